Source: an optimization exercise on an open RTL-to-GDS flow (aim: small area, a short achievable clock period and few clock cycles per item). Production flows keep margins and buffers that such runs may drop. Where RTL was checked, it was by simulation tests only, not by an equivalence proof against the original. Order is by start time. A run may have started before the one above it ended, and the first run may already hold edits. Not every run is shown, and edits may drop behaviour that the tests do not exercise. For runs 2 to 5, only the layout was checked, not whether the RTL still works. Power figures rest on the tool's default switching activity, not on a simulated workload.

==> design.v <==
module mux2 
	#(parameter N = 64)
	(input logic [N-1:0] d0, d1,
	input logic s,
	output logic [N-1:0] y);
	assign y = s ? d1 : d0;
endmodule
module mux4
	#(parameter N = 64)
	(input logic [N-1:0] d00, d01, d10, d11,
	input logic [1:0] s,
	output logic [N-1:0] y);
    always_comb
        case (s)
            2'b00: y = d00;
            2'b01: y = d01;
            2'b10: y = d10;
            2'b11: y = d11;
            default: y = 2'b00;
        endcase
endmodule
module adder 
	#(parameter N = 64)
	(input logic [N-1:0] a, b,
	output logic [N-1:0] y);
	assign y = a + b;
endmodule
module sl2 
	#(parameter N = 64)
	(input logic [N-1:0] a,					
	output logic [N-1:0] y);
	assign y[0] = 1'b0;
	assign y[1] = 1'b0;
	assign y[63:2] = a[61:0];
endmodule
module flopr 
	#(parameter N = 64)
	(input logic clk, reset,
	input logic [N-1:0] d,
	output logic [N-1:0] q);
	always_ff @(posedge clk, posedge reset)
		if (reset) q <= 'b0;
		else q <= d;
endmodule
module flopr_e 
	#(parameter N = 64)
	(input logic clk, reset, enable,
	 input logic [N-1: 0] d,
	 output logic [N-1: 0] q);
	always_ff @(posedge clk, posedge reset)
		if (reset)       q <= '0;
		else if (enable) q <= d;
endmodule
module alu
	#(parameter N = 64)
	(input logic [N-1:0] a, b,
	input logic [3:0] ALUControl,
	output logic [N-1:0] result,
	output logic zero);
	always_comb 
		begin
			case(ALUControl)
				4'b0000: result = a & b;
				4'b0001: result = a | b;
				4'b0010: result = a + b;
				4'b0110: result = a - b;
				4'b0111: result = b;
				default: result = '1;
			endcase
			zero = (result == 0)?  1'b1 : 1'b0;
		end
endmodule
module signext
	(input logic [31:0] a,
	output logic [63:0] y);
	always_comb 
		begin			
			casez(a[31:21])
				11'b111_1100_00?0: y = {{55{a[20]}},a[20:12]}; 					 
				11'b101_1010_????: y = {{45{a[23]}},a[23:5]}; 					 
				11'b110_1001_01??: y = {48'b0, a[20:5]} << (a[22:21] * 16);	 
				default: y = '0;                                				 
		 	endcase
	 	end
endmodule
module regfile
	(input logic clk, reset, we3,
	input logic [4:0] ra1, ra2, wa3,
	input logic [63:0] wd3,
	output logic [63:0] rd1,rd2);
	logic [31:0][63:0] REGS;
	always_ff @(posedge clk, posedge reset)
		begin
			if (reset)
				begin
					for(int i = 0; i < 31; ++i) REGS[i] <= i;
					REGS[31] <= 0;
				end
			else if (we3 && wa3!= 5'd31) REGS[wa3] <= wd3;
		end
	always_comb 
		begin
			rd1 = (wa3 == ra1 && we3 && wa3!= 5'd31)? wd3: REGS[ra1];
			rd2 = (wa3 == ra2 && we3 && wa3!= 5'd31)? wd3: REGS[ra2];
		end		
endmodule
module maindec
	(input logic [10:0] Op,
	output logic Reg2Loc, ALUSrc, MemtoReg, RegWrite, MemRead, MemWrite, Branch,
	output logic [1:0] ALUOp);
	logic [8:0] signalValue;
	always_comb 
		begin
			casez(Op)
				11'b100_0101_1000: signalValue = 9'b0_0_0_1_0_0_0_10;  
				11'b110_0101_1000: signalValue = 9'b0_0_0_1_0_0_0_10;  
				11'b100_0101_0000: signalValue = 9'b0_0_0_1_0_0_0_10;  
				11'b101_0101_0000: signalValue = 9'b0_0_0_1_0_0_0_10;  
				11'b111_1100_0010: signalValue = 9'b0_1_1_1_1_0_0_00;  
				11'b111_1100_0000: signalValue = 9'b1_1_0_0_0_1_0_00;  
				11'b101_1010_0???: signalValue = 9'b1_0_0_0_0_0_1_01;  
				11'b110_1001_01??: signalValue = 9'b0_1_0_1_0_0_0_01;  
				default: signalValue = 9'b0_0_0_0_0_0_0_00;
			endcase
			{Reg2Loc, ALUSrc, MemtoReg, RegWrite, MemRead, MemWrite, Branch, ALUOp} = signalValue;
		end
endmodule
module aludec
	(input logic [10:0] funct,  
	input logic [1:0]  aluop,  
	output logic [3:0] alucontrol);  				
	always_comb
		if (aluop == 2'b00) alucontrol = 4'b0010;													 
		else if (aluop == 2'b01) alucontrol = 4'b0111; 											 
		else if((aluop == 2'b10) & (funct == 11'b10001011000)) alucontrol = 4'b0010;	 
		else if((aluop == 2'b10) & (funct == 11'b11001011000)) alucontrol = 4'b0110;	 
		else if((aluop == 2'b10) & (funct == 11'b10001010000)) alucontrol = 4'b0000;	 
		else if((aluop == 2'b10) & (funct == 11'b10101010000)) alucontrol = 4'b0001;	 
		else alucontrol = 4'b0000;
endmodule
module controller 
	(input logic [10:0] instr,
	output logic [3:0] AluControl,						
	output logic reg2loc, regWrite, AluSrc, Branch,
	memtoReg, memRead, memWrite);
	logic [1:0] AluOp_s;
	maindec decPpal	(.Op(instr), 
							.Reg2Loc(reg2loc), 
							.ALUSrc(AluSrc), 
							.MemtoReg(memtoReg), 
							.RegWrite(regWrite), 
							.MemRead(memRead), 
							.MemWrite(memWrite), 
							.Branch(Branch), 
							.ALUOp(AluOp_s));	
	aludec 	decAlu 	(.funct(instr), 
							.aluop(AluOp_s), 
							.alucontrol(AluControl));
endmodule
module fetch
	#(parameter N = 64)
	(input logic PCSrc_F, clk, reset, stall,
	input logic[N-1:0] PCBranch_F,
	output logic[N-1:0] imem_addr_F);
	logic [N-1:0] pc_in, add_out;
	logic [N-1:0] add_in;
	assign add_in = 3'd4;
	adder #(N)	Add(imem_addr_F, add_in, add_out);
	mux2 #(N)	Mux(add_out, PCBranch_F,PCSrc_F,pc_in);
	flopr_e #(N)	PC(clk, reset, ~stall, pc_in, imem_addr_F);
endmodule
module decode 
	#(parameter N = 64)
	(input logic regWrite_D, reg2loc_D, clk, reset,
	input logic [N-1:0] writeData3_D,
	input logic [31:0] instr_D,
	input logic [4:0] wa3_D,
	output logic [4:0] ra1_D, ra2_D,
	output logic [N-1:0] signImm_D, readData1_D, readData2_D);
	logic [4:0] ra2;	
	assign ra1_D = instr_D[9:5];
	assign ra2_D = ra2;		
	mux2 #(5) ra2mux	(.d0(instr_D[20:16]), .d1(instr_D[4:0]), .s(reg2loc_D), .y(ra2));
	regfile registers	(.clk(clk), .reset(reset), .we3(regWrite_D), .ra1(instr_D[9:5]), .ra2(ra2), .wa3(wa3_D), 
							.wd3(writeData3_D), .rd1(readData1_D), .rd2(readData2_D));				
	signext ext	(.a(instr_D), .y(signImm_D));	
endmodule
module execute
	#(parameter N = 64)
	(input logic AluSrc,
	input logic [3:0] AluControl,
	input logic [N-1:0] PC_E, signImm_E, readData1_E, readData2_E,
	output logic [N-1:0] PCBranch_E, aluResult_E, writeData_E,
	output logic zero_E);
	logic [N-1:0] slOut, muxOut;
	sl2 #(N)		Shift(signImm_E, slOut);
	adder #(N)	Add(PC_E, slOut, PCBranch_E);
	mux2 #(N)	Mux(readData2_E, signImm_E, AluSrc, muxOut);
	alu #(N) 	Alu(readData1_E, muxOut, AluControl, aluResult_E, zero_E);
	assign writeData_E = readData2_E;
endmodule
module memory 	
	(input logic Branch_M, zero_M,					
	output logic PCSrc_M);
	assign PCSrc_M = Branch_M & zero_M;
endmodule
module writeback 
	#(parameter N = 64)
	(input logic [N-1:0] aluResult_W, DM_readData_W,
	input logic memtoReg,
	output logic [N-1:0] writeData3_W);					
	mux2 #(64) MtoRmux (.d0(aluResult_W), .d1(DM_readData_W), .s(memtoReg), .y(writeData3_W));
endmodule
module forwarding_unit 
    (input logic exmem_regwrite, memwb_regwrite,
    input logic  [4:0] idex_rn1, idex_rm2, exmem_rd, memwb_rd,
    output logic [1:0] forwardA, forwardB);
    logic [1:0] forA, forB;
    always_comb 
        begin
            if (exmem_regwrite && exmem_rd !== 31 && exmem_rd === idex_rn1)
                forA = 2'b10;
            else if (memwb_regwrite && memwb_rd !== 31 && memwb_rd === idex_rn1)  
                forA = 2'b01;
            else
                forA = 2'b00;
            if (exmem_regwrite && exmem_rd !== 31 && exmem_rd === idex_rm2)
                forB = 2'b10;
            else if (memwb_regwrite && memwb_rd !== 31 && memwb_rd === idex_rm2)
                forB = 2'b01;
            else
                forB = 2'b00;
            forwardA = forA;
            forwardB = forB;
        end
endmodule
module hazard_detection_unit
	(input logic idex_memread,
	input logic [4:0] idex_rd, ifid_rn1, ifid_rm2,
	output logic stall);
	assign stall = idex_memread && ((idex_rd === ifid_rn1) || (idex_rd === ifid_rm2));
endmodule
module datapath 
	#(parameter N = 64)
	(input logic reset, clk,
	input logic reg2loc,									
	input logic AluSrc,
	input logic [3:0] AluControl,
	input logic	Branch,
	input logic memRead,
	input logic memWrite,
	input logic regWrite,	
	input logic memtoReg,									
	input logic [31:0] IM_readData,
	input logic [N-1:0] DM_readData,
	output logic [N-1:0] IM_addr, DM_addr, DM_writeData,
	output logic DM_writeEnable, DM_readEnable, stall, PCSrc);					
	logic PCSrc_signal, stall_signal, stall_hdu;
	logic [N-1:0] PCBranch_E, aluResult_E, writeData_E, writeData3; 
	logic [N-1:0] signImm_D, readData1_D, readData2_D;
	logic zero_E;
	logic [95:0] qIF_ID;
	logic [280:0] qID_EX;
	logic [202:0] qEX_MEM;
	logic [134:0] qMEM_WB;
	assign stall = stall_signal;
	assign PCSrc = PCSrc_signal;
	fetch #(64) FETCH (.PCSrc_F(PCSrc_signal),
							.clk(clk),
							.reset(reset),
							.PCBranch_F(qEX_MEM[197:134]),
							.imem_addr_F(IM_addr),
							.stall(stall_signal));							
	flopr_e #(96) IF_ID 	(.clk(clk),
						.reset(reset), 
						.enable(~stall_signal),
						.d({IM_addr, IM_readData}),
						.q(qIF_ID));
	logic [4:0] ra1_D, ra2_D;  
	decode #(64)  DECODE 	(.regWrite_D(qMEM_WB[134]),
							.reg2loc_D(reg2loc), 
							.clk(clk),
							.reset(reset),
							.writeData3_D(writeData3),
							.instr_D(qIF_ID[31:0]), 
							.signImm_D(signImm_D), 
							.readData1_D(readData1_D),
							.readData2_D(readData2_D),
							.wa3_D(qMEM_WB[4:0]),
							.ra1_D(ra1_D),
							.ra2_D(ra2_D));				
	logic [9:0] IDEX_mux_out, ID_EX_control;
	hazard_detection_unit HAZARD (.idex_memread(qID_EX[264]), .idex_rd(qID_EX[4:0]), 
									.ifid_rn1(ra1_D), .ifid_rm2(ra2_D), .stall(stall_hdu));
	assign stall_signal = stall_hdu & ~PCSrc_signal;
	mux2 #(10)	controlMUX (.d0({AluSrc, AluControl, Branch, memRead, memWrite, regWrite, memtoReg}), 
						.d1('0), 
						.s(stall_signal), 
						.y(IDEX_mux_out));
	mux2 #(10)  flushMUX1	(.d0(IDEX_mux_out),
									.d1('0),
									.s(PCSrc_signal),
									.y(ID_EX_control));
	flopr  #(281) ID_EX    (.clk(clk),
							.reset(reset), 
							.d({ra1_D, ra2_D, 
							ID_EX_control,
							qIF_ID[95:32], signImm_D, readData1_D, readData2_D, qIF_ID[4:0]}),
							.q(qID_EX));
	logic [N-1:0] f_Rd1, f_Rd2;
	logic [1:0] fwd1, fwd2;
	forwarding_unit FWD (.exmem_regwrite(qEX_MEM[199]), .memwb_regwrite(qMEM_WB[134]),
						.idex_rn1(qID_EX[280:276]), .idex_rm2(qID_EX[275:271]),
						.exmem_rd(qEX_MEM[4:0]), .memwb_rd(qMEM_WB[4:0]),
						.forwardA(fwd1), .forwardB(fwd2));
	mux4 #(N) MuxRd1 	(.d00(qID_EX[132:69]), 	 
						.d01(writeData3), 		 
						.d10(qEX_MEM[132:69]), 	 
						.d11(qID_EX[132:69]), 	 
						.s(fwd1), 
						.y(f_Rd1));
	mux4 #(N) MuxRd2	(.d00(qID_EX[68:5]), 	 
						.d01(writeData3),  		 
						.d10(qEX_MEM[132:69]), 	 
						.d11(qID_EX[68:5]), 	 
						.s(fwd2), 
						.y(f_Rd2));
	execute  #(64) EXECUTE	(.AluSrc(qID_EX[270]),
									.AluControl(qID_EX[269:266]),
									.PC_E(qID_EX[260:197]), 
									.signImm_E(qID_EX[196:133]), 
									.readData1_E(f_Rd1),  
									.readData2_E(f_Rd2),  
									.PCBranch_E(PCBranch_E), 
									.aluResult_E(aluResult_E), 
									.writeData_E(writeData_E), 
									.zero_E(zero_E));											
	logic [4:0] EX_MEM_control;
	logic zero_E_control;
	mux2 #(5) flushMUX2	(.d0(qID_EX[265:261]),
								.d1('0),
								.s(PCSrc_signal),
								.y(EX_MEM_control));
	mux2 #(1) flushMUX3	(.d0(zero_E),
								.d1('0),
								.s(PCSrc_signal),
								.y(zero_E_control));
	flopr #(203) EX_MEM	(.clk(clk),
						.reset(reset), 
						.d({EX_MEM_control, PCBranch_E, zero_E_control, aluResult_E, writeData_E, qID_EX[4:0]}),
						.q(qEX_MEM));
	memory MEMORY	(.Branch_M(qEX_MEM[202]), 
						.zero_M(qEX_MEM[133]), 
						.PCSrc_M(PCSrc_signal));
	assign DM_writeData = qEX_MEM[68:5];
	assign DM_addr = qEX_MEM[132:69];
	assign DM_writeEnable = qEX_MEM[200];
	assign DM_readEnable = qEX_MEM[201];
	flopr #(135) MEM_WB	(.clk(clk),
								.reset(reset), 
								.d({qEX_MEM[199:198], qEX_MEM[132:69],	DM_readData, qEX_MEM[4:0]}),
								.q(qMEM_WB));
	writeback #(64) WRITEBACK	(.aluResult_W(qMEM_WB[132:69]), 
										.DM_readData_W(qMEM_WB[68:5]), 
										.memtoReg(qMEM_WB[133]), 
										.writeData3_W(writeData3));		
endmodule
module processor_arm 
	#(parameter N = 64)
	(input logic CLOCK_50, reset,
	output logic [N-1:0] IM_addr,
	input logic [31:0] IM_readData,
	output logic [N-1:0] DM_writeData, DM_addr,
	output logic DM_writeEnable, DM_readEnable,
	input logic [N-1:0] DM_readData);
	logic [31:0] q;		
	logic [3:0] AluControl;
	logic reg2loc, regWrite, AluSrc, Branch, memtoReg, memRead, memWrite, stall_signal, PCSrc_signal;
	logic [10:0] instr;
	assign q = PCSrc_signal ? 32'b0 : IM_readData;
	controller c	(.instr(instr), 
						.AluControl(AluControl), 
						.reg2loc(reg2loc), 
						.regWrite(regWrite), 
						.AluSrc(AluSrc), 
						.Branch(Branch),
						.memtoReg(memtoReg), 
						.memRead(memRead), 
						.memWrite(memWrite));
	datapath #(64) dp	(.reset(reset), 
							.clk(CLOCK_50), 
							.reg2loc(reg2loc), 
							.AluSrc(AluSrc), 
							.AluControl(AluControl), 
							.Branch(Branch), 
							.memRead(memRead),
							.memWrite(memWrite), 
							.regWrite(regWrite), 
							.memtoReg(memtoReg), 
							.stall(stall_signal),
							.PCSrc(PCSrc_signal),
							.IM_readData(q), 
							.DM_readData(DM_readData), 
							.IM_addr(IM_addr), 
							.DM_addr(DM_addr), 
							.DM_writeData(DM_writeData), 
							.DM_writeEnable(DM_writeEnable), 
							.DM_readEnable(DM_readEnable));				
	flopr_e #(11)	IF_ID_TOP 	(.clk(CLOCK_50),
									.reset(reset), 
									.enable(~stall_signal),
									.d(q[31:21]), 
									.q(instr));
endmodule
==> run.sh <==
#!/bin/bash
# synth_recipe.tcl (not shown) runs the flow's synth.tcl, then flattens the netlist and writes it again
# the make line also repeats each setting of config.mk as NAME=value (left out here)
make -C /OpenROAD-flow-scripts/flow DESIGN_CONFIG=/design/flow/config.mk WORK_HOME=/design/flow/orfs CLKGATE_MAP_FILE= SYNTH_SCRIPT=/design/flow/synth_recipe.tcl finish
==> config.mk <==
export PLATFORM = sky130hd
export DESIGN_NAME = processor_arm
export DESIGN_NICKNAME = processor_arm
export VERILOG_FILES = /design/flow/design.v
export SDC_FILE = /design/flow/constraint.sdc
export NUM_CORES = 8
export LEC_CHECK = 0
export CAP_MARGIN = 20
export CORE_MARGIN = 2
export CORE_UTILIZATION = 40
export SETUP_SLACK_MARGIN = 0.5
export SLEW_MARGIN = 20
==> constraint.sdc <==
create_clock -name core_clock -period 8.5 [get_ports {CLOCK_50}]
set_input_delay 1.7000 -clock core_clock [delete_from_list [all_inputs] [get_ports {CLOCK_50}]]
set_output_delay 1.7000 -clock core_clock [all_outputs]
set_load 0.01 [all_outputs]
==> out/qor.txt, run 1 <==
status: finished clean
Worst-path clk slew: 0.06 ns
H-tree levels: 5
Crit. End Element: register
final hold vios: 0
Setup TNS: 0 ns
HP Class: register to register
final WL: 600000 um
initial antenna violation count: 32
Setup crit start kind: register
pin count of the biggest net entering global routing: 173
pwr/cell area: 191 nW/um^2
count leader, synth: nand2_1
top cell type's share of synthesized area: 45.7%
root buffer cell: clkbuf_16
Initial DRT Pass Iterations: 7
CP max stage cell: o311ai_1
CTS Hold Bufs: 0
Post-synth EDFFs: 0
Worst path most repeated cell: buf_4
top cells by area, synth: dfrtp_1, nand2_1, mux4_2
Post-Syn Area: 150000 sq um
total CTS buffers: 312
IO Port Bufs: 291
Commonest cells post-synth: nand2_1, dfrtp_1, o21ai_0, clkbuf_1, nand3_1
share of flip-flops with an asynchronous set or reset: 100%
Lkg Pwr: 71.6 nW
global route overflow: 0
mean area per synthesized cell: 9.07 sq um
max-slew violations: 0
Final ANT Viol Nets: 0
Clock Latency Late Sink: 0.95 ns
vias in the first global route: 121000
clock skew: 0.0527 ns
Ports: 292
Fmax achieved: 128 MHz
clk sinks: 2824
hpwl dp: 372000 um
final design utilization: 44.9%
peak per-stage delay on the critical path: 0.65 ns
flops & latches, synth: 2824
max-cap violation count: 0
Tot Pwr: 32.2 mW
sequential-to-total area share from yosys stat: 47.0%
filler cell count: 36100
die area: 381000 sq um
dpl ws: 0.208 ns
Starting DRT DRC Count: 15200
biggest area consumer among synthesized cells: dfrtp_1
Netlist cell types: 101
die height: 617 um
Mapped Cells: 16600
core area: 375000 sq um
Final min period: 7.82 ns
Least-Margin Pin Slew: 1.21 ns
Site Rows: 225
RSZ-0062 raised after global routing: false
worst vdd ir: 0.140 mV
DR vias/cell: 6.06
Max-slew headroom: 19.5%
DIE WIDTH: 617 um
residual DRC count: 0
Final Net Count: 16100
CTS tree: done
Synthesis Warnings: 13
Critical Path AT: 8.67 ns
area grow syn2layout: 11.9%
CP Max Fanout: 11
via count: 128000
Initial Util: 40.1%
Final period util: 91.9%
clock buffer depth: 4
final setup violation count: 0
kind of critical path: register to register
critical path required time: 9.36 ns
placer congestion estimate: 1.04
Setup WS post-layout: 0.685 ns
dominant synthesized flop cell: dfrtp_1
gr usage total: 31.0%
share of layout cells above drive strength 1: 12.0%
global-route wire length before repair: 874000 um
Avg WL per Cell: 28.4 um
==> worst paths after layout <==
check                                                 end  slack (ns)             from  depth (start not counted)
max                                      dp.EX_MEM.q[133]        0.68   dp.MEM_WB.q[1]                         29
min                                      dp.EX_MEM.q[135]        0.35  dp.ID_EX.q[198]                          0
max reg2reg                              dp.EX_MEM.q[133]        0.68   dp.MEM_WB.q[1]                         29
min reg2reg                              dp.EX_MEM.q[135]        0.35  dp.ID_EX.q[198]                          0
max in group asynchronous  dp.DECODE.registers.REGS[1649]        5.25            reset                          5
min in group asynchronous   dp.DECODE.registers.REGS[165]        1.61            reset                          3
==> where the power goes <==
part / switching, mW / total (mW) / internal (mW)
logic: 2.57 / 3.59 / 1.02
registers: 0.460 / 14.2 / 13.7
clock network: 5.96 / 14.4 / 8.49
==> critical path, delay by kind of cell, from the launching register on <==
family                   cells  cell delay (ns)
adder cells (fa/ha/maj)      1             0.38
buffers and inverters        5             0.96
AND/OR/NAND/NOR             11             2.88
XOR/XNOR                     3             0.80
flip-flops                   1             0.44
AO/OA/AOI/OAI                9             2.25
==> kinds of logic (layout without fill, tap and decap cells) <==
kind of cell / Yosys count / in the layout / share of synthesized area (%)
xor gates and xnor gates: 187 / 187 / 1.11
adders and majority gates: 176 / 176 / 1.42
DFF: 2824 / 2824 / 47.0
muxes: 904 / 904 / 11.4
buffers and inverters: 1787 / 1326 / 5.04
AOI/OAI and AO/OA: 3843 / 3843 / 14.8
other: 0 / 7 / 0
and+or+nand+nor: 6864 / 6864 / 19.2
==> layout make-up <==
class | instances | area [sq um] | share of cell area, %
tap | 4994 | 6250 | 3.71
multi-input combinational | 12000 | 73400 | 43.6
clock buffer | 437 | 9010 | 5.35
timing repair buffer | 693 | 6930 | 4.12
antenna | 7 | 17.5 | 0.0104
clock inverter | 122 | 1700 | 1.01
inverter | 74 | 304 | 0.181
sequential | 2824 | 70800 | 42.0
==> routing by layer <==
layer  track usage (%)  share of wire [%]  vias up
met5                 0              0.015        -
met3              6.24                9.5     1269
met4              13.7                5.0       16
met2              46.1                 43     6372
met1              43.7                 42    63700
li1                  -                  -    56500
==> state kept, by name, indices dropped and copies added (netlist names) <==
signal / count
dp.ID_EX.q: 279
dp.IF_ID.q: 96
dp.MEM_WB.q: 135
dp.FETCH.PC.q: 64
dp.DECODE.registers.REGS: 2048
dp.EX_MEM.q: 202
==> layout by cell type (no fill, tap or decap), types with 52 or more instances in the layout <==
| master | netlist | routed |
|---|---|---|
| mux2i_4 | 1 | 62 |
| buf_4 | 200 | 320 |
| nor2_1 | 382 | 378 |
| a311oi_1 | 326 | 326 |
| mux2_2 | 93 | 93 |
| dfrtp_1 | 2749 | 2739 |
| mux4_2 | 640 | 640 |
| inv_1 | 72 | 68 |
| a21o_1 | 134 | 134 |
| clkbuf_8 | 0 | 57 |
| mux2i_1 | 168 | 97 |
| xnor2_1 | 115 | 113 |
| clkbuf_16 | 0 | 320 |
| o21ai_0 | 2260 | 2259 |
| clkinv_2 | 0 | 52 |
| a31oi_1 | 114 | 113 |
| ha_1 | 142 | 139 |
| nand3_1 | 1191 | 1191 |
| o31ai_1 | 94 | 91 |
| nor3_1 | 87 | 81 |
| dfstp_2 | 75 | 75 |
| xor2_1 | 68 | 68 |
| nand4_1 | 63 | 63 |
| and3_1 | 211 | 208 |
| clkdlybuf4s50_1 | 0 | 291 |
| buf_12 | 0 | 74 |
| nand2_1 | 4676 | 4642 |
| a21oi_1 | 583 | 579 |
| clkbuf_1 | 1350 | 61 |
==> per-stage QoR <==
stage / hold WS, ns / cells / area [sq um]
after floorplan: 0.331 / 16600 / 150000
after global placement: 0.333 / 20500 / 157000
after detailed placement: 0.335 / 20600 / 157000
after CTS: 0.348 / 21100 / 168000
after global routing: 0.346 / 21100 / 168000
final: 0.346 / 21100 / 168000
==> what timing repair did <==
item                                    in CTS  in global routing
cloned                                       1                  0
gates resized for setup                     14                 35
endpoints found under the setup margin       1                  1
pin swaps                                    2                  6
setup buffers                                1                  7
Testbench counts, summed over its fixed seeds: cycles 288,328, instrs 217,597.
==> run 2, diff against run 1 <==
==> design.v (replaced) <==
module regfile
	(input logic clk, reset, we3,
	input logic [4:0] ra1, ra2, wa3,
	input logic [63:0] wd3,
	output logic [63:0] rd1, rd2);
	logic [30:0][63:0] REGS;
	logic [30:0] written;
	always_ff @(posedge clk, posedge reset)
		if (reset) written <= '0;
		else if (we3 && wa3 != 5'd31) written[wa3] <= 1'b1;
	always_ff @(posedge clk)
		for (int i = 0; i < 31; i++)
			if (we3 && wa3 == i) REGS[i] <= wd3;
	logic [31:0][63:0] rv;
	logic [31:0] wv;
	logic [63:0] r1, r2;
	logic w1, w2;
	assign rv = {64'b0, REGS};
	assign wv = {1'b0, written};
	assign r1 = rv[ra1];
	assign r2 = rv[ra2];
	assign w1 = wv[ra1];
	assign w2 = wv[ra2];
	assign rd1 = w1 ? r1 : {59'b0, ra1 & {5{ra1 != 5'd31}}};
	assign rd2 = w2 ? r2 : {59'b0, ra2 & {5{ra2 != 5'd31}}};
endmodule
module processor_arm
	#(parameter N = 64)
	(input logic CLOCK_50, reset,
	output logic [N-1:0] IM_addr,
	input logic [31:0] IM_readData,
	output logic [N-1:0] DM_writeData, DM_addr,
	output logic DM_writeEnable, DM_readEnable,
	input logic [N-1:0] DM_readData);
	logic clk;
	assign clk = CLOCK_50;
	logic [63:0] pc;                     
	logic [31:0] instr_D;                
	logic [63:0] tgt_D;                  
	logic [63:0] A_E, B_E, S_E;          
	logic cin_E;
	logic [1:0] op_E;                    
	logic we_E, ld_E, st_E;
	logic [4:0] rd_E;
	logic [63:0] res_M, S_M;             
	logic we_M, ld_M, st_M;
	logic [4:0] rd_M;
	logic stall, redirect_D;
	logic f_uncond;
	logic [63:0] f_target;
	assign IM_addr = pc;
	assign f_uncond = (IM_readData[31:24] == 8'hB4) && (IM_readData[4:0] == 5'd31);
	assign f_target = pc + {{43{IM_readData[23]}}, IM_readData[23:5], 2'b00};
	always_ff @(posedge clk, posedge reset)
		if (reset) begin
			pc <= '0;
			instr_D <= '0;
		end else if (redirect_D) begin
			pc <= tgt_D;
			instr_D <= '0;
		end else if (!stall) begin
			if (f_uncond) begin
				pc <= f_target;
				instr_D <= '0;
			end else begin
				pc <= pc + 64'd4;
				instr_D <= IM_readData;
			end
		end
	always_ff @(posedge clk)
		if (!stall) tgt_D <= f_target;
	logic [10:0] op;
	logic isR, isSUB, isAND, isORR, isLD, isST, isCBZ, isMOVZ;
	logic [4:0] rn, rm, rt, p2;
	logic [63:0] wd_M;
	logic [63:0] rf1, rf2, res_E;
	logic zero_E;
	assign op = instr_D[31:21];
	assign isAND = (op == 11'b10001010000);
	assign isORR = (op == 11'b10101010000);
	assign isSUB = (op == 11'b11001011000);
	assign isR = (op == 11'b10001011000) | isSUB | isAND | isORR;
	assign isLD = (op == 11'b11111000010);
	assign isST = (op == 11'b11111000000);
	assign isCBZ = (instr_D[31:24] == 8'b10110100);
	assign isMOVZ = (instr_D[31:23] == 9'b110100101);
	assign rt = instr_D[4:0];
	assign rn = instr_D[9:5];
	assign rm = instr_D[20:16];
	assign p2 = instr_D[28] ? rt : rm;
	regfile registers (.clk(clk), .reset(reset), .we3(we_M), .ra1(rn), .ra2(p2), .wa3(rd_M),
		.wd3(wd_M), .rd1(rf1), .rd2(rf2));
	logic e1, e2, m1, m2;
	assign e1 = we_E && (rd_E == rn);
	assign e2 = we_E && (rd_E == p2);
	assign m1 = we_M && (rd_M == rn);
	assign m2 = we_M && (rd_M == p2);
	logic use1, use2;
	assign use1 = isR | isLD | isST;
	assign use2 = isR | isST | isCBZ;
	assign stall = (ld_E && ((use1 && e1) || (use2 && e2))) || (isCBZ && ld_M && m2);
	logic [63:0] v1, v2;
	assign v1 = e1 ? res_E : m1 ? wd_M : rf1;
	assign v2 = e2 ? res_E : m2 ? wd_M : rf2;
	logic rt_zero;
	assign rt_zero = e2 ? zero_E : m2 ? (res_M == 64'b0) : (rf2 == 64'b0);
	assign redirect_D = isCBZ && !stall && rt_zero;
	logic [63:0] imm;
	always_comb
		if (isMOVZ) imm = {48'b0, instr_D[20:5]} << {instr_D[22:21], 4'b0};
		else imm = {{55{instr_D[20]}}, instr_D[20:12]};
	always_ff @(posedge clk) begin
		A_E <= isMOVZ ? 64'b0 : v1;
		B_E <= isR ? (isSUB ? ~v2 : v2) : imm;
		S_E <= v2;
		cin_E <= isSUB;
		op_E <= {isORR, isAND};
		rd_E <= instr_D[4:0];
	end
	always_ff @(posedge clk, posedge reset)
		if (reset) begin
			we_E <= 1'b0;
			ld_E <= 1'b0;
			st_E <= 1'b0;
		end else begin
			we_E <= !stall && (isR || isLD || isMOVZ) && (instr_D[4:0] != 5'd31);
			ld_E <= !stall && isLD;
			st_E <= !stall && isST;
		end
	always_comb
		case (op_E)
			2'b01: res_E = A_E & B_E;
			2'b10: res_E = A_E | B_E;
			default: res_E = A_E + B_E + {63'b0, cin_E};
		endcase
	always_comb
		case (op_E)
			2'b01: zero_E = ((A_E & B_E) == 64'b0);
			2'b10: zero_E = ((A_E | B_E) == 64'b0);
			default: zero_E = ((A_E ^ B_E) == {A_E[62:0] | B_E[62:0], cin_E});
		endcase
	always_ff @(posedge clk) begin
		res_M <= res_E;
		S_M <= S_E;
		rd_M <= rd_E;
	end
	always_ff @(posedge clk, posedge reset)
		if (reset) begin
			we_M <= 1'b0;
			ld_M <= 1'b0;
			st_M <= 1'b0;
		end else begin
			we_M <= we_E;
			ld_M <= ld_E;
			st_M <= st_E;
		end
	assign DM_addr = res_M;
	assign DM_writeData = S_M;
	assign DM_writeEnable = st_M;
	assign DM_readEnable = ld_M;
	assign wd_M = ld_M ? DM_readData : res_M;
endmodule
==> run 2 against run 1 <==
Compared with the run above:
- still clean on timing, DRC and antenna
- clock-buffer cell count decreased by 88
- utilization increased by 0.78 points
- die area decreased by 13%
- sequential share of layout area increased by 6.3 points
- sequential power decreased by 3%
- non-clock buffer count decreased by 52
- fmax increased by 7.0%
- largest cell class is now sequential cells
==> out/qor.txt, run 2 <==
Logic pwr share: 14.4%
DR WL met2: 250000 um
flops & latches, synth: 2514
final WL: 603000 um
initial antenna violation count: 56
Final min period: 7.31 ns
register share of total power: 44.6%
via count: 107000
Site Rows: 209
final setup violation count: 0
clock share of power: 41.0%
Mapped Cells: 10700
max-slew violations: 0
share of layout cells above drive strength 1: 15.0%
Clock Latency Late Sink: 0.97 ns
Setup crit start kind: register
Max-slew headroom: 6.25%
CP Cell Sequence: buf_4, mux2i_4, buf_12, nand2_1, a211oi_1, nor4_4, nor2_4, a41oi_1, nor4_1, nand4_1, o31ai_4, buf_12, buf_4, a2111oi_0, a221o_1
Crit. End Element: register
Final ANT Viol Nets: 0
area grow syn2layout: 13.7%
post-CTS setup buffers: 0
Avg WL per Cell: 39.3 um
max-cap violation count: 0
CP max stage cell: dfrtp_4
clk sinks: 2514
clock buffer depth: 4
die area: 330000 sq um
Starting DRT DRC Count: 20700
met1 WL: 218000 um
reg2reg end: pc[49]
CTS resizes: 0
critical path required time: 9.29 ns
hold slack: 0.320 ns
max reg flops: 1984
Lkg Pwr: 49.9 nW
biggest area consumer among synthesized cells: edfxtp_1
Commonest cells post-synth: edfxtp_1, nand2_1, a21oi_1, mux4_2, o21ai_0
Least-Margin Pin Slew: 1.40 ns
pwr/cell area: 210 nW/um^2
core area: 324000 sq um
largest register by flop count: registers.REGS
Ports: 292
internal power: 22.2 mW
DIE WIDTH: 574 um
Final period util: 86.0%
final hold vios: 0
worst vdd ir: 0.155 mV
Setup TNS: 0 ns
sequential-to-total area share from yosys stat: 55.0%
H-tree levels: 5
placer congestion estimate: 1.03
Initial Util: 40.2%
flop-to-flop setup slack: 1.19 ns
kind of critical path: register to register
CTS Hold Bufs: 0
Post-synth EDFFs: 2048
residual DRC count: 0
total CTS buffers: 288
CP Max Fanout: 56
Final Net Count: 11000
met3 WL: 87000 um
gr usage total: 35.3%
global route overflow: 0
CTS tree: done
vias in the first global route: 101000
count leader, synth: edfxtp_1
commonest non-fill, non-tap cell in the layout: edfxtp_1
hpwl dp: 381000 um
P_sw: 8.75 mW
top cell type's share of synthesized area: 47.3%
Critical Path AT: 8.10 ns
Worst-path clk slew: 0.07 ns
die height: 574 um
global-route wire length before repair: 822000 um
highest routed layer: met5
filler cell count: 29100
FF-to-FF path depth: 15
peak per-stage delay on the critical path: 0.99 ns
RSZ-0062 raised after global routing: false
Post-Syn Area: 130000 sq um
clock skew: 0.0754 ns
dominant synthesized flop cell: edfxtp_1
worst r2r src: instr_D[28]
HP Class: register to register
pin count of the biggest net entering global routing: 112
root buffer cell: clkbuf_16
Initial DRT Pass Iterations: 9
hold worst-path end: S_M[49]
mean area per synthesized cell: 12.1 sq um
top cells by area, synth: edfxtp_1, mux4_2, dfxtp_1
most frequent cells in the layout: edfxtp_1, nand2_1, a21oi_1
status: finished clean
Netlist cell types: 94
IO Port Bufs: 291
share of flip-flops with an asynchronous set or reset: 5.29%
hold path start: S_E[49]
Fmax achieved: 137 MHz
DR vias/cell: 7.01
Cells on Worst Hold Path: 0
switching part of the total: 28.2%
Synthesis Warnings: 2
run 2: cell types whose count changed in the layout (fill, tap and decap cells not counted), sizes merged, moves of 198 or more:
cell	delta
nand2	-3514
a211oi	+500
nand3	-845
o21ai	-1668
dfrtp	-2616
dfxtp	+333
a311oi	-298
a21oi	+198
edfxtp	+2048
run 2: per-layer routing:
layer	track usage (%)	up-vias
li1	-	41900
met1	45.9	53900
met2	50.0	9480
met3	11.6	2137
met4	23.5	33
met5	0.990	-
run 2: cell families after synthesis:
logic type / after synthesis / share of synthesized area (%)
compound gates: 3029 / 15.2
fa+ha+maj: 201 / 1.95
xor+xnor: 247 / 1.66
simple gates: 2621 / 9.13
flops: 2514 / 55.0
mux: 967 / 13.5
buf+inv: 1155 / 3.63
run 2: cell type report:
type                    instances  area (sq um)  area share [%]
well taps                    4325          5410            3.66
multi-input cells            7065         54500            36.9
inverters                     238           918           0.621
clock inverters               167          1650            1.12
clock buffers                 349          7750            5.24
flip-flops and latches       2514         71500            48.4
diodes                         43           108          0.0728
repair buffers                641          5990            4.05
run 2: how the worst max path moves through the flow:
stage,start,to,slack [ns],depth (start not counted)
after floorplan,reset,instr_D[0],3.25,1
after detailed placement,instr_D[28],pc[49],1.70,15
final,instr_D[28],pc[49],1.19,15
after CTS,instr_D[28],pc[49],1.63,15
after global routing,instr_D[28],pc[49],1.35,15
after global placement,instr_D[28],instr_D[17],1.66,15
run 2: stage by stage:
stage | cells | setup WS [ns] | util, % | total power, mW | instance area [sq um]
3_5_place_dp | 14800 | 1.70 | 42.7 | 18.3 | 138000
5_1_grt | 15300 | 1.35 | 45.7 | 31.5 | 148000
2_1_floorplan | 10700 | 3.25 | - | 16.2 | 130000
6_report | 15300 | 1.19 | 45.7 | 31.0 | 148000
3_3_place_gp | 14800 | 1.66 | 42.7 | 18.2 | 138000
4_1_cts | 15300 | 1.63 | 45.6 | 30.8 | 148000
run 2: power by group through the flow:
stage / registers, mW / clock network, mW / logic, mW
after detailed placement: 14.1 / 0 / 4.21
after global placement: 14.1 / 0 / 4.18
after global routing: 13.8 / 13.2 / 4.48
after CTS: 13.8 / 12.7 / 4.23
after floorplan: 14.0 / 0 / 2.20
final: 13.8 / 12.7 / 4.46
run 2: worst max-delay path, delay by kind of cell, from the launching register on:
kind / cells / cell delay, ns
flops: 1 / 0.99
buf+inv: 4 / 1.67
simple gates: 5 / 2.27
mux: 1 / 0.47
compound gates: 5 / 1.49
==> run 3, diff against run 2 <==
--- a/design.v
+++ b/design.v
@@ -1,28 +1,36 @@
 module regfile
 	(input logic clk, reset, we3,
-	input logic [4:0] ra1, ra2, wa3,
+	input logic [30:0] sel1,
+	input logic [31:0] sel2,             
+	input logic [4:0] wa3,
 	input logic [63:0] wd3,
-	output logic [63:0] rd1, rd2);
+	output logic [63:0] rd1, rd2,
+	output logic zero2);
 	logic [30:0][63:0] REGS;
-	logic [30:0] written;
+	logic [30:0] written, zf;
+	logic wzero;
+	assign wzero = (wd3 == 64'b0);
 	always_ff @(posedge clk, posedge reset)
 		if (reset) written <= '0;
 		else if (we3 && wa3 != 5'd31) written[wa3] <= 1'b1;
 	always_ff @(posedge clk)
 		for (int i = 0; i < 31; i++)
-			if (we3 && wa3 == i) REGS[i] <= wd3;
-	logic [31:0][63:0] rv;
-	logic [31:0] wv;
-	logic [63:0] r1, r2;
-	logic w1, w2;
-	assign rv = {64'b0, REGS};
-	assign wv = {1'b0, written};
-	assign r1 = rv[ra1];
-	assign r2 = rv[ra2];
-	assign w1 = wv[ra1];
-	assign w2 = wv[ra2];
-	assign rd1 = w1 ? r1 : {59'b0, ra1 & {5{ra1 != 5'd31}}};
-	assign rd2 = w2 ? r2 : {59'b0, ra2 & {5{ra2 != 5'd31}}};
+			if (we3 && wa3 == i) begin
+				REGS[i] <= wd3;
+				zf[i] <= wzero;
+			end
+	always_comb begin
+		rd1 = '0;
+		rd2 = '0;
+		zero2 = sel2[31];
+		for (int i = 0; i < 31; i++) begin
+			rd1 = rd1 | ({64{sel1[i] & written[i]}} & REGS[i])
+			          | ({64{sel1[i] & ~written[i]}} & 64'(i));
+			rd2 = rd2 | ({64{sel2[i] & written[i]}} & REGS[i])
+			          | ({64{sel2[i] & ~written[i]}} & 64'(i));
+			zero2 = zero2 | (sel2[i] & (written[i] ? zf[i] : (i == 0)));
+		end
+	end
 endmodule
 module processor_arm
 	#(parameter N = 64)
@@ -34,9 +42,13 @@
 	input logic [N-1:0] DM_readData);
 	logic clk;
 	assign clk = CLOCK_50;
-	logic [63:0] pc;                     
+	logic [7:0] lo;                      
+	logic [53:0] hb;                     
+	logic [11:0] hv;                     
+	logic hc;
 	logic [31:0] instr_D;                
-	logic [63:0] tgt_D;                  
+	logic [7:0] tlo_D;                   
+	logic tc_D;                          
 	logic [63:0] A_E, B_E, S_E;          
 	logic cin_E;
 	logic [1:0] op_E;                    
@@ -46,29 +58,61 @@
 	logic we_M, ld_M, st_M;
 	logic [4:0] rd_M;
 	logic stall, redirect_D;
+	logic [53:0] hi;
+	assign hi = hb + {{42{hv[11]}}, hv} + {53'b0, hc};
+	assign IM_addr = {hb, lo, 2'b00};
 	logic f_uncond;
-	logic [63:0] f_target;
-	assign IM_addr = pc;
+	logic [8:0] f_tlo;                   
 	assign f_uncond = (IM_readData[31:24] == 8'hB4) && (IM_readData[4:0] == 5'd31);
-	assign f_target = pc + {{43{IM_readData[23]}}, IM_readData[23:5], 2'b00};
+	assign f_tlo = {1'b0, lo} + {1'b0, IM_readData[12:5]};
+	logic [4:0] f_p2;
+	logic [30:0] sel1_F, sel1_D;
+	logic [31:0] sel2_F, sel2_D;
+	assign f_p2 = IM_readData[28] ? IM_readData[4:0] : IM_readData[20:16];
+	always_comb
+		for (int i = 0; i < 32; i++) begin
+			if (i < 31) sel1_F[i] = (IM_readData[9:5] == i);
+			sel2_F[i] = (f_p2 == i);
+		end
+	logic [11:0] d_hv;
+	assign d_hv = {instr_D[23], instr_D[23:13]} + {11'b0, tc_D} - {11'b0, lo == 8'd0};
 	always_ff @(posedge clk, posedge reset)
 		if (reset) begin
-			pc <= '0;
+			lo <= '0;
+			hb <= '0;
+			hv <= '0;
+			hc <= 1'b0;
 			instr_D <= '0;
-		end else if (redirect_D) begin
-			pc <= tgt_D;
-			instr_D <= '0;
-		end else if (!stall) begin
-			if (f_uncond) begin
-				pc <= f_target;
+		end else begin
+			hb <= hi;
+			if (redirect_D) begin
+				lo <= tlo_D;
+				hv <= d_hv;
+				hc <= 1'b0;
 				instr_D <= '0;
+			end else if (stall) begin
+				hv <= '0;
+				hc <= 1'b0;
 			end else begin
-				pc <= pc + 64'd4;
 				instr_D <= IM_readData;
+				if (f_uncond) begin
+					lo <= f_tlo[7:0];
+					hv <= {IM_readData[23], IM_readData[23:13]};
+					hc <= f_tlo[8];
+				end else begin
+					lo <= lo + 8'd1;
+					hv <= '0;
+					hc <= (lo == 8'hFF);
+				end
 			end
 		end
 	always_ff @(posedge clk)
-		if (!stall) tgt_D <= f_target;
+		if (!stall) begin
+			tlo_D <= f_tlo[7:0];
+			tc_D <= f_tlo[8];
+			sel1_D <= sel1_F;
+			sel2_D <= sel2_F;
+		end
 	logic [10:0] op;
 	logic isR, isSUB, isAND, isORR, isLD, isST, isCBZ, isMOVZ;
 	logic [4:0] rn, rm, rt, p2;
@@ -82,14 +126,15 @@
 	assign isR = (op == 11'b10001011000) | isSUB | isAND | isORR;
 	assign isLD = (op == 11'b11111000010);
 	assign isST = (op == 11'b11111000000);
-	assign isCBZ = (instr_D[31:24] == 8'b10110100);
+	assign isCBZ = (instr_D[31:24] == 8'b10110100) && (instr_D[4:0] != 5'd31);
 	assign isMOVZ = (instr_D[31:23] == 9'b110100101);
 	assign rt = instr_D[4:0];
 	assign rn = instr_D[9:5];
 	assign rm = instr_D[20:16];
 	assign p2 = instr_D[28] ? rt : rm;
-	regfile registers (.clk(clk), .reset(reset), .we3(we_M), .ra1(rn), .ra2(p2), .wa3(rd_M),
-		.wd3(wd_M), .rd1(rf1), .rd2(rf2));
+	logic rf_zero2;
+	regfile registers (.clk(clk), .reset(reset), .we3(we_M), .sel1(sel1_D), .sel2(sel2_D), .wa3(rd_M),
+		.wd3(wd_M), .rd1(rf1), .rd2(rf2), .zero2(rf_zero2));
 	logic e1, e2, m1, m2;
 	assign e1 = we_E && (rd_E == rn);
 	assign e2 = we_E && (rd_E == p2);
@@ -103,7 +148,7 @@
 	assign v1 = e1 ? res_E : m1 ? wd_M : rf1;
 	assign v2 = e2 ? res_E : m2 ? wd_M : rf2;
 	logic rt_zero;
-	assign rt_zero = e2 ? zero_E : m2 ? (res_M == 64'b0) : (rf2 == 64'b0);
+	assign rt_zero = e2 ? zero_E : m2 ? (res_M == 64'b0) : rf_zero2;
 	assign redirect_D = isCBZ && !stall && rt_zero;
 	logic [63:0] imm;
 	always_comb
--- a/config.mk
+++ b/config.mk
@@ -7,6 +7,6 @@
 export LEC_CHECK = 0
 export CAP_MARGIN = 20
 export CORE_MARGIN = 2
-export CORE_UTILIZATION = 40
-export SETUP_SLACK_MARGIN = 0.5
+export CORE_UTILIZATION = 50
+export SETUP_SLACK_MARGIN = 4.0
 export SLEW_MARGIN = 20
==> run 3 against run 2 <==
Compared with the run above:
- sequential cell count grew 50
- largest power group unchanged
- hold slack worse by 0.0095 ns
- critical path type unchanged
- die area fell by 29%
- cell count decreased by 20%
- still clean
- via count shrank 5.8%
- register-to-register slack gained 2.5 ns
- fmax increased by 53%
==> out/qor.txt, run 3 <==
status: finished clean
Ports: 292
Initial DRT Pass Iterations: 14
clock buffer depth: 4
HP Class: register to register
critical path required time: 9.34 ns
Netlist cell types: 94
max-cap violation count: 0
vias in the first global route: 91600
Clock Latency Late Sink: 1.01 ns
Fmax achieved: 209 MHz
Worst-path clk slew: 0.06 ns
H-tree levels: 5
hold slack: 0.311 ns
gr usage total: 51.6%
placer congestion estimate: 1.03
Worst path most repeated cell: xnor2_1
Max-slew headroom: 8.26%
Post-Syn Area: 114000 sq um
Post-Layout Cell Count: 12300
hpwl dp: 358000 um
kind of critical path: register to register
global-route wire length before repair: 811000 um
sequential-to-total area share from yosys stat: 63.8%
Synthesis Warnings: 2
Commonest cells post-synth: edfxtp_1, a22oi_1, a221oi_1, a22o_1, clkbuf_1
biggest area consumer among synthesized cells: edfxtp_1
commonest non-fill, non-tap cell in the layout: edfxtp_1
worst vdd ir: 0.246 mV
Least-Margin Pin Slew: 1.36 ns
Final period util: 56.2%
Mapped Cells: 8814
pwr/cell area: 219 nW/um^2
final hold vios: 0
mux share of post-synthesis cell area: 1.07%
top cells by area, synth: edfxtp_1, dfxtp_1, a221oi_1
critical path's top delay family: simple AND/OR/NAND/NOR gates
Simple-Gate Fraction of Synth Area: 7.88%
Crit. End Element: register
die area: 232000 sq um
Final ANT Viol Nets: 0
IO Port Bufs: 289
CP Cell Sequence: mux2i_1, xnor2_1, nor2_2, and4b_4, buf_4, or4_1, o211ai_1, o21ai_1, xnor2_1, a21oi_1
Lkg Pwr: 45.4 nW
area grow syn2layout: 14.6%
synthesized-area fraction occupied by adder cells: 2.44%
share of layout cells above drive strength 1: 10.2%
max-slew violations: 0
Avg WL per Cell: 50.4 um
Setup TNS: 0 ns
Setup crit start kind: register
Compound-Gate Fraction of Synth Area: 19.9%
Final Net Count: 9314
via count: 101000
share of flip-flops with an asynchronous set or reset: 5.62%
Placed Cells: 11700
core area: 227000 sq um
mean area per synthesized cell: 13.0 sq um
Post-synth EDFFs: 2087
DIE WIDTH: 482 um
dominant synthesized flop cell: edfxtp_1
clk sinks: 2564
Critical Path AT: 5.61 ns
RSZ-0062 raised after global routing: true
Site Rows: 175
pin count of the biggest net entering global routing: 74
clock skew: 0.0659 ns
residual DRC count: 0
final WL: 619000 um
Synth Area in XOR/XNOR: 1.68%
WP buf/inv: 1
Final min period: 4.78 ns
most frequent cells in the layout: edfxtp_1, a22oi_1, a221oi_1
max reg flops: 1984
Initial Util: 50.3%
Starting DRT DRC Count: 25100
die height: 482 um
global route overflow: 0
CP max stage cell: dfrtp_1
flops & latches, synth: 2564
root buffer cell: clkbuf_16
top cell type's share of synthesized area: 54.8%
CTS tree: done
DR vias/cell: 8.25
initial antenna violation count: 67
CP Max Fanout: 19
peak per-stage delay on the critical path: 0.73 ns
count leader, synth: edfxtp_1
largest register by flop count: registers.REGS
dpl ws: 3.29 ns
final setup violation count: 0
total CTS buffers: 289
Setup WS post-layout: 3.72 ns
largest family of logic cells by synthesized area: compound AO/OA/AOI/OAI gates
==> run 3: cell types whose count changed in the layout (fill, tap and decap cells not counted), sizes merged, moves of 120 or more <==
cell	before	now
nand2	1162	337
a22oi	16	664
mux4	612	0
a22o	3	574
a221oi	55	585
a211oi	532	63
a21oi	784	327
o21ai	595	262
nand4	83	341
mux2i	253	53
nand3	347	215
o22ai	134	14
==> run 3: final cells by class <==
| cell class | count | area (sq um) |
|---|---|---|
| diodes | 64 | 160 |
| clock buffers | 348 | 7700 |
| clock inverters | 150 | 1470 |
| fillers | 18100 | 96200 |
| inverters | 284 | 1080 |
| multi-input cells | 5301 | 38600 |
| flip-flops and latches | 2564 | 72900 |
| well taps | 3009 | 3760 |
| repair buffers | 556 | 5360 |
| repair inverters | 1 | 5.00 |
==> run 3: kinds of logic after synthesis <==
group                    Yosys count
AO/OA/AOI/OAI                   2971
flip-flops                      2564
AND/OR/NAND/NOR                 1774
buffers and inverters            951
adder cells (fa/ha/maj)          219
XOR/XNOR                         219
multiplexers                     115
other                              1
==> run 3: repair_timing <==
item | 4_1_cts | 5_1_grt
resized for setup | 12 | 17
setup endpoints to repair | 62 | 50
hold buffers | 0 | 0
pin swaps | 1 | 2
setup buffers | 1 | 2
cloned | 1 | 1
==> run 3: path summary, 6_finish.rpt <==
path / from / endpoint / slack (ns) / cells past startpoint
max reg2reg: instr_D[19] / B_E[24] / 3.72 / 10
min in group asynchronous: reset / hb[40] / 1.05 / 2
max: instr_D[19] / B_E[24] / 3.72 / 10
min: S_E[5] / S_M[5] / 0.31 / 0
max in group asynchronous: reset / ld_M / 5.97 / 4
min reg2reg: S_E[5] / S_M[5] / 0.31 / 0
==> run 3: metal layers <==
layer	vias up	wire length [um]	share of wire [%]	track usage, %
met4	40	56700	9.2	35.4
met3	3685	115000	19	26.7
met5	-	1090	0.18	2.31
met1	48800	203000	33	63.3
met2	12500	243000	39	69.9
li1	36300	-	-	-
==> run 3: power breakdown <==
group          leakage [nW]  switching [mW]  total (mW)  internal [mW]
logic                  17.3            1.36        2.07          0.703
registers              23.6           0.212        14.1           13.9
clock network          4.49            5.36        12.6           7.24
total                  45.4            6.94        28.8           21.8
==> run 3: stage by stage <==
step / total power [mW] / utilization, % / area [sq um]
2_1_floorplan: 15.3 / - / 114000
3_3_place_gp: 16.3 / 53.3 / 121000
3_5_place_dp: 16.3 / 53.4 / 121000
4_1_cts: 28.5 / 57.5 / 131000
5_1_grt: 29.2 / 57.6 / 131000
6_report: 28.8 / 57.7 / 131000
==> run 4, diff against run 3 <==
--- a/design.v
+++ b/design.v
@@ -50,7 +50,7 @@
 	logic [7:0] tlo_D;                   
 	logic tc_D;                          
 	logic [63:0] A_E, B_E, S_E;          
-	logic cin_E;
+	logic sub_E;                         
 	logic [1:0] op_E;                    
 	logic we_E, ld_E, st_E;
 	logic [4:0] rd_E;
@@ -68,14 +68,14 @@
 	logic [4:0] f_p2;
 	logic [30:0] sel1_F, sel1_D;
 	logic [31:0] sel2_F, sel2_D;
+	logic f_movz;
+	assign f_movz = (IM_readData[31:23] == 9'b110100101);
 	assign f_p2 = IM_readData[28] ? IM_readData[4:0] : IM_readData[20:16];
 	always_comb
 		for (int i = 0; i < 32; i++) begin
-			if (i < 31) sel1_F[i] = (IM_readData[9:5] == i);
+			if (i < 31) sel1_F[i] = (IM_readData[9:5] == i) && !f_movz;
 			sel2_F[i] = (f_p2 == i);
 		end
-	logic [11:0] d_hv;
-	assign d_hv = {instr_D[23], instr_D[23:13]} + {11'b0, tc_D} - {11'b0, lo == 8'd0};
 	always_ff @(posedge clk, posedge reset)
 		if (reset) begin
 			lo <= '0;
@@ -84,16 +84,13 @@
 			hc <= 1'b0;
 			instr_D <= '0;
 		end else begin
-			hb <= hi;
 			if (redirect_D) begin
 				lo <= tlo_D;
-				hv <= d_hv;
-				hc <= 1'b0;
+				hv <= {instr_D[23], instr_D[23:13]};
+				hc <= tc_D;
 				instr_D <= '0;
-			end else if (stall) begin
-				hv <= '0;
-				hc <= 1'b0;
-			end else begin
+			end else if (!stall) begin
+				hb <= hi;
 				instr_D <= IM_readData;
 				if (f_uncond) begin
 					lo <= f_tlo[7:0];
@@ -136,17 +133,32 @@
 	regfile registers (.clk(clk), .reset(reset), .we3(we_M), .sel1(sel1_D), .sel2(sel2_D), .wa3(rd_M),
 		.wd3(wd_M), .rd1(rf1), .rd2(rf2), .zero2(rf_zero2));
 	logic e1, e2, m1, m2;
-	assign e1 = we_E && (rd_E == rn);
-	assign e2 = we_E && (rd_E == p2);
-	assign m1 = we_M && (rd_M == rn);
-	assign m2 = we_M && (rd_M == p2);
+	logic d_we;
+	assign d_we = (isR || isLD || isMOVZ) && (instr_D[4:0] != 5'd31);
+	always_ff @(posedge clk, posedge reset)
+		if (reset) begin
+			e1 <= 1'b0;
+			e2 <= 1'b0;
+			m1 <= 1'b0;
+			m2 <= 1'b0;
+		end else if (stall) begin
+			e1 <= 1'b0;
+			e2 <= 1'b0;
+			m1 <= we_E && (rd_E == rn) && !isMOVZ;
+			m2 <= we_E && (rd_E == p2);
+		end else begin
+			e1 <= d_we && (instr_D[4:0] == IM_readData[9:5]) && !f_movz;
+			e2 <= d_we && (instr_D[4:0] == f_p2);
+			m1 <= we_E && (rd_E == IM_readData[9:5]) && !f_movz;
+			m2 <= we_E && (rd_E == f_p2);
+		end
 	logic use1, use2;
 	assign use1 = isR | isLD | isST;
 	assign use2 = isR | isST | isCBZ;
 	assign stall = (ld_E && ((use1 && e1) || (use2 && e2))) || (isCBZ && ld_M && m2);
-	logic [63:0] v1, v2;
-	assign v1 = e1 ? res_E : m1 ? wd_M : rf1;
-	assign v2 = e2 ? res_E : m2 ? wd_M : rf2;
+	logic [63:0] o1, o2;
+	assign o1 = m1 ? wd_M : rf1;
+	assign o2 = m2 ? wd_M : rf2;
 	logic rt_zero;
 	assign rt_zero = e2 ? zero_E : m2 ? (res_M == 64'b0) : rf_zero2;
 	assign redirect_D = isCBZ && !stall && rt_zero;
@@ -154,11 +166,12 @@
 	always_comb
 		if (isMOVZ) imm = {48'b0, instr_D[20:5]} << {instr_D[22:21], 4'b0};
 		else imm = {{55{instr_D[20]}}, instr_D[20:12]};
+	logic [63:0] resA_E;
 	always_ff @(posedge clk) begin
-		A_E <= isMOVZ ? 64'b0 : v1;
-		B_E <= isR ? (isSUB ? ~v2 : v2) : imm;
-		S_E <= v2;
-		cin_E <= isSUB;
+		A_E <= e1 ? resA_E : (isSUB ? ~o1 : o1);
+		B_E <= (e2 && isR) ? res_E : (isR ? o2 : imm);
+		S_E <= e2 ? res_E : o2;
+		sub_E <= isSUB;
 		op_E <= {isORR, isAND};
 		rd_E <= instr_D[4:0];
 	end
@@ -168,21 +181,25 @@
 			ld_E <= 1'b0;
 			st_E <= 1'b0;
 		end else begin
-			we_E <= !stall && (isR || isLD || isMOVZ) && (instr_D[4:0] != 5'd31);
+			we_E <= !stall && d_we;
 			ld_E <= !stall && isLD;
 			st_E <= !stall && isST;
 		end
+	logic [63:0] sum_E;
+	logic subA;
+	assign sum_E = A_E + B_E;
+	assign subA = sub_E ^ isSUB;
 	always_comb
 		case (op_E)
-			2'b01: res_E = A_E & B_E;
-			2'b10: res_E = A_E | B_E;
-			default: res_E = A_E + B_E + {63'b0, cin_E};
+			2'b01: begin res_E = A_E & B_E; resA_E = (A_E & B_E) ^ {64{isSUB}}; end
+			2'b10: begin res_E = A_E | B_E; resA_E = (A_E | B_E) ^ {64{isSUB}}; end
+			default: begin res_E = sum_E ^ {64{sub_E}}; resA_E = sum_E ^ {64{subA}}; end
 		endcase
 	always_comb
 		case (op_E)
 			2'b01: zero_E = ((A_E & B_E) == 64'b0);
 			2'b10: zero_E = ((A_E | B_E) == 64'b0);
-			default: zero_E = ((A_E ^ B_E) == {A_E[62:0] | B_E[62:0], cin_E});
+			default: zero_E = sub_E ? ((A_E ^ B_E) == '1) : ((A_E ^ B_E) == {A_E[62:0] | B_E[62:0], 1'b0});
 		endcase
 	always_ff @(posedge clk) begin
 		res_M <= res_E;
--- a/config.mk
+++ b/config.mk
@@ -7,6 +7,7 @@
 export LEC_CHECK = 0
 export CAP_MARGIN = 20
 export CORE_MARGIN = 2
-export CORE_UTILIZATION = 50
-export SETUP_SLACK_MARGIN = 4.0
+export CORE_UTILIZATION = 40
+export CTS_CLUSTER_SIZE = 30
+export SETUP_SLACK_MARGIN = 5.0
 export SLEW_MARGIN = 20
==> run 4 against run 3 <==
Compared with the run above:
- clock skew is 0.017 ns higher
- worst setup slack better by 0.79 ns
- largest power group unchanged
- synthesized cell count grew 7.0%
- total power decreased by 1.9%
- global-route usage decreased by 11 points
- register-to-register slack improved by 0.79 ns
==> out/qor.txt, run 4 <==
share of layout cells above drive strength 1: 17.1%
area grow syn2layout: 21.1%
max reg flops: 1984
Post-Syn Area: 117000 sq um
final design utilization: 48.7%
placer congestion estimate: 1.06
clk sinks: 2567
dominant synthesized flop cell: edfxtp_1
mean area per synthesized cell: 12.4 sq um
Fmax achieved: 251 MHz
Final min period: 3.99 ns
count leader, synth: edfxtp_1
Final Net Count: 10200
Commonest cells post-synth: edfxtp_1, a22oi_1, a21oi_1, clkbuf_1, a221oi_1
Netlist cell types: 94
biggest area consumer among synthesized cells: edfxtp_1
Ports: 292
Initial Util: 40.2%
HP Class: register to register
die area: 297000 sq um
flops & latches, synth: 2567
hpwl dp: 368000 um
DR vias/cell: 7.57
switching part of the total: 23.6%
final hold vios: 0
Post-synth EDFFs: 2087
critical path required time: 9.25 ns
Least-Margin Pin Slew: 1.48 ns
Final ANT Viol Nets: 0
Setup crit start kind: register
DIE WIDTH: 545 um
status: finished clean
initial antenna violation count: 59
Critical Path AT: 4.73 ns
clock share of power: 44.4%
worst vdd ir: 0.157 mV
final setup violation count: 0
Avg WL per Cell: 46.4 um
Logic pwr share: 6.0%
Crit. End Element: register
pwr/cell area: 199 nW/um^2
Site Rows: 198
H-tree levels: 5
sequential-to-total area share from yosys stat: 62.3%
Synthesis Warnings: 2
max-cap violation count: 0
register share of total power: 49.6%
P_sw: 6.64 mW
CTS tree: done
core area: 291000 sq um
Placed Cells: 13200
top cells by area, synth: edfxtp_1, a22oi_1, dfxtp_1
clock buffer depth: 4
Worst-path clk slew: 0.06 ns
Mapped Cells: 9435
Tot Pwr: 28.2 mW
vias in the first global route: 97000
final WL: 651000 um
share of flip-flops with an asynchronous set or reset: 5.73%
max-slew violations: 0
internal power: 21.5 mW
pin count of the biggest net entering global routing: 148
residual DRC count: 0
Setup TNS: 0 ns
IO Port Bufs: 289
total CTS buffers: 275
gr usage total: 41.0%
root buffer cell: clkbuf_16
Max-slew headroom: 1.15%
Post-Layout Cell Count: 14000
commonest non-fill, non-tap cell in the layout: edfxtp_1
CP Max Fanout: 28
Lkg Pwr: 49.5 nW
global route overflow: 0
Starting DRT DRC Count: 25300
largest register by flop count: registers.REGS
die height: 545 um
Final period util: 46.9%
RSZ-0062 raised after global routing: true
Clock Latency Late Sink: 0.92 ns
Initial DRT Pass Iterations: 10
via count: 106000
kind of critical path: register to register
clock skew: 0.0827 ns
global-route wire length before repair: 844000 um
most frequent cells in the layout: edfxtp_1, a22oi_1, a221oi_1
CTS Hold Bufs: 0
top cell type's share of synthesized area: 53.5%
==> run 4: power groups by stage <==
stage | logic [mW] | registers, mW | clock network (mW)
after floorplan | 0.707 | 14.2 | 0
after global placement | 1.43 | 14.2 | 0
after detailed placement | 1.44 | 14.2 | 0
after CTS | 1.55 | 14.0 | 12.4
after global routing | 1.76 | 14.0 | 12.9
final | 1.70 | 14.0 | 12.5
==> run 4: metrics by stage <==
| stage | cell area, sq um | setup WS [ns] | hold WS [ns] |
|---|---|---|---|
| 6_report | 142000 | 4.51 | 0.313 |
| 5_1_grt | 142000 | 4.76 | 0.325 |
| 4_1_cts | 139000 | 4.76 | 0.313 |
| 3_5_place_dp | 126000 | 2.94 | 0.312 |
| 3_3_place_gp | 126000 | 2.47 | 0.312 |
| 2_1_floorplan | 117000 | 4.22 | 0.310 |
==> run 4: area by class of cell <==
cell class / count / area [sq um]
diodes: 49 / 123
clock buffers: 331 / 7320
clock inverters: 154 / 1720
well taps: 3900 / 4880
flip-flops and latches: 2567 / 73100
fillers: 25300 / 149000
multi-input cells: 5879 / 45000
repair buffers: 834 / 8490
inverters: 302 / 1150
==> run 4: per-layer routing <==
layer / global-route usage (%) / share of wire (%)
met1: 52.3 / 34
met2: 56.2 / 39
met3: 19.4 / 19
met4: 24.4 / 8.4
met5: 0.208 / 0.12
==> run 4: cells by family after synthesis <==
kind of cell / share of synthesized area, %
compound gates: 20.6
xor+xnor: 2.43
fa+ha+maj: 2.17
buf+inv: 3.27
flops: 62.3
mux: 1.14
other cells: 0.00320
simple gates: 8.07
==> run 4: timing repair <==
action / 4_1_cts / 5_1_grt
setup buffers: 111 / 107
cloned: 12 / 19
setup endpoints to repair: 844 / 419
resized for setup: 680 / 388
pin swaps: 94 / 149
==> run 4: worst max-delay path, cell delays in order, from the launching register on <==
cell and delay (ns):
dfrtp_1 0.68, and2_4 0.54, buf_8 0.44, buf_8 0.48, a22o_1 0.25, a221oi_1 0.06, nand4_1 0.19, nor3_2 0.11
a211oi_4 0.54, nor2_1 0.08, o21ai_1 0.33
==> run 4: worst paths after layout <==
check / from / endpoint / slack, ns / depth (start not counted)
hold reg to reg: S_E[60] / S_M[60] / 0.31 / 0
setup reg to reg: registers.written[2] / B_E[43] / 4.51 / 10
hold / removal: S_E[60] / S_M[60] / 0.31 / 0
min in group asynchronous: reset / we_M / 1.42 / 3
setup / recovery: registers.written[2] / B_E[43] / 4.51 / 10
max in group asynchronous: reset / ld_M / 6.37 / 3
==> run 5, diff against run 4 <==
==> flow/run.sh (new file) <==
#!/bin/bash
# Own flow: the standard layout (standard.sh, unchanged synthesis and steps),
# with the port buffers made from ordinary buffer cells instead of the
# clkdlybuf4s50 delay cells that buffer_ports picks by default.
set -euo pipefail
bash standard.sh "BUFFER_PORTS_ARGS=-buffer_cell sky130_fd_sc_hd__buf_4" finish > standard_flow.log 2>&1
==> standard.sh (new file) <==
#!/bin/bash
# synth_recipe.tcl (not shown) runs the flow's synth.tcl, then flattens the netlist and writes it again
# the make line also repeats each setting of config.mk as NAME=value (left out here)
make -C /OpenROAD-flow-scripts/flow DESIGN_CONFIG=/design/flow/config.mk WORK_HOME=/design/flow/orfs CLKGATE_MAP_FILE= SYNTH_SCRIPT=/design/flow/synth_recipe.tcl "${@:-finish}"
removed: run.sh
==> run 5 against run 4 <==
Compared with the run above:
- now fails the layout checks on slew limit
- non-clock buffer count rose by 12
- critical path depth decreased by 1
- sequential power hardly changed
- area after synthesis unchanged
- largest power group unchanged
- highest routed layer unchanged
==> out/qor.txt, run 5 <==
status: complete, but fails checks
Worst-path clk slew: 0.07 ns
pin count of the biggest net entering global routing: 148
flops & latches, synth: 2567
switching part of the total: 23.9%
kind of critical path: register to register
Synthesis Warnings: 2
Post-synth EDFFs: 2087
Final ANT Viol Nets: 0
Setup TNS: 0 ns
Mapped Cells: 9435
area grow syn2layout: 20.0%
gr usage total: 41.3%
Crit. End Element: register
H-tree levels: 5
Max-slew headroom: -2.08%
CP Max Fanout: 26
HP Class: register to register
Worst Setup EP: A_E[2]
WP buf/inv: 1
die area: 297000 sq um
Netlist cell types: 94
Failing Checks: slew limit
Ports: 292
Fmax achieved: 252 MHz
CTS tree: done
hpwl dp: 370000 um
DR vias/cell: 7.62
final setup violation count: 0
clock share of power: 43.8%
share of layout cells above drive strength 1: 19.0%
top cells by area, synth: edfxtp_1, a22oi_1, dfxtp_1
share of flip-flops with an asynchronous set or reset: 5.73%
biggest area consumer among synthesized cells: edfxtp_1
commonest non-fill, non-tap cell in the layout: edfxtp_1
peak per-stage delay on the critical path: 0.95 ns
dpl ws: 3.48 ns
global route overflow: 0
root buffer cell: clkbuf_16
CP max stage cell: a211oi_1
core area: 291000 sq um
critical path required time: 9.24 ns
placed cell area: 125000 sq um
Placed Cells: 13200
final hold vios: 0
Critical Path AT: 4.70 ns
CTS Hold Bufs: 0
count leader, synth: edfxtp_1
max-cap violation count: 0
worst r2r src: sel1_D[5]
Register Area: 73100 sq um
most frequent cells in the layout: edfxtp_1, a22oi_1, buf_4
pwr/cell area: 198 nW/um^2
final WL: 651000 um
Logic pwr share: 6.0%
Clock Latency Late Sink: 0.92 ns
clock buffer depth: 4
Setup WS post-layout: 4.54 ns
register share of total power: 50.2%
sequential-to-total area share from yosys stat: 62.3%
FF-to-FF path depth: 9
Post-Syn Area: 117000 sq um
filler cell count: 25200
internal power: 21.2 mW
Post-Layout Cell Count: 14000
Starting DRT DRC Count: 25500
max reg flops: 1984
clk sinks: 2567
vias in the first global route: 96700
largest register by flop count: registers.REGS
fin area: 141000 sq um
Site Rows: 198
Final Net Count: 10200
reg2reg end: A_E[2]
worst vdd ir: 0.151 mV
critical path's top delay family: compound AO/OA/AOI/OAI gates
CP Cell Sequence: and2_4, buf_4, a22o_1, a221oi_1, nand4_1, nor4_2, a211oi_1, a21oi_1, xnor2_1
P_sw: 6.65 mW
dominant synthesized flop cell: edfxtp_1
area occupied by multi-input gates: 44400 sq um
die height: 545 um
IO Port Bufs: 289
CP Depth: 9
clock skew: 0.118 ns
Initial DRT Pass Iterations: 19
placer congestion estimate: 1.04
crit path from: sel1_D[5]
DIE WIDTH: 545 um
Setup crit start kind: register
global-route wire length before repair: 849000 um
final design utilization: 48.3%
residual DRC count: 0
Final min period: 3.96 ns
via count: 107000
Commonest cells post-synth: edfxtp_1, a22oi_1, a21oi_1, clkbuf_1, a221oi_1
flop-to-flop setup slack: 4.54 ns
RSZ-0062 raised after global routing: true
Final period util: 46.6%
initial antenna violation count: 69
max-slew violations: 15
mean area per synthesized cell: 12.4 sq um
Least-Margin Pin Slew: 1.53 ns
Lkg Pwr: 49.1 nW
Avg WL per Cell: 46.4 um
top cell type's share of synthesized area: 53.5%
total CTS buffers: 280
Initial Util: 40.2%
==> run 5: cell counts after synthesis <==
No cell type changed its count.
==> run 5: cell type report <==
class                   count  share of cell area (%)
flip-flops and latches   2567                    52.0
multi-input cells        5876                    31.6
repair buffers            846                    5.77
clock buffers             349                    5.36
well taps                3900                    3.47
clock inverters           133                   0.894
inverters                 302                   0.831
diodes                     58                   0.103
==> run 5: logic make-up (layout without fill, tap and decap cells) <==
family	count (synthesis)	in the layout	synth area share [%]
AO/OA/AOI/OAI	3319	3319	20.6
XOR/XNOR	325	325	2.43
adder cells (fa/ha/maj)	201	201	2.17
buffers and inverters	1002	1630	3.27
flip-flops	2567	2567	62.3
multiplexers	132	132	1.14
other	1	60	0.00320
AND/OR/NAND/NOR	1888	1897	8.07
==> run 5: worst register-to-register path, cell delays in order (launching register included) <==
cell and delay (ns):
edfxtp_1 0.45, and2_4 0.78, buf_4 0.70, a22o_1 0.26, a221oi_1 0.05, nand4_1 0.15, nor4_2 0.12, a211oi_1 0.95
a21oi_1 0.14, xnor2_1 0.18
==> run 5: timing repair <==
action / CTS / global route
buffers inserted: 120 / 111
pin swaps: 97 / 136
endpoints found under the hold margin: 0 / 0
setup endpoints to repair: 645 / 376
resized for setup: 477 / 294
cloned: 13 / 15
==> run 5: power by group through the flow <==
stage	logic, mW	registers (mW)	clock network, mW
detailed placement	1.43	14.2	0
finish	1.68	14.0	12.2
global placement	1.41	14.2	0
CTS	1.54	14.0	12.1
global route	1.73	14.0	12.6
floorplan	0.707	14.2	0
==> run 5: layer usage <==
metal | part of all wire [%] | GRT usage [%] | vias to the layer above | routed length, um
li1 | - | - | 38600 | -
met1 | 35 | 52.3 | 51800 | 225000
met2 | 38 | 55.5 | 12700 | 249000
met3 | 18 | 20.9 | 3791 | 120000
met4 | 8.5 | 25.2 | 66 | 55600
met5 | 0.12 | 0.849 | - | 813
==> run 5: worst min-delay path by stage <==
stage                     slack [ns]      end    start  depth (start not counted)
after floorplan                 0.31   S_M[0]   S_E[0]                          0
after global placement          0.31  S_M[55]  S_E[55]                          0
after detailed placement        0.31   S_M[5]   S_E[5]                          0
after CTS                       0.33  S_M[16]  S_E[16]                          0
after global routing            0.33  S_M[16]  S_E[16]                          0
final                           0.33  S_M[16]  S_E[16]                          0
==> run 5: through the flow <==
step	hold WS (ns)	power, mW
finish	0.326	27.8
global route	0.329	28.3
CTS	0.328	27.6
detailed placement	0.312	15.7
global placement	0.312	15.6
floorplan	0.310	14.9
==> run 6, diff against run 5 <==
--- a/design.v
+++ b/design.v
@@ -1,15 +1,14 @@
 module regfile
 	(input logic clk, reset, we3,
-	input logic [30:0] sel1,
-	input logic [31:0] sel2,             
+	input logic [30:0] sel1, sel2,
 	input logic [4:0] wa3,
 	input logic [63:0] wd3,
+	input logic wzero,                   
 	output logic [63:0] rd1, rd2,
-	output logic zero2);
+	output logic zero2,
+	output logic [30:0] written);
 	logic [30:0][63:0] REGS;
-	logic [30:0] written, zf;
-	logic wzero;
-	assign wzero = (wd3 == 64'b0);
+	logic [30:0] zf;
 	always_ff @(posedge clk, posedge reset)
 		if (reset) written <= '0;
 		else if (we3 && wa3 != 5'd31) written[wa3] <= 1'b1;
@@ -22,13 +21,11 @@
 	always_comb begin
 		rd1 = '0;
 		rd2 = '0;
-		zero2 = sel2[31];
+		zero2 = 1'b0;
 		for (int i = 0; i < 31; i++) begin
-			rd1 = rd1 | ({64{sel1[i] & written[i]}} & REGS[i])
-			          | ({64{sel1[i] & ~written[i]}} & 64'(i));
-			rd2 = rd2 | ({64{sel2[i] & written[i]}} & REGS[i])
-			          | ({64{sel2[i] & ~written[i]}} & 64'(i));
-			zero2 = zero2 | (sel2[i] & (written[i] ? zf[i] : (i == 0)));
+			rd1 = rd1 | ({64{sel1[i]}} & REGS[i]);
+			rd2 = rd2 | ({64{sel2[i]}} & REGS[i]);
+			zero2 = zero2 | (sel2[i] & zf[i]);
 		end
 	end
 endmodule
@@ -43,7 +40,9 @@
 	logic clk;
 	assign clk = CLOCK_50;
 	logic [7:0] lo;                      
-	logic [53:0] hb;                     
+	logic [11:0] mid;                    
+	logic [41:0] top;                    
+	logic [1:0] td;                      
 	logic [11:0] hv;                     
 	logic hc;
 	logic [31:0] instr_D;                
@@ -55,31 +54,45 @@
 	logic we_E, ld_E, st_E;
 	logic [4:0] rd_E;
 	logic [63:0] res_M, S_M;             
+	logic zres_M;                        
 	logic we_M, ld_M, st_M;
 	logic [4:0] rd_M;
 	logic stall, redirect_D;
-	logic [53:0] hi;
-	assign hi = hb + {{42{hv[11]}}, hv} + {53'b0, hc};
-	assign IM_addr = {hb, lo, 2'b00};
+	logic [13:0] mid_sum;
+	assign mid_sum = {2'b00, mid} + {{2{hv[11]}}, hv} + {13'b0, hc};
+	logic [41:0] top_next;
+	always_comb begin
+		logic all1, all0;
+		all1 = 1'b1;
+		all0 = 1'b1;
+		for (int i = 0; i < 42; i++) begin
+			top_next[i] = top[i] ^ ((td == 2'b01) ? all1 : (td == 2'b11) ? all0 : 1'b0);
+			all1 = all1 & top[i];
+			all0 = all0 & ~top[i];
+		end
+	end
+	assign IM_addr = {top, mid, lo, 2'b00};
 	logic f_uncond;
 	logic [8:0] f_tlo;                   
 	assign f_uncond = (IM_readData[31:24] == 8'hB4) && (IM_readData[4:0] == 5'd31);
 	assign f_tlo = {1'b0, lo} + {1'b0, IM_readData[12:5]};
-	logic [4:0] f_p2;
-	logic [30:0] sel1_F, sel1_D;
-	logic [31:0] sel2_F, sel2_D;
+	logic [4:0] f_rn, f_p2;
+	logic [30:0] sel1_F, sel1_D, sel2_F, sel2_D;
 	logic f_movz;
 	assign f_movz = (IM_readData[31:23] == 9'b110100101);
+	assign f_rn = IM_readData[9:5];
 	assign f_p2 = IM_readData[28] ? IM_readData[4:0] : IM_readData[20:16];
 	always_comb
-		for (int i = 0; i < 32; i++) begin
-			if (i < 31) sel1_F[i] = (IM_readData[9:5] == i) && !f_movz;
+		for (int i = 0; i < 31; i++) begin
+			sel1_F[i] = (f_rn == i) && !f_movz;
 			sel2_F[i] = (f_p2 == i);
 		end
 	always_ff @(posedge clk, posedge reset)
 		if (reset) begin
 			lo <= '0;
-			hb <= '0;
+			mid <= '0;
+			top <= '0;
+			td <= '0;
 			hv <= '0;
 			hc <= 1'b0;
 			instr_D <= '0;
@@ -90,7 +103,9 @@
 				hc <= tc_D;
 				instr_D <= '0;
 			end else if (!stall) begin
-				hb <= hi;
+				mid <= mid_sum[11:0];
+				top <= top_next;
+				td <= mid_sum[13:12];
 				instr_D <= IM_readData;
 				if (f_uncond) begin
 					lo <= f_tlo[7:0];
@@ -114,8 +129,10 @@
 	logic isR, isSUB, isAND, isORR, isLD, isST, isCBZ, isMOVZ;
 	logic [4:0] rn, rm, rt, p2;
 	logic [63:0] wd_M;
-	logic [63:0] rf1, rf2, res_E;
+	logic wzero_M;
+	logic [63:0] rd1, rd2, res_E;
 	logic zero_E;
+	logic [30:0] written;
 	assign op = instr_D[31:21];
 	assign isAND = (op == 11'b10001010000);
 	assign isORR = (op == 11'b10101010000);
@@ -131,36 +148,47 @@
 	assign p2 = instr_D[28] ? rt : rm;
 	logic rf_zero2;
 	regfile registers (.clk(clk), .reset(reset), .we3(we_M), .sel1(sel1_D), .sel2(sel2_D), .wa3(rd_M),
-		.wd3(wd_M), .rd1(rf1), .rd2(rf2), .zero2(rf_zero2));
-	logic e1, e2, m1, m2;
+		.wd3(wd_M), .wzero(wzero_M), .rd1(rd1), .rd2(rd2), .zero2(rf_zero2), .written(written));
+	logic e1, e2, m1, m2, n1, n2;
 	logic d_we;
 	assign d_we = (isR || isLD || isMOVZ) && (instr_D[4:0] != 5'd31);
+	logic [31:0] unwritten;
+	always_comb begin
+		unwritten = {1'b0, ~written};
+		if (we_M) unwritten[rd_M] = 1'b0;
+	end
 	always_ff @(posedge clk, posedge reset)
 		if (reset) begin
 			e1 <= 1'b0;
 			e2 <= 1'b0;
 			m1 <= 1'b0;
 			m2 <= 1'b0;
+			n1 <= 1'b0;
+			n2 <= 1'b0;
 		end else if (stall) begin
 			e1 <= 1'b0;
 			e2 <= 1'b0;
 			m1 <= we_E && (rd_E == rn) && !isMOVZ;
 			m2 <= we_E && (rd_E == p2);
-		end else begin
-			e1 <= d_we && (instr_D[4:0] == IM_readData[9:5]) && !f_movz;
+			n1 <= unwritten[rn] && !isMOVZ;
+			n2 <= unwritten[p2];
+		end else begin
+			e1 <= d_we && (instr_D[4:0] == f_rn) && !f_movz;
 			e2 <= d_we && (instr_D[4:0] == f_p2);
-			m1 <= we_E && (rd_E == IM_readData[9:5]) && !f_movz;
+			m1 <= we_E && (rd_E == f_rn) && !f_movz;
 			m2 <= we_E && (rd_E == f_p2);
+			n1 <= unwritten[f_rn] && !f_movz;
+			n2 <= unwritten[f_p2];
 		end
 	logic use1, use2;
 	assign use1 = isR | isLD | isST;
 	assign use2 = isR | isST | isCBZ;
 	assign stall = (ld_E && ((use1 && e1) || (use2 && e2))) || (isCBZ && ld_M && m2);
 	logic [63:0] o1, o2;
-	assign o1 = m1 ? wd_M : rf1;
-	assign o2 = m2 ? wd_M : rf2;
+	assign o1 = m1 ? wd_M : n1 ? {59'b0, rn} : rd1;
+	assign o2 = m2 ? wd_M : n2 ? {59'b0, p2} : rd2;
 	logic rt_zero;
-	assign rt_zero = e2 ? zero_E : m2 ? (res_M == 64'b0) : rf_zero2;
+	assign rt_zero = e2 ? zero_E : m2 ? zres_M : n2 ? (p2 == 5'd0) : rf_zero2;
 	assign redirect_D = isCBZ && !stall && rt_zero;
 	logic [63:0] imm;
 	always_comb
@@ -203,6 +231,7 @@
 		endcase
 	always_ff @(posedge clk) begin
 		res_M <= res_E;
+		zres_M <= zero_E;
 		S_M <= S_E;
 		rd_M <= rd_E;
 	end
@@ -221,4 +250,5 @@
 	assign DM_writeEnable = st_M;
 	assign DM_readEnable = ld_M;
 	assign wd_M = ld_M ? DM_readData : res_M;
+	assign wzero_M = ld_M ? (DM_readData == 64'b0) : zres_M;
 endmodule
==> run 6 against run 5 <==
Compared with the run above:
- the run now finishes clean
- utilization down 0.91 points
- final area down 3.0%
- hold slack worse by 0.013 ns
- total power up 8.6%
- first-iteration DRC count up 5.5%
- critical path depth up 5
- clock skew down 0.062 ns
- worst setup slack better by 0.12 ns
==> out/qor.txt, run 6 <==
commonest non-fill, non-tap cell in the layout: edfxtp_1
final WL: 634000 um
top cell type's share of synthesized area: 54.1%
top cells by area, synth: edfxtp_1, dfxtp_1, a22oi_1
placer congestion estimate: 1.02
final setup violation count: 0
dominant synthesized flop cell: edfxtp_1
count leader, synth: edfxtp_1
Post-synth EDFFs: 2086
sequential-to-total area share from yosys stat: 63.1%
via count: 104000
CTS Hold Bufs: 0
die height: 542 um
Fmax achieved: 260 MHz
CP Max Fanout: 7
final design utilization: 47.4%
Avg WL per Cell: 47.5 um
critical path required time: 9.26 ns
placed cell area: 123000 sq um
gr usage total: 41.4%
Ports: 292
Setup crit start kind: register
die area: 294000 sq um
max-slew violations: 0
Final ANT Viol Nets: 0
vias in the first global route: 94600
IO Port Bufs: 289
peak per-stage delay on the critical path: 0.78 ns
clock share of power: 43.0%
clock buffer depth: 4
Mapped Cells: 9044
root buffer cell: clkbuf_16
Least-Margin Pin Slew: 1.34 ns
Crit. End Element: register
Site Rows: 197
area grow syn2layout: 17.8%
flops & latches, synth: 2571
H-tree levels: 5
Netlist cell types: 101
Critical Path AT: 4.60 ns
Tot Pwr: 30.2 mW
Initial DRT Pass Iterations: 17
residual DRC count: 0
initial antenna violation count: 33
worst vdd ir: 0.169 mV
CP max stage cell: a222oi_1
max reg flops: 1984
Post-Syn Area: 116000 sq um
DR vias/cell: 7.77
pin count of the biggest net entering global routing: 79
Initial Util: 40.2%
most frequent cells in the layout: edfxtp_1, a22oi_1, buf_4
hpwl dp: 361000 um
max-cap violation count: 0
area occupied by multi-input gates: 41500 sq um
Final period util: 45.2%
Final min period: 3.84 ns
Clock Latency Late Sink: 0.92 ns
mean area per synthesized cell: 12.8 sq um
Worst-path clk slew: 0.07 ns
filler cell count: 25200
share of flip-flops with an asynchronous set or reset: 5.87%
Synthesis Warnings: 2
Lkg Pwr: 47.3 nW
CTS tree: done
switching part of the total: 26.0%
global-route wire length before repair: 832000 um
largest register by flop count: registers.REGS
Max-slew headroom: 10.4%
HP Class: register to register
Logic pwr share: 10.2%
clock skew: 0.0557 ns
fin area: 136000 sq um
biggest area consumer among synthesized cells: edfxtp_1
final hold vios: 0
Final Net Count: 9555
kind of critical path: register to register
P_sw: 7.85 mW
Commonest cells post-synth: edfxtp_1, a22oi_1, a221oi_1, a22o_1, clkbuf_1
register share of total power: 46.9%
share of layout cells above drive strength 1: 17.5%
Register Area: 73100 sq um
total CTS buffers: 285
status: finished clean
Starting DRT DRC Count: 26900
pwr/cell area: 222 nW/um^2
clk sinks: 2571
RSZ-0062 raised after global routing: true
CP Cell Sequence: inv_1, ha_4, a222oi_1, o211ai_1, o2bb2ai_2, nor4_4, a311oi_2, buf_4, nor4bb_4, buf_12, buf_4, nor2b_4, buf_12, mux2_2
internal power: 22.4 mW
DIE WIDTH: 542 um
global route overflow: 0
core area: 288000 sq um
Setup TNS: 0 ns
## run 6: cell types whose count changed in the layout (fill, tap and decap cells not counted), moves of 50 or more
cell	delta
a21o_1	-69
a21oi_1	-154
a221oi_1	+108
a222oi_1	+123
a22o_1	+107
a22oi_1	-296
and2_4	-56
buf_4	-71
mux2_2	+68
nand2_1	-64
nand4_1	-113
nor2_1	+50
o21ai_0	-68
## run 6: power by group through the flow
stage | Clock, mW | Combinational [mW] | Sequential (mW)
floorplan | 0 | 1.27 | 14.4
global placement | 0 | 2.69 | 14.4
detailed placement | 0 | 2.71 | 14.4
CTS | 12.9 | 2.80 | 14.2
global route | 13.3 | 3.07 | 14.2
finish | 13.0 | 3.07 | 14.2
## run 6: logic make-up (layout without fill, tap and decap cells)
family | count (synthesis) | count (layout) | synth area share (%)
AOI/OAI and AO/OA | 3071 | 3074 | 20.1
DFF | 2571 | 2571 | 63.1
and+or+nand+nor | 1751 | 1752 | 7.48
buffers and inverters | 1004 | 1473 | 3.32
xor gates and xnor gates | 313 | 313 | 2.46
muxes | 172 | 173 | 1.75
adders and majority gates | 161 | 161 | 1.77
other | 1 | 45 | 0.00324
## run 6: layout make-up
type | count | area share (%)
inverters | 266 | 0.758
multi-input cells | 5475 | 30.4
clock buffers | 339 | 5.53
clock inverters | 171 | 1.44
repair buffers | 695 | 4.65
repair inverters | 2 | 0.0119
flip-flops and latches | 2571 | 53.6
well taps | 3781 | 3.47
diodes | 43 | 0.0789
## run 6: final timing paths
check                          end  depth (start not counted)    start  slack, ns
max                         mid[9]                         14   A_E[9]       4.66
min                        S_M[36]                          0  S_E[36]       0.31
max reg2reg                 mid[9]                         14   A_E[9]       4.66
min reg2reg                S_M[36]                          0  S_E[36]       0.31
max in group asynchronous       m2                          3    reset       6.02
min in group asynchronous  top[13]                          2    reset       1.01
## run 6: worst max-delay path: cells and delay by family (launching register included)
kind / cells / cell delay (ns)
buffers and inverters: 5 / 0.72
flip-flops: 1 / 0.33
AND/OR/NAND/NOR: 3 / 0.77
adder cells (fa/ha/maj): 1 / 0.26
multiplexers: 1 / 0.26
AO/OA/AOI/OAI: 4 / 1.37
## run 6: repair_timing
action	CTS	global route
pin swaps	21	83
gates resized for setup	269	283
cloned	8	10
endpoints found under the setup margin	547	395
hold endpoints to repair	0	0
setup buffers	56	44
## run 6: per-layer routing
layer | up-vias | GRT usage (%) | share of wire (%)
met2 | 12400 | 55.7 | 39
met5 | - | 0.115 | 0.033
li1 | 37100 | - | -
met3 | 3154 | 17.2 | 18
met1 | 50900 | 53.5 | 34
met4 | 18 | 28.8 | 9.2
## run 6: through the flow
step	hold WS (ns)	setup slack [ns]	instances
2_1_floorplan	0.310	4.34	9045
3_3_place_gp	0.310	2.91	12700
3_5_place_dp	0.312	3.30	12700
4_1_cts	0.315	4.82	13200
5_1_grt	0.322	4.68	13300
6_report	0.313	4.66	13300
Testbench counts for the RTL of run 6, summed over its fixed seeds: cycles 229,640, instrs 217,597.
==> run 7, diff against run 6 <==
==> flow/run.sh (replaced) <==
#!/bin/bash
# Own flow: the standard layout (standard.sh, unchanged synthesis and steps), with
# - the port buffers made from ordinary buffer cells instead of the clkdlybuf4s50
#   delay cells that buffer_ports picks by default;
# - clock tree synthesis with larger sink clusters and without dummy loads.
set -euo pipefail
bash standard.sh \
  "BUFFER_PORTS_ARGS=-buffer_cell sky130_fd_sc_hd__buf_4" \
  "CTS_ARGS=-sink_clustering_enable -repair_clock_nets -dont_use_dummy_load -sink_clustering_size 24 -sink_clustering_max_diameter 80" \
  finish > standard_flow.log 2>&1
--- a/config.mk
+++ b/config.mk
@@ -8,6 +8,5 @@
 export CAP_MARGIN = 20
 export CORE_MARGIN = 2
 export CORE_UTILIZATION = 40
-export CTS_CLUSTER_SIZE = 30
 export SETUP_SLACK_MARGIN = 5.0
 export SLEW_MARGIN = 20
==> run 7 against run 6 <==
Compared with the run above:
- hold slack worse by 0.083 ns
- via count fell by 1.5%
- utilization down 2.0 points
- routed wire length fell by 0.56%
- sequential share of layout area is 2.3 points higher
- register-to-register slack improved by 0.02 ns
- clock skew grew 0.060 ns
- clock-buffer cell count fell by 189
- combinational power about the same
- sequential cell count unchanged
==> out/qor.txt, run 7 <==
dominant synthesized flop cell: edfxtp_1
Post-Syn Area: 116000 sq um
largest register by flop count: registers.REGS
Max-slew headroom: 11.7%
clock skew: 0.116 ns
Avg WL per Cell: 48.6 um
clock buffer depth: 4
total CTS buffers: 150
CTS tree: done
Synth Area in XOR/XNOR: 2.46%
FF-to-FF path depth: 15
worst vdd ir: 0.136 mV
DR vias/cell: 7.87
most frequent cells in the layout: edfxtp_1, a22oi_1, buf_4
hold slack: 0.231 ns
via count: 102000
final WL: 630000 um
placer congestion estimate: 1.02
top cell type's share of synthesized area: 54.1%
die height: 542 um
Setup WS post-layout: 4.68 ns
Netlist cell types: 101
Final ANT Viol Nets: 0
pin count of the biggest net entering global routing: 79
Commonest cells post-synth: edfxtp_1, a22oi_1, a221oi_1, a22o_1, clkbuf_1
kind of critical path: register to register
Post-synth EDFFs: 2086
initial antenna violation count: 33
sequential-to-total area share from yosys stat: 63.1%
root buffer cell: clkbuf_16
critical path required time: 9.24 ns
Setup TNS: 0 ns
gr usage total: 41.2%
Site Rows: 197
Initial Util: 40.2%
Final Net Count: 9422
status: finished clean
global route overflow: 0
Critical Path AT: 4.56 ns
flops & latches, synth: 2571
Final period util: 44.9%
peak per-stage delay on the critical path: 0.52 ns
Starting DRT DRC Count: 26700
CP Cell Sequence: inv_1, ha_1, nand4_1, o21ai_1, o2111ai_2, nor4_4, a311oi_2, buf_4, nor4bb_4, buf_6, buf_12, nand2b_4, buf_12, a21oi_1, xor2_1
DIE WIDTH: 542 um
synthesized-area fraction occupied by adder cells: 1.77%
max-cap violation count: 0
hpwl dp: 361000 um
Final min period: 3.82 ns
Clock Latency Late Sink: 0.91 ns
Cells on Worst Hold Path: 0
die area: 294000 sq um
share of flip-flops with an asynchronous set or reset: 5.87%
Ports: 292
max-slew violations: 0
CP max stage cell: ha_1
CP Max Fanout: 8
Simple-Gate Fraction of Synth Area: 7.48%
Least-Margin Pin Slew: 1.32 ns
mean area per synthesized cell: 12.8 sq um
CTS Hold Bufs: 0
H-tree levels: 4
Compound-Gate Fraction of Synth Area: 20.1%
Worst-path clk slew: 0.10 ns
biggest area consumer among synthesized cells: edfxtp_1
Setup crit start kind: register
final design utilization: 45.4%
clk sinks: 2571
Lkg Pwr: 44.6 nW
filler cell count: 25700
largest family of logic cells by synthesized area: compound AO/OA/AOI/OAI gates
IO Port Bufs: 289
Mapped Cells: 9044
max reg flops: 1984
dpl ws: 3.30 ns
final hold vios: 0
Synthesis Warnings: 2
Initial DRT Pass Iterations: 14
RSZ-0062 raised after global routing: true
HP Class: register to register
global-route wire length before repair: 826000 um
top cells by area, synth: edfxtp_1, dfxtp_1, a22oi_1
mux share of post-synthesis cell area: 1.75%
residual DRC count: 0
Crit. End Element: register
count leader, synth: edfxtp_1
share of layout cells above drive strength 1: 15.2%
commonest non-fill, non-tap cell in the layout: edfxtp_1
Worst path most repeated cell: buf_12
final setup violation count: 0
core area: 288000 sq um
area grow syn2layout: 12.9%
vias in the first global route: 93100
pwr/cell area: 188 nW/um^2
Fmax achieved: 262 MHz
[run 7: cell counts after synthesis]
Identical to the previous run, type by type.
[run 7: cell families (layout without fill, tap and decap cells)]
family | count (synthesis) | after routing
buf+inv | 1004 | 1116
compound gates | 3071 | 3074
xor+xnor | 313 | 313
fa+ha+maj | 161 | 161
flops | 2571 | 2571
mux | 172 | 172
simple gates | 1751 | 1752
other cells | 1 | 32
[run 7: routing by layer]
metal	global-route usage [%]	routed length, um	vias up
met3	16.4	110000	2901
met1	53.8	218000	50400
met4	27.4	56100	28
met5	0.214	517	-
met2	55.8	246000	12200
li1	-	-	36600
[run 7: report_power, final]
| part | switching (mW) | total (mW) | internal [mW] |
|---|---|---|---|
| Sequential | 0.193 | 14.2 | 14.0 |
| Combinational | 2.19 | 3.06 | 0.867 |
| Clock | 4.24 | 7.39 | 3.16 |
| Total | 6.62 | 24.6 | 18.0 |
[run 7: timing repair]
action | CTS | global route
gates cloned | 9 | 12
hold endpoints to repair | 0 | 0
pin swaps | 17 | 76
buffers inserted | 65 | 31
endpoints found under the setup margin | 571 | 469
gates resized for setup | 278 | 291
[run 7: worst max-delay path: cells and delay by family, from the launching register on]
family | cells | cell delay [ns]
AOI/OAI and AO/OA | 4 | 0.90
xor gates and xnor gates | 1 | 0.14
adders and majority gates | 1 | 0.52
buffers and inverters | 5 | 0.70
DFF | 1 | 0.35
and+or+nand+nor | 4 | 1.09
[run 7: per-stage QoR]
step	cell area, sq um	total power [mW]	std cells
after floorplan	116000	15.6	9045
after global routing	131000	24.9	12900
after detailed placement	123000	17.1	12700
after CTS	129000	24.2	12900
after global placement	123000	17.1	12700
final	131000	24.6	13000
[run 7: cell type report]
type / instances / area (sq um) / share of cell area (%)
diodes: 30 / 75.1 / 0.0574
clock buffers: 150 / 3750 / 2.87
well taps: 3781 / 4730 / 3.62
multi-input cells: 5474 / 41400 / 31.7
flip-flops and latches: 2571 / 73100 / 56.0
repair buffers: 695 / 6450 / 4.94
repair inverters: 5 / 60.1 / 0.0460
inverters: 266 / 1050 / 0.805
[run 7: path summary, 6_finish.rpt]
path | startpoint | to | slack, ns
max | B_E[27] | top[36] | 4.68
min | S_E[36] | S_M[36] | 0.23
max reg2reg | B_E[27] | top[36] | 4.68
min reg2reg | S_E[36] | S_M[36] | 0.23
max in group asynchronous | reset | ld_M | 5.99
min in group asynchronous | reset | top[8] | 1.00
==> run 8, diff against run 7 <==
--- a/design.v
+++ b/design.v
@@ -122,8 +122,11 @@
 		if (!stall) begin
 			tlo_D <= f_tlo[7:0];
 			tc_D <= f_tlo[8];
-			sel1_D <= sel1_F;
-			sel2_D <= sel2_F;
+		end
+	always_ff @(posedge clk)
+		for (int i = 0; i < 31; i++) begin
+			sel1_D[i] <= stall ? ((instr_D[9:5] == i) && !isMOVZ) : sel1_F[i];
+			sel2_D[i] <= stall ? (p2 == i) : sel2_F[i];
 		end
 	logic [10:0] op;
 	logic isR, isSUB, isAND, isORR, isLD, isST, isCBZ, isMOVZ;
--- a/flow/run.sh
+++ b/flow/run.sh
@@ -6,5 +6,6 @@
 set -euo pipefail
 bash standard.sh \
   "BUFFER_PORTS_ARGS=-buffer_cell sky130_fd_sc_hd__buf_4" \
+  "SETUP_SLACK_MARGIN=5.5" \
   "CTS_ARGS=-sink_clustering_enable -repair_clock_nets -dont_use_dummy_load -sink_clustering_size 24 -sink_clustering_max_diameter 80" \
   finish > standard_flow.log 2>&1
--- a/config.mk
+++ b/config.mk
@@ -9,4 +9,4 @@
 export CORE_MARGIN = 2
 export CORE_UTILIZATION = 40
 export SETUP_SLACK_MARGIN = 5.0
-export SLEW_MARGIN = 20
+export SLEW_MARGIN = 35
==> run 8 against run 7 <==
Compared with the run above:
- die area shrank 0.39%
- routed wire length grew 3.8%
- highest routed layer unchanged
- sequential share of layout area shrank 3.9 points
- combinational power grew about 40%
- clock-buffer cell count shrank 3
- global-route usage grew 0.51 points
==> out/qor.txt, run 8 <==
status: finished clean
hold path start: S_E[17]
Avg WL per Cell: 48.5 um
global-route wire length before repair: 838000 um
hold slack: 0.291 ns
CP Max Fanout: 11
Least-Margin Pin Slew: 1.38 ns
share of flip-flops with an asynchronous set or reset: 5.87%
IO Port Bufs: 289
Initial Util: 40.1%
flop-to-flop setup slack: 5.13 ns
Site Rows: 197
Max-slew headroom: 8.21%
hpwl dp: 347000 um
count leader, synth: edfxtp_1
Worst path most repeated cell: xor2_1
CP max stage cell: ha_2
Worst-path clk slew: 0.09 ns
clock skew: 0.0915 ns
WP buf/inv: 3
worst r2r src: B_E[52]
Critical Path AT: 4.15 ns
Mapped Cells: 9120
final hold vios: 0
residual DRC count: 0
Post-Syn Area: 115000 sq um
Clock Latency Late Sink: 0.93 ns
area grow syn2layout: 21.6%
core area: 287000 sq um
Synthesis Warnings: 2
CTS Hold Bufs: 0
critical path required time: 9.28 ns
max-cap violation count: 0
gr usage total: 41.7%
FF-to-FF path depth: 14
CP Cell Sequence: inv_1, ha_2, xor2_1, a31oi_1, o21ai_2, nand4_1, nor4_4, a221oi_4, nor3_4, buf_12, nand2b_4, buf_4, nor2_2, xor2_1
largest register by flop count: registers.REGS
RSZ-0062 raised after global routing: true
reg2reg end: top[6]
most frequent cells in the layout: edfxtp_1, a22oi_1, a22o_1
initial antenna violation count: 68
H-tree levels: 4
top cells by area, synth: edfxtp_1, dfxtp_1, a22oi_1
Setup TNS: 0 ns
global route overflow: 0
die height: 541 um
Setup crit start kind: register
via count: 108000
DR vias/cell: 8.00
Final period util: 39.6%
worst vdd ir: 0.175 mV
root buffer cell: clkbuf_16
Initial DRT Pass Iterations: 14
Final Net Count: 9891
Post-synth EDFFs: 2024
Final ANT Viol Nets: 0
vias in the first global route: 95700
total CTS buffers: 147
Final min period: 3.37 ns
Cells on Worst Hold Path: 0
share of layout cells above drive strength 1: 25.6%
hold worst-path end: S_M[17]
die area: 293000 sq um
sequential-to-total area share from yosys stat: 62.8%
final setup violation count: 0
final design utilization: 48.8%
final WL: 654000 um
Ports: 292
DIE WIDTH: 541 um
Starting DRT DRC Count: 27800
Netlist cell types: 94
top cell type's share of synthesized area: 52.7%
max-slew violations: 0
placer congestion estimate: 1.08
pwr/cell area: 185 nW/um^2
peak per-stage delay on the critical path: 0.49 ns
commonest non-fill, non-tap cell in the layout: edfxtp_1
critical path's top delay family: simple AND/OR/NAND/NOR gates
CTS tree: done
clk sinks: 2571
dominant synthesized flop cell: edfxtp_1
mean area per synthesized cell: 12.6 sq um
kind of critical path: register to register
Commonest cells post-synth: edfxtp_1, a22oi_1, a221oi_1, a22o_1, clkbuf_1
clock buffer depth: 4
Lkg Pwr: 47.5 nW
flops & latches, synth: 2571
HP Class: register to register
max reg flops: 1984
Crit. End Element: register
pin count of the biggest net entering global routing: 77
Fmax achieved: 297 MHz
biggest area consumer among synthesized cells: edfxtp_1
-- run 8: changes by cell type after synthesis, moves of 12 or more --
cell	previous run	this run
xor2_1	86	105
nor2_1	424	386
nand4_1	222	245
nand2_1	368	356
xnor2_1	219	186
o21ai_1	4	16
nand3_1	330	295
nor3_1	124	199
a21oi_1	346	394
dfxtp_1	334	396
edfxtp_1	2086	2024
o22ai_1	59	90
a21o_1	82	70
-- run 8: timing repair --
item / in CTS / in global routing
resized for setup: 1359 / 490
pin swaps: 220 / 222
setup endpoints to repair: 1268 / 1083
buffers inserted: 341 / 189
cloned: 34 / 16
-- run 8: cells by family after synthesis --
| logic type | share of synthesized area (%) |
|---|---|
| compound gates | 20.4 |
| flops | 62.8 |
| simple gates | 7.71 |
| buf+inv | 3.41 |
| xor+xnor | 2.21 |
| mux | 1.70 |
| fa+ha+maj | 1.77 |
| other cells | 0.00325 |
-- run 8: worst register-to-register path, stage by stage, from the launching register on --
cell	delay (ns)
dfxtp_1	0.34
inv_1	0.05
ha_2	0.49
xor2_1	0.18
a31oi_1	0.11
o21ai_2	0.27
nand4_1	0.21
nor4_4	0.37
a221oi_4	0.16
nor3_4	0.27
buf_12	0.17
nand2b_4	0.25
buf_4	0.17
nor2_2	0.04
xor2_1	0.15
-- run 8: final cells by class --
| cell class | instances | area (sq um) |
|---|---|---|
| antenna | 84 | 210 |
| clock buffer | 147 | 3680 |
| fill | 24700 | 147000 |
| inverter | 271 | 1040 |
| multi-input combinational | 5540 | 44900 |
| sequential | 2571 | 73000 |
| tap | 3781 | 4730 |
| timing repair buffer | 1101 | 12600 |
-- run 8: metal layers --
metal	wire [um]	track usage (%)	part of all wire, %
met5	1090	0.855	0.17
met4	67100	30.2	10
met3	126000	21.8	19
met2	250000	56.2	38
met1	209000	50.3	32
-- run 8: worst max path at each step --
stage | from | end | slack, ns | cells past startpoint
after CTS | ld_M | DM_readEnable | 5.21 | 1
final | B_E[52] | top[6] | 5.13 | 14
after floorplan | rd_M[0] | registers.REGS[512] | 4.44 | 4
after global routing | B_E[21] | top[6] | 5.08 | 14
after detailed placement | sub_E | top[38] | 3.85 | 11
after global placement | sub_E | top[15] | 3.49 | 12
-- run 8: metrics by stage --
| stage | power (mW) | instance area [sq um] | instances | setup slack [ns] |
|---|---|---|---|---|
| finish | 25.9 | 140000 | 13500 | 5.13 |
| global route | 26.2 | 140000 | 13400 | 5.08 |
| CTS | 25.2 | 136000 | 13200 | 5.21 |
| detailed placement | 17.6 | 123000 | 12700 | 3.85 |
| global placement | 17.5 | 122000 | 12700 | 3.49 |
| floorplan | 16.0 | 116000 | 9121 | 4.44 |
-- run 8: power breakdown --
group | leakage, nW | total, mW | switching [mW] | internal (mW)
Sequential | 23.2 | 14.3 | 0.288 | 14.0
Clock | 1.81 | 7.36 | 4.26 | 3.10
Combinational | 22.4 | 4.28 | 2.75 | 1.53
Testbench counts for the RTL of run 8, summed over its fixed seeds: cycles 229,640, instrs 217,597.
==> run 9, diff against run 8 <==
--- a/config.mk
+++ b/config.mk
@@ -7,6 +7,7 @@
 export LEC_CHECK = 0
 export CAP_MARGIN = 20
 export CORE_MARGIN = 2
-export CORE_UTILIZATION = 40
+export CORE_UTILIZATION = 45
+export PLACE_DENSITY = 0.7
 export SETUP_SLACK_MARGIN = 5.0
 export SLEW_MARGIN = 35
==> run 9 against run 8 <==
Compared with the run above:
- die area fell by 11%
- via count rose by 0.99%
- register-to-register slack barely moved
- largest power group unchanged
- highest routed layer unchanged
==> out/qor.txt, run 9 <==
gr usage total: 46.2%
Max-slew headroom: 22.0%
Lkg Pwr: 47.7 nW
clk sinks: 2571
core area: 254000 sq um
max-slew violations: 0
Starting DRT DRC Count: 30700
pwr/cell area: 184 nW/um^2
mean area per synthesized cell: 12.6 sq um
Synthesis Warnings: 2
global route overflow: 0
global-route wire length before repair: 821000 um
max-cap violation count: 0
Crit. End Element: register
top cell type's share of synthesized area: 52.7%
Site Rows: 185
Mapped Cells: 9120
Fmax achieved: 298 MHz
Initial Util: 45.3%
share of flip-flops with an asynchronous set or reset: 5.87%
most frequent cells in the layout: edfxtp_1, a22oi_1, buf_4
critical path required time: 9.27 ns
Final min period: 3.35 ns
clock skew: 0.0955 ns
status: finished clean
residual DRC count: 0
largest register by flop count: registers.REGS
area grow syn2layout: 21.4%
RSZ-0062 raised after global routing: true
final WL: 639000 um
die area: 260000 sq um
final setup violation count: 0
count leader, synth: edfxtp_1
Critical Path AT: 4.12 ns
Final Net Count: 9939
biggest area consumer among synthesized cells: edfxtp_1
share of layout cells above drive strength 1: 26.2%
pin count of the biggest net entering global routing: 88
total CTS buffers: 140
Setup crit start kind: register
vias in the first global route: 96600
hold path start: S_E[19]
Final period util: 39.5%
placer congestion estimate: 1.04
dominant synthesized flop cell: edfxtp_1
commonest non-fill, non-tap cell in the layout: edfxtp_1
Commonest cells post-synth: edfxtp_1, a22oi_1, a221oi_1, a22o_1, clkbuf_1
Initial DRT Pass Iterations: 17
max reg flops: 1984
clock buffer depth: 3
final hold vios: 0
Least-Margin Pin Slew: 1.17 ns
DIE WIDTH: 510 um
die height: 510 um
via count: 109000
sequential-to-total area share from yosys stat: 62.8%
Ports: 292
Avg WL per Cell: 48.6 um
Clock Latency Late Sink: 0.92 ns
Netlist cell types: 94
initial antenna violation count: 65
worst r2r src: A_E[60]
DR vias/cell: 8.29
root buffer cell: clkbuf_16
worst vdd ir: 0.262 mV
kind of critical path: register to register
Setup TNS: 0 ns
Final ANT Viol Nets: 0
CP Max Fanout: 8
H-tree levels: 4
top cells by area, synth: edfxtp_1, dfxtp_1, a22oi_1
Post-Syn Area: 115000 sq um
IO Port Bufs: 289
HP Class: register to register
CTS tree: done
Worst-path clk slew: 0.09 ns
hpwl dp: 343000 um
Tot Pwr: 25.7 mW
crit path from: A_E[60]
Post-synth EDFFs: 2024
flops & latches, synth: 2571
filler cell count: 20200
## run 9: cell types whose count changed in the layout (fill, tap and decap cells not counted), moves of 12 or more
cell and change:
nor3_2 -12, o21ai_1 -15, dfxtp_2 +13, diode_2 +15, buf_6 -18, buf_4 +79
clkbuf_16 -12
## run 9: cell type report
class | instances | area [sq um] | share of cell area [%]
timing repair buffer | 1157 | 12800 | 9.16
clock buffer | 140 | 3500 | 2.50
timing repair inverter | 3 | 48.8 | 0.0349
antenna | 99 | 248 | 0.177
sequential | 2571 | 73000 | 52.2
inverter | 271 | 1060 | 0.755
tap | 3366 | 4210 | 3.01
multi-input combinational | 5536 | 45100 | 32.2
## run 9: metal layers
metal  GRT usage (%)  vias to the layer above  routed length, um
met3            27.8                     5011             130000
met2            60.9                    14600             239000
li1                -                    37900                  -
met1            53.2                    51500             193000
met5            6.30                        -               3160
met4            36.0                       96              74100
## run 9: worst max-delay path, cell delays in order, from the launching register on
cell and delay, ns:
dfxtp_1 0.35, inv_1 0.05, ha_2 0.35, nor4bb_1 0.34
a31oi_1 0.08, o21ai_1 0.26, nand4_1 0.30, nor4_4 0.36
a221oi_4 0.17, nor3_4 0.26, buf_4 0.15, buf_6 0.10
buf_6 0.14, buf_16 0.15, nand4b_1 0.12, nand3_1 0.07
## run 9: worst paths after layout
path	endpoint	slack, ns	cells after the start
worst min-delay path	S_M[19]	0.30	0
worst max-delay path	hv[2]	5.15	15
max in group asynchronous	m2	6.31	3
worst min register to register	S_M[19]	0.30	0
min in group asynchronous	top[25]	0.92	2
worst max register to register	hv[2]	5.15	15
## run 9: repair_timing
| action | CTS | global route |
|---|---|---|
| cloned | 38 | 8 |
| setup buffers | 343 | 217 |
| endpoints found under the hold margin | 0 | 0 |
| pin swaps | 241 | 234 |
| gates resized for setup | 1294 | 565 |
| endpoints found under the setup margin | 1178 | 897 |
| hold buffers | 0 | 0 |
## run 9: power breakdown
part / leakage (nW) / total, mW / switching (mW) / internal, mW
logic: 22.8 / 4.33 / 2.82 / 1.50
clock network: 1.73 / 7.08 / 4.14 / 2.94
registers: 23.2 / 14.3 / 0.289 / 14.0
## run 9: stage by stage
stage                     hold WS [ns]  cells  area [sq um]  utilization [%]  setup WS (ns)
after global routing             0.301  13100        140000             54.9           5.16
after CTS                        0.303  12800        135000             53.1           5.27
after global placement           0.311  12300        122000             48.0           3.37
after floorplan                  0.310   9121        116000                -           4.44
final                            0.302  13100        140000             55.0           5.15
after detailed placement         0.312  12300        122000             48.1           3.26
## run 9: cells by family (layout without fill, tap and decap cells)
group / after synthesis / count (layout) / synth area share (%)
xor+xnor: 291 / 291 / 2.21
other cells: 1 / 101 / 0.00325
fa+ha+maj: 161 / 161 / 1.77
flops: 2571 / 2571 / 62.8
mux: 164 / 166 / 1.70
compound gates: 3131 / 3134 / 20.4
buf+inv: 1026 / 1571 / 3.41
simple gates: 1775 / 1782 / 7.71
==> run 10, diff against run 9 <==
--- a/flow/run.sh
+++ b/flow/run.sh
@@ -6,6 +6,6 @@
 set -euo pipefail
 bash standard.sh \
   "BUFFER_PORTS_ARGS=-buffer_cell sky130_fd_sc_hd__buf_4" \
-  "SETUP_SLACK_MARGIN=5.5" \
+  "SETUP_SLACK_MARGIN=5.25" \
   "CTS_ARGS=-sink_clustering_enable -repair_clock_nets -dont_use_dummy_load -sink_clustering_size 24 -sink_clustering_max_diameter 80" \
   finish > standard_flow.log 2>&1
==> run 10 against run 9 <==
Compared with the run above:
- sequential power barely moved
- clock-buffer cell count increased by 7
- via count decreased by 4.5%
- synthesized cell count did not move
- clock skew increased by 0.022 ns
- critical path depth decreased by 5
- register-to-register slack worse by 0.18 ns
- highest routed layer unchanged
- largest cell class unchanged
- sequential share of layout area increased by 2.7 points
==> out/qor.txt, run 10 <==
status: finished clean
Worst Setup EP: B_E[34]
max-slew violations: 0
mean area per synthesized cell: 12.6 sq um
final WL: 628000 um
CP Cell Sequence: buf_4, a22o_1, a221oi_1, nand3_1, nor3_4, nor3_1, a21oi_2, nor2_1, nor2_1, o22ai_1
flops & latches, synth: 2571
CP Max Fanout: 22
max-cap violation count: 0
die area: 260000 sq um
final hold vios: 0
global route overflow: 0
IO Port Bufs: 289
WP buf/inv: 1
core area: 254000 sq um
Post-synth EDFFs: 2024
Final Net Count: 9559
clock buffer depth: 3
Final ANT Viol Nets: 0
vias in the first global route: 94200
Post-Syn Area: 115000 sq um
gr usage total: 45.8%
H-tree levels: 4
max reg flops: 1984
kind of critical path: register to register
RSZ-0062 raised after global routing: true
CTS tree: done
CP max stage cell: dfxtp_4
commonest non-fill, non-tap cell in the layout: edfxtp_1
Netlist cell types: 94
worst r2r src: sel2_D[26]
largest register by flop count: registers.REGS
Site Rows: 185
die height: 510 um
flop-to-flop setup slack: 4.96 ns
Starting DRT DRC Count: 26500
dominant synthesized flop cell: edfxtp_1
Top Usage Layer GRT: met2
M1 GR Usage: 56.1%
hold slack: 0.319 ns
pwr/cell area: 191 nW/um^2
Clock Latency Late Sink: 0.89 ns
Final min period: 3.54 ns
Worst-path clk slew: 0.09 ns
area grow syn2layout: 14.9%
Initial Util: 45.3%
critical path required time: 9.15 ns
met3 Track Usage GR: 23.9%
sequential-to-total area share from yosys stat: 62.8%
most frequent cells in the layout: edfxtp_1, a22oi_1, a221oi_1
Setup crit start kind: register
CP Depth: 10
Final period util: 41.6%
clock skew: 0.118 ns
Fmax achieved: 283 MHz
DIE WIDTH: 510 um
root buffer cell: clkbuf_16
Ports: 292
Commonest cells post-synth: edfxtp_1, a22oi_1, a221oi_1, a22o_1, clkbuf_1
via count: 104000
total CTS buffers: 147
peak per-stage delay on the critical path: 0.63 ns
reg2reg end: B_E[34]
residual DRC count: 0
Initial DRT Pass Iterations: 13
crit path from: sel2_D[26]
Worst path most repeated cell: nor2_1
top cell type's share of synthesized area: 52.7%
worst vdd ir: 0.144 mV
initial antenna violation count: 69
biggest area consumer among synthesized cells: edfxtp_1
share of flip-flops with an asynchronous set or reset: 5.87%
Mapped Cells: 9120
final setup violation count: 0
DR vias/cell: 8.18
share of layout cells above drive strength 1: 18.3%
pin count of the biggest net entering global routing: 82
count leader, synth: edfxtp_1
met2 Usage GRT: 62.1%
clk sinks: 2571
critical path's top delay family: compound AO/OA/AOI/OAI gates
Crit. End Element: register
FF-to-FF path depth: 10
HP Class: register to register
Critical Path AT: 4.19 ns
Least-Margin Pin Slew: 1.22 ns
Setup TNS: 0 ns
Synthesis Warnings: 2
Lkg Pwr: 44.6 nW
hpwl dp: 354000 um
Avg WL per Cell: 49.3 um
Max-slew headroom: 18.6%
top cells by area, synth: edfxtp_1, dfxtp_1, a22oi_1
global-route wire length before repair: 815000 um
placer congestion estimate: 1.03
run 10: changes by cell type in the layout (fill, tap and decap cells not counted), moves of 36 or more:
cell,change
buf_6,-216
dfxtp_1,+144
dfxtp_2,-132
buf_4,-68
o21ai_0,+48
buf_12,-40
diode_2,-36
run 10: cell families (layout without fill, tap and decap cells):
family / count (synthesis) / count (layout) / synth area share [%]
flip-flops: 2571 / 2571 / 62.8
AO/OA/AOI/OAI: 3131 / 3133 / 20.4
buffers and inverters: 1026 / 1195 / 3.41
AND/OR/NAND/NOR: 1775 / 1780 / 7.71
other: 1 / 65 / 0.00325
multiplexers: 164 / 165 / 1.70
XOR/XNOR: 291 / 291 / 2.21
adder cells (fa/ha/maj): 161 / 161 / 1.77
run 10: worst min-delay path by stage:
stage               slack, ns      end     from  cells after the start
floorplan                0.31   S_M[0]   S_E[0]                      0
global placement         0.31  S_M[17]  S_E[17]                      0
detailed placement       0.31  S_M[44]  S_E[44]                      0
CTS                      0.32  S_M[63]  S_E[63]                      0
global route             0.32  S_M[37]  S_E[37]                      0
finish                   0.32  S_M[63]  S_E[63]                      0
run 10: final cells by class:
cell class	count	area [sq um]
Inverter	271	1030
Fill cell	21200	122000
Antenna cell	63	158
Sequential cell	2571	72800
Clock buffer	147	3680
Tap cell	3366	4210
Multi-Input combinational cell	5532	43000
Timing Repair Buffer	777	7730
run 10: metal layers:
metal	share of wire (%)	wire (um)
met2	39	243000
met5	0.27	1680
met4	9.4	58900
met3	19	121000
met1	32	204000
run 10: power by group:
group	switching (mW)	internal (mW)
Clock	4.17	3.08
Combinational	2.55	1.16
Sequential	0.353	14.0
Total	7.07	18.2
run 10: metrics by stage:
stage	cell area (sq um)	instances	util (%)	total power [mW]	setup WS [ns]
floorplan	116000	9121	-	15.9	4.36
global placement	122000	12300	47.9	17.6	3.08
detailed placement	122000	12300	48.1	17.6	3.48
CTS	129000	12500	50.9	24.7	5.11
global route	132000	12700	52.1	25.6	4.98
finish	133000	12700	52.1	25.3	4.96
run 10: repair_timing:
item	4_1_cts	5_1_grt
pin swaps	93	127
gates cloned	10	11
hold buffers	0	0
buffers inserted	88	118
setup endpoints to repair	659	369
resized for setup	525	317
==> run 11, diff against run 10 <==
--- a/flow/run.sh
+++ b/flow/run.sh
@@ -6,6 +6,6 @@
 set -euo pipefail
 bash standard.sh \
   "BUFFER_PORTS_ARGS=-buffer_cell sky130_fd_sc_hd__buf_4" \
-  "SETUP_SLACK_MARGIN=5.25" \
+  "SETUP_SLACK_MARGIN=5.4" \
   "CTS_ARGS=-sink_clustering_enable -repair_clock_nets -dont_use_dummy_load -sink_clustering_size 24 -sink_clustering_max_diameter 80" \
   finish > standard_flow.log 2>&1
==> run 11 against run 10 <==
Compared with the run above:
- still clean on timing, DRC and antenna
- sequential cell count did not move
- hold slack got worse by 0.033 ns
- register-to-register slack got worse by 0.13 ns
- final area rose by 3.3%
- total power rose by 0.27%
- critical path type unchanged
- synthesized cell count did not move
- first-iteration DRC count rose by 11%
- non-clock buffer count rose by 258
- area after synthesis did not move
- worst setup slack got worse by 0.13 ns
- clock-buffer cell count fell by 9
- die area did not move
- critical endpoint is now top[3]
==> out/qor.txt, run 11 <==
Final period util: 43.2%
CTS tree: done
Netlist cell types: 94
Max-slew headroom: 19.7%
Final min period: 3.67 ns
Critical Path AT: 4.40 ns
via count: 107000
top cell type's share of synthesized area: 52.7%
Initial DRT Pass Iterations: 23
Cells on Worst Hold Path: 0
status: finished clean
reg2reg end: top[3]
DR vias/cell: 8.25
Post-Syn Area: 115000 sq um
most frequent cells in the layout: edfxtp_1, a22oi_1, buf_4
total CTS buffers: 138
Initial Util: 45.3%
Register Area: 72900 sq um
max-cap violation count: 0
IO Port Bufs: 289
hold path start: S_E[24]
root buffer cell: clkbuf_16
Post-synth EDFFs: 2024
global-route wire length before repair: 810000 um
Clock Latency Late Sink: 0.91 ns
Final ANT Viol Nets: 0
hpwl dp: 348000 um
vias in the first global route: 95600
Lkg Pwr: 46.6 nW
RSZ-0062 raised after global routing: true
flops & latches, synth: 2571
sequential-to-total area share from yosys stat: 62.8%
die height: 510 um
kind of critical path: register to register
Mapped Cells: 9120
Setup TNS: 0 ns
peak per-stage delay on the critical path: 0.43 ns
clock skew: 0.128 ns
dominant synthesized flop cell: edfxtp_1
final hold vios: 0
Starting DRT DRC Count: 29500
pwr/cell area: 185 nW/um^2
Worst-path clk slew: 0.09 ns
Worst path most repeated cell: buf_12
biggest area consumer among synthesized cells: edfxtp_1
placer congestion estimate: 1.01
worst r2r src: A_E[3]
Site Rows: 185
Least-Margin Pin Slew: 1.20 ns
mean area per synthesized cell: 12.6 sq um
HP Class: register to register
Avg WL per Cell: 48.3 um
area occupied by multi-input gates: 44300 sq um
max reg flops: 1984
CP Cell Sequence: inv_2, ha_4, nor4bb_4, a31oi_1, o21ai_2, nand4_1, nor4_4, a221oi_4, buf_12, nor3_4, buf_12, buf_8, nand2b_4, a21oi_2, xor2_1
top cells by area, synth: edfxtp_1, dfxtp_1, a22oi_1
DIE WIDTH: 510 um
CP max stage cell: nor4_4
area grow syn2layout: 18.8%
commonest non-fill, non-tap cell in the layout: edfxtp_1
clk sinks: 2571
worst vdd ir: 0.273 mV
core area: 254000 sq um
dpl ws: 3.47 ns
Setup crit start kind: register
die area: 260000 sq um
Commonest cells post-synth: edfxtp_1, a22oi_1, a221oi_1, a22o_1, clkbuf_1
filler cell count: 20600
initial antenna violation count: 71
clock buffer depth: 3
final WL: 627000 um
Setup WS post-layout: 4.83 ns
pin count of the biggest net entering global routing: 106
hold worst-path end: S_M[24]
share of layout cells above drive strength 1: 22.9%
Synthesis Warnings: 2
max-slew violations: 0
Ports: 292
CP Max Fanout: 7
global route overflow: 0
count leader, synth: edfxtp_1
residual DRC count: 0
Fmax achieved: 273 MHz
gr usage total: 45.5%
H-tree levels: 4
critical path required time: 9.23 ns
Crit. End Element: register
final setup violation count: 0
Final Net Count: 9809
FF-to-FF path depth: 15
largest register by flop count: registers.REGS
flop-to-flop setup slack: 4.83 ns
share of flip-flops with an asynchronous set or reset: 5.87%
==> run 11: cell types whose count changed in the layout (fill, tap and decap cells not counted), sizes merged <==
cell,previous run,this run
nand2b,27,28
clkinvlp,1,2
clkbuf,154,147
buf,767,1019
diode,63,68
a211o,14,13
clkinv,1,0
bufbuf,3,7
o21ai,272,273
==> run 11: worst max path at each step <==
stage	start	end	slack, ns	cells past startpoint
detailed placement	sub_E	top[23]	3.47	11
global placement	B_E[58]	top[32]	2.80	13
floorplan	we_M	registers.REGS[320]	4.37	4
CTS	A_E[2]	top[34]	4.93	16
global route	A_E[3]	top[28]	4.86	16
finish	A_E[3]	top[3]	4.83	15
==> run 11: kinds of logic (layout without fill, tap and decap cells) <==
kind of cell	Yosys count	after routing	synth area share, %
AOI/OAI and AO/OA	3131	3133	20.4
DFF	2571	2571	62.8
and+or+nand+nor	1775	1781	7.71
buffers and inverters	1026	1444	3.41
xor gates and xnor gates	291	291	2.21
muxes	164	165	1.70
adders and majority gates	161	161	1.77
other	1	70	0.00325
==> run 11: final cells by class <==
cell class	instances	share of cell area, %
Sequential cell	2571	53.2
Multi-Input combinational cell	5533	32.3
Timing Repair Buffer	1035	7.98
Tap cell	3366	3.07
Clock buffer	138	2.52
Inverter	271	0.759
Antenna cell	68	0.124
==> run 11: report_power, final <==
| part | internal [mW] | leakage [nW] | switching (mW) | total [mW] |
|---|---|---|---|---|
| clock network | 2.90 | 1.70 | 4.05 | 6.95 |
| logic | 1.41 | 21.7 | 2.72 | 4.13 |
| registers | 14.0 | 23.2 | 0.293 | 14.3 |
| total | 18.3 | 46.6 | 7.06 | 25.4 |
==> run 11: per-stage QoR <==
| step | hold slack (ns) | area, sq um | instances | power (mW) | utilization (%) |
|---|---|---|---|---|---|
| floorplan | 0.310 | 116000 | 9121 | 15.9 | - |
| global placement | 0.311 | 122000 | 12300 | 17.6 | 47.9 |
| detailed placement | 0.312 | 122000 | 12300 | 17.6 | 48.1 |
| CTS | 0.312 | 132000 | 12700 | 24.6 | 52.1 |
| global route | 0.304 | 137000 | 12900 | 25.6 | 53.8 |
| finish | 0.286 | 137000 | 13000 | 25.4 | 53.8 |
==> run 11: per-layer routing <==
| metal | vias up | share of wire (%) | global-route usage (%) |
|---|---|---|---|
| li1 | 37600 | - | - |
| met1 | 50900 | 31 | 52.7 |
| met2 | 14000 | 38 | 61.2 |
| met3 | 4514 | 20 | 25.9 |
| met4 | 80 | 11 | 35.0 |
| met5 | - | 0.32 | 2.76 |
==> run 11: repair_timing <==
action                                  CTS  global route
pin swaps                               172           186
gates cloned                             24             7
gates resized for setup                 917           484
endpoints found under the setup margin  955           668
setup buffers                           256           194
hold buffers                              0             0
==> run 11: worst max-delay path, delay by kind of cell, from the launching register on <==
family          cells  cell delay, ns
xor+xnor            1            0.15
fa+ha+maj           1            0.27
buf+inv             4            0.55
compound gates      4            0.65
simple gates        5            1.56
flops               1            0.36

[port drivers added, routing unchanged]
In the flow no input, the clock included, has a driving cell. The finished layouts below were timed again as built, in two steps. Step 1 sets driving cells, clkbuf_16 on the clock port and buf_2 on the other inputs (assumed; they add their load-dependent delay and slew). Step 2, shift: input delay + t, output delay - t, t = (earliest + latest rising clock arrival at the registers) / 2. This alone moves slack from input paths to output paths. Three values: ideal ports, drivers, drivers and shift; two values: the first two.
run	shift t [ns]	slack for setup (ns)	worst register clock-pin slew, ns
run 1	1.044	0.685 / 0.685 / 0.685	0.07 / 0.07
run 2	1.050	1.194 / 1.194 / 1.194	0.07 / 0.07
run 3	1.078	3.723 / 3.723 / 2.952	0.07 / 0.07
run 4	0.980	4.514 / 4.514 / 4.021	0.08 / 0.08
run 5	0.972	4.535 / 4.535 / 4.009	0.07 / 0.07
run 6	0.992	4.660 / 4.660 / 4.015	0.07 / 0.07
run 7	0.972	4.681 / 4.681 / 4.097	0.11 / 0.11
run 8	0.984	5.132 / 5.119 / 4.476	0.11 / 0.11
run 9	0.972	5.146 / 5.118 / 4.496	0.10 / 0.10
run 10	0.930	4.963 / 4.963 / 4.314	0.10 / 0.10
run 11	0.940	4.830 / 4.830 / 4.318	0.10 / 0.10
The setup slack of run 3, which loses most, moves by 0.000 ns with the drivers and by -0.771 ns with both steps.
